What follows belongs to an exercise in optimizing a design on an open flow for small area; a production flow would make more cautious choices. In this exercise RTL edits were held to simulation tests only and were not proved equivalent to the original. The runs stand in the order in which they began. Some may have run side by side, so a run need not build on the results above it, and the first need not be the original design. The series may have gaps, and a smaller design here may also do less where the tests do not look. In runs 6 to 12 the design's own scripts or RTL, not TritonCTS, make the clock network. No driver is modelled on the clock port, so clock power and skew are understated where the tree is cut down; a real chip needs a root buffer or a tree.

$ cat flow/config.mk
export PLATFORM = sky130hd
export DESIGN_NAME = uart_top
export DESIGN_NICKNAME = uart_top
export VERILOG_FILES = /design/flow/design.v
export SDC_FILE = /design/flow/constraint.sdc
export NUM_CORES = 4
export LEC_CHECK = 0
export CAP_MARGIN = 20
export CORE_MARGIN = 2
export CORE_UTILIZATION = 40
export SLEW_MARGIN = 20
$ cat flow/constraint.sdc
create_clock -name core_clock -period 40.0 [get_ports {clk}]
set_input_delay 8.0000 -clock core_clock [delete_from_list [all_inputs] [get_ports {clk}]]
set_output_delay 8.0000 -clock core_clock [all_outputs]
set_load 0.01 [all_outputs]
$ cat flow/design.v
`timescale 1ns / 1ps
module baudGenerator #(  parameter CLK_FREQ  = 25000000,
                                  BAUD_RATE = 19200,
                                  WIDTH	   = 8 ) 
                      ( input clk, 
                        input reset, 
                        output max_tick
                      );
  parameter DVSR = CLK_FREQ/(16*BAUD_RATE);	 
  reg [WIDTH-1:0] count;
  always @(posedge clk, negedge reset)
		begin
			if(!reset)
				count <= {WIDTH{1'b0}};
          	else if(count == DVSR)
          		count <= {WIDTH{1'b0}};
          	else
              count <= count + 1;
		end
  assign max_tick = (count == DVSR)? 1'b1 : 1'b0; 
endmodule
`timescale 1ns / 1ps
module fifo_buf #(parameter 	WIDTH = 8,
				DEPTH = 8) 
                (input  clk, 
                 input  reset, 
                 input  wr_en, 
                 input  rd_en,  
                 output full, 
                 output empty, 
                 output not_empty,
                 input  [WIDTH-1:0] w_data, 
                 output reg [WIDTH-1:0] r_data);
	reg [WIDTH-1:0] mem [DEPTH-1:0]; 
	reg [$clog2(DEPTH):0] rd_ptr, wr_ptr; 		 
	integer i;
	always @(posedge clk, negedge reset)
		begin
			if(!reset)
				begin
					r_data <= 0;
				end
			else if(rd_en && (!empty)) 
				begin
					r_data <= mem[rd_ptr[$clog2(DEPTH)-1:0]];
				end
		end
	always @(posedge clk, negedge reset)
		begin
			if(!reset)
				begin
					for(i=0; i<8; i=i+1)
						mem[i] <= 0;
				end
			else if(wr_en && (!full)) 
				begin
					mem[wr_ptr[$clog2(DEPTH)-1:0]] <= w_data;
				end
		end
	always @(posedge clk, negedge reset)
		begin
			if(!reset)
				begin
					rd_ptr <= 0;
					wr_ptr <= 0;
				end
			else
				begin
					if(rd_en && (!empty))
						rd_ptr <= rd_ptr + 1;
					if(wr_en && (!full))
						wr_ptr <= wr_ptr + 1;
				end
		end
	assign full  = ((wr_ptr[$clog2(DEPTH)] != rd_ptr[$clog2(DEPTH)]) &&(wr_ptr[$clog2(DEPTH)-1:0] == rd_ptr[$clog2(DEPTH)-1:0]))? 1'b1 : 1'b0;
	assign empty = (wr_ptr == rd_ptr)? 1'b1 : 1'b0;
	assign not_empty = ~empty;
endmodule
`timescale 1ns / 1ps
module uart_rx #(parameter DBIT = 8,
			                    SB_TICK = 16 )
               (  input clk, 
                  input reset, 
                  input rx, 
                  input s_tick, 
                  output reg rx_done_tick, 
                  output [7:0] dout );
	parameter [1:0] IDLE  = 2'b00,
					        START = 2'b01,
					        DATA  = 2'b10,
					        STOP  = 2'b11;	
	reg [1:0] cur_state, next_state;
	reg [7:0] b_reg, b_next;
	reg [2:0] n_reg, n_next;
	reg [3:0] s_reg, s_next;
	always @(posedge clk, negedge reset)
		begin
			if(!reset)
				begin
					cur_state <= IDLE;
					b_reg	<= 0;
					n_reg	<= 0;
					s_reg 	<= 0;
				end
			else
				begin
					cur_state <= next_state;
					b_reg <= b_next;
					n_reg <= n_next;
					s_reg <= s_next;
				end
		end
	always @(*)
		begin
			next_state = cur_state;
			rx_done_tick = 1'b0;
			s_next = s_reg;
			n_next = n_reg;
			b_next = b_reg;
			case(cur_state)
				IDLE	: begin 
							if(rx == 1'b0)
								begin
									next_state = START;
									s_next = 0;
								end
						  end
				START	: begin
							if(s_tick) 
								if(s_reg == 7)
									begin
										next_state = DATA;
										s_next = 0;
										n_next = 0;
									end
								else
									s_next = s_reg + 1;
						 end
				DATA	: begin
							if(s_tick)
								if(s_reg == 15)
									begin
										s_next = 0;
										b_next = {rx, b_reg[7:1]};
										if(n_reg == (DBIT-1))
											next_state = STOP;
										else
											n_next = n_reg + 1;
									end
								else
									s_next = s_reg + 1;
						 end
				STOP	: begin
							if(s_tick)
								if(s_reg == (SB_TICK-1))
									begin
										next_state = IDLE;
										rx_done_tick = 1'b1;
									end
								else
									s_next = s_reg + 1;
						  end
			endcase
		end
	assign dout = b_reg;
endmodule
`timescale 1ns / 1ps
module uart_tx #(parameter DBIT = 8,  
                           SB_TICK = 16)  
                (  input clk, 
                   input reset, 
                   input tx_start, 
                   input s_tick, 
                   input [7:0] din, 
                   output tx_done_tick, 
                   output tx );
	parameter [1:0] IDLE  = 2'b00,
					      START = 2'b01,
					      DATA  = 2'b10,
					      STOP  = 2'b11;
	reg [1:0] cur_state, next_state;
	reg [7:0] b_reg, b_next;
	reg [2:0] n_reg, n_next;
	reg [3:0] s_reg, s_next;
	reg tx_reg, tx_next;
  	reg tx_done_tick_reg, tx_done_tick_reg_next;
	always @(posedge clk, negedge reset)
		begin
			if(!reset)
				begin
					cur_state <= IDLE;
					b_reg	<= 0;
					n_reg	<= 0;
					s_reg 	<= 0;
					tx_reg  <= 1'b1;
                  	tx_done_tick_reg <= 1'b0;
				end
			else
				begin
					cur_state <= next_state;
					b_reg <= b_next;
					n_reg <= n_next;
					s_reg <= s_next;
					tx_reg <= tx_next;
					tx_done_tick_reg <= tx_done_tick_reg_next;
				end
		end
	always @(*)
		begin
			next_state = cur_state;
			tx_done_tick_reg_next = 1'b0;
			s_next = s_reg;
			n_next = n_reg;
			b_next = b_reg;
			tx_next = tx_reg;
			case(cur_state)
				IDLE	: begin 
							if(tx_start)
								begin
									next_state = START;
									s_next = 0;
								end
						  end
				START	: begin
							tx_next = 1'b0;
                  			if(s_tick) begin
								if(s_reg == 15)
									begin
                                      	b_next = din;
										next_state = DATA;
										s_next = 0;
										n_next = 0;
									end
								else
									s_next = s_reg + 1;
                            end
						 end
				DATA	: begin
							tx_next = b_reg[0];
                  			if(s_tick) begin
								if(s_reg == 15)
									begin
										s_next = 0;
										b_next = b_reg >> 1;
										if(n_reg == (DBIT-1))
											next_state = STOP;
										else
											n_next = n_reg + 1;
									end
								else
									s_next = s_reg + 1;
                            end
						 end
				STOP	: begin
							tx_next = 1'b1; 
                  			if(s_tick) begin
								if(s_reg == (SB_TICK-1))
									begin
										next_state = IDLE;
										tx_done_tick_reg_next = 1'b1;
									end
								else
									s_next = s_reg + 1;
                  			end
						  end
			endcase
		end	
  assign tx = tx_reg;
  assign tx_done_tick = ((reset!=0)&&(cur_state==IDLE))? 1'b1 : tx_done_tick_reg;
endmodule
`timescale 1ns / 1ps
module uart_rcvr #( parameter W = 8 )
                  (  input clk, 
                     input reset, 
                     input s_tick, 
                     input rx, 
                     input rd_uart, 
                     output [W-1:0] r_data, 
                     output rx_empty, 
                     output rx_full );
	wire [W-1:0]rx_dout;
	wire rx_done_tick;
	uart_rx UART_RX (	.clk(clk), 
						.reset(reset), 
						.rx(rx), 
						.s_tick(s_tick), 
						.rx_done_tick(rx_done_tick), 
						.dout(rx_dout)
					 );
	fifo_buf FIFO_RX (	.clk(clk), 
						.reset(reset), 
						.wr_en(rx_done_tick), 
						.rd_en(rd_uart), 
						.w_data(rx_dout), 
						.r_data(r_data), 
						.full(rx_full), 
						.empty(rx_empty),
						.not_empty()
					 );
endmodule
`timescale 1ns / 1ps
module uart_txmt #(parameter 	WIDTH = 8, 
				                      DBIT = 8,			 
                              SB_TICK = 16)  
                  (  input clk, 
                     input reset, 
                     input s_tick, 
                     input [WIDTH-1:0] w_data, 
                     input wr_uart, 
                     output tx, 
                     output tx_full );
	wire [WIDTH-1:0]tx_din;
	wire tx_done_tick, tx_empty;
	wire tx_fifo_not_empty;  
	fifo_buf FIFO_TX ( .clk(clk), 
						.reset(reset), 
						.wr_en(wr_uart), 
						.rd_en(tx_done_tick), 
						.w_data(w_data), 
						.r_data(tx_din), 
						.full(tx_full), 
						.empty(),
						.not_empty(tx_fifo_not_empty)
					);
	uart_tx  #( 
				.DBIT(DBIT),			 
				.SB_TICK(SB_TICK)    
			  )
			UART_TX( 	.clk(clk), 
						.reset(reset), 
						.tx_start(tx_fifo_not_empty), 
						.s_tick(s_tick), 
						.din(tx_din), 
						.tx_done_tick(tx_done_tick), 
						.tx(tx)
					);
endmodule
`timescale 1ns / 1ps
module uart_top #(	parameter WIDTH = 8,
			                        BR = 115200,
  			                      CLK_FQ = 25000000)
                (  input clk, 
                   input reset,
                   input rd_uart, 
                   input wr_uart,
                   input rx,
                   input [WIDTH-1:0] w_data,
                   output [WIDTH-1:0] r_data,
                   output tx,
                   output rx_fifo_full, 
                   output rx_fifo_empty, 
                   output tx_fifo_full );
	wire tick;
  	baudGenerator #(.BAUD_RATE(BR),
                  	.CLK_FREQ(CLK_FQ),
                  	.WIDTH(WIDTH)
                   )  
  		   BAUD_GEN (	.clk(clk), 
				.reset(reset), 
				.max_tick(tick)
			 );
 	 uart_rcvr UART_RCVR (	.clk(clk), 
				.reset(reset), 
				.s_tick(tick), 
				.rx(rx), 
				.rd_uart(rd_uart), 
				.r_data(r_data),
				.rx_empty(rx_fifo_empty), 
				.rx_full(rx_fifo_full)
                        );
	uart_txmt UART_TXMT	(	.clk(clk), 
					.reset(reset), 
					.s_tick(tick), 
					.w_data(w_data), 
					.wr_uart(wr_uart), 
					.tx(tx), 
					.tx_full(tx_fifo_full)
				);
endmodule
$ cat flow/run.sh
#!/bin/bash
# synth_recipe.tcl (not shown) runs the flow's synth.tcl, then flattens the netlist and writes it again
# the make line also repeats each setting of config.mk as NAME=value (left out here)
make -C /OpenROAD-flow-scripts/flow DESIGN_CONFIG=/design/flow/config.mk WORK_HOME=/design/flow/orfs CLKGATE_MAP_FILE= SYNTH_SCRIPT=/design/flow/synth_recipe.tcl finish
==> results by group, run 1 <==
Setup path
  • WP buf/inv: 1
  • Crit path kind: register to primary output
  • Worst path required time: 32.00 ns
  • CP endpoint kind: primary output
  • Crit path DAT: 2.70 ns
  • Crit path launch type: register
  • Crit path cell chain: xor2_1, or2_1, nor3_1, clkdlybuf4s50_1
  • Logic depth of the worst path, buffers included: 4
  • Critical path endpoint: tx_fifo_full
  • Critical Path Fanout Max: 26
  • Worst Reg-to-Reg Cells: 6
  • Critical Path Start: UART_TXMT.FIFO_TX.rd_ptr[2]
  • Worst path top cell family by delay: flip-flops
  • Max incr delay on CP: 0.91 ns
  • R2R setup slack: 36.92 ns
  • R2r endpoint: UART_RCVR.FIFO_RX.r_data[5]
  • FF-to-FF Start: UART_RCVR.FIFO_RX.rd_ptr[2]
  • CP max-delay cell: dfrtp_1

Route
  • Wire per inst: 16.9 um
  • DR vias/cell: 5.31
  • First-pass DRT Iterations: 4
  • DR vias: 6,059
  • Antenna viol nets, final: 0
  • Total Wirelength: 19.2 mm
  • Drt drc: 0
  • Initial drt markers: 352

Yosys
  • Fraction of registers with async set/reset: 1.00
  • Sequential share of the synthesized area: 0.517
  • Top cells by area, synth: dfrtp_1 51%, mux2_2 14%, ha_1 5.5%, mux2_4 4.9%, nand2_1 2.7%
  • Largest area contributor in the netlist: dfrtp_1
  • Synth unique cells: 60
  • Share of the synthesized area in the top cell type: 0.515
  • Mean Syn Cell Area: 12.3 sq um
  • Number of synthesized flops with an enable pin: 0
  • Mapped Nets: 857
  • Synth Instances: 801
  • Synth Register Bits: 204
  • Leading register cell type out of synthesis: dfrtp_1
  • Mapped Area: 9870 sq um
  • Yosys warning count: 5

Global routing
  • First-pass GRT wire length: 32.8 mm
  • Vias in the first global route: 6,097
  • GRT overflow: 0
  • GRT Resource Usage Total: 0.153
  • Largest net degree at the start of global routing: 82
  • Antenna violations before repair: 0

CTS
  • H-tree depth: 1
  • Root Driver: clkbuf_16
  • Total CTS buffers: 23
  • Worst skew pair latency: 0.50 ns
  • Sink Count: 204
  • CTS tree: done
  • Resized Gates After CTS: 0
  • Postcts setup bufs: 0
  • Clock transition at path regs: 0.06 ns
  • Clock buffer depth: 3
  • Hold-fix buffer count after cts: 0

STA
  • Final setup fails: 0
  • Clock Skew: 0.00584 ns
  • Pins over their slew limit: 0
  • Fin crit share: 0.267
  • Min Clock Period, post-route: 10.70 ns
  • Final hold vios: 0
  • Max frequency: 93.5 MHz
  • Slew HR: 0.310
  • Unrepaired setup endpoints after global routing: no
  • Aggregate negative setup slack: 0 ns
  • Final WS setup: 29.30 ns
  • Worst slew pin tran: 1.02 ns

Finish
  • Commonest non-fill, non-tap cell in the layout: dfrtp_1
  • Antenna diodes: 0
  • Share of cells above drive strength 1: 0.247
  • # fillers: 2,271
  • Nets@finish: 862
  • Area Overhead vs Synth: 11.6%
  • Most frequent cells in the layout: 203 x dfrtp_1, 121 x mux2_2, 70 x nand2_1, 43 x ha_1, 40 x o21ai_0

Floorplan
  • Die Height: 161 um
  • Die area: 25,900 sq um
  • Core outline area: 24,200 sq um
  • Ports: 25
  • Rows: 57
  • Initial core utilization: 0.407
  • Die extent in x: 161 um

Place
  • Placer Congestion: 0.727
  • Dpl ws: 29.81 ns
  • HPWL Detailed: 12.8 mm
  • Port buffer count: 24

Status
  • Status: no timing/DRC/antenna violations

Hold path
  • Min-Delay Path Class: register to register

Flow run
  • MaxCap Viol Count: 0
==> final cells by class <==
type                    instances  area, sq um  area share
flip-flops and latches        204         5110       0.464
multi-input cells             526         4420       0.402
clock buffers                  33          643      0.0584
well taps                     324          405      0.0368
repair buffers                 28          278      0.0252
inverters                      23         86.3     0.00784
clock inverters                 3         67.6     0.00614
==> how the worst min path moves through the flow <==
stage	start	endpoint	slack, ns	cells after the start
after global placement	BAUD_GEN.count[7]	BAUD_GEN.count[7]	0.46	1
after global routing	UART_RCVR.FIFO_RX.r_data[1]	UART_RCVR.FIFO_RX.r_data[1]	0.50	2
after CTS	BAUD_GEN.count[7]	BAUD_GEN.count[7]	0.47	1
after detailed placement	BAUD_GEN.count[7]	BAUD_GEN.count[7]	0.46	1
final	BAUD_GEN.count[7]	BAUD_GEN.count[7]	0.47	1
after floorplan	BAUD_GEN.count[7]	BAUD_GEN.count[7]	0.43	1
==> worst reg2reg max path, cell delays in order (launching register included) <==
cell and delay (ns):
dfrtp_1 0.93, inv_1 0.24, ha_1 0.40, or4_1 0.53, nor2_1 0.50, a221oi_1 0.23
o21ai_0 0.17
==> synth_stat cells, types with 6 or more instances <==
cell type,instances
mux2_2,121
nor2_1,18
buf_2,12
a222oi_1,12
and3_1,6
xnor2_1,13
dfrtp_1,203
a21oi_1,18
inv_1,23
buf_1,10
ha_1,43
xor2_1,9
clkbuf_1,20
mux2i_1,9
mux2_4,32
and2_1,6
a22oi_1,7
nand2_1,70
o21ai_0,42
o211ai_1,6
nor3_1,7
a221oi_1,10
nand3_1,27
==> metrics by stage <==
stage                     hold slack [ns]  instances  area, sq um  utilization
after global placement              0.463       1105        10300        0.424
final                               0.466       1141        11000        0.454
after CTS                           0.472       1141        11000        0.454
after floorplan                     0.433        801         9870            -
after detailed placement            0.463       1105        10300        0.424
after global routing                0.497       1141        11000        0.454
==> routing by layer <==
layer | GRT usage | vias to the layer above | share of wire
li1 | - | 2891 | -
met1 | 0.220 | 3057 | 0.49
met2 | 0.246 | 76 | 0.46
met3 | 0.0213 | 35 | 0.028
met4 | 0.0345 | 0 | 0.022
met5 | 0 | - | 0
==> kinds of logic after synthesis <==
family | after synthesis | share of synthesized area
muxes | 166 | 0.200
and+or+nand+nor | 165 | 0.0824
buffers and inverters | 71 | 0.0346
xor gates and xnor gates | 22 | 0.0195
AOI/OAI and AO/OA | 130 | 0.0910
adders and majority gates | 43 | 0.0545
DFF | 204 | 0.517
Power of run 1 is not shown: the default activity estimate is doubtful for this run.
==> run 2, diff against run 1 <==
==> flow/design.v (replaced) <==
`timescale 1ns / 1ps
module uart_top #(parameter WIDTH = 8,
                            BR = 115200,
                            CLK_FQ = 25000000)
                (  input clk,
                   input reset,
                   input rd_uart,
                   input wr_uart,
                   input rx,
                   input [WIDTH-1:0] w_data,
                   output [WIDTH-1:0] r_data,
                   output tx,
                   output rx_fifo_full,
                   output rx_fifo_empty,
                   output tx_fifo_full );
  reg [3:0] bcnt;
  wire tick = (bcnt == 4'd13);
  always @(posedge clk, negedge reset)
    if (!reset)     bcnt <= 4'd0;
    else if (tick)  bcnt <= 4'd0;
    else            bcnt <= bcnt + 4'd1;
  reg       rx_idle;
  reg [7:0] rc;
  reg [7:0] rb;
  wire rx_end  = ~rx_idle & tick & (rc == 8'h0F);
  always @(posedge clk, negedge reset)
    if (!reset)               rx_idle <= 1'b1;
    else if (rx_idle)         rx_idle <= rx;
    else if (rx_end)          rx_idle <= 1'b1;
  always @(posedge clk)
    if (rx_idle)              rc <= 8'h78;
    else if (tick)            rc <= rc + 8'd1;
  always @(posedge clk)
    if (~rx_idle & tick & rc[7] & (rc[3:0] == 4'hF))
      rb <= {rx, rb[7:1]};
  reg [7:0] rmem [0:7];
  reg [3:0] rwp, rrp;
  reg [7:0] rdata;
  wire r_empty = (rwp == rrp);
  wire r_full  = (rwp[2:0] == rrp[2:0]) & (rwp[3] != rrp[3]);
  wire r_push  = rx_end & ~r_full;
  wire r_pop   = rd_uart & ~r_empty;
  always @(posedge clk)
    if (r_push) rmem[rwp[2:0]] <= rb;
  always @(posedge clk, negedge reset)
    if (!reset) begin
      rwp <= 4'd0; rrp <= 4'd0; rdata <= 8'd0;
    end else begin
      if (r_push) rwp <= rwp + 4'd1;
      if (r_pop) begin
        rrp   <= rrp + 4'd1;
        rdata <= rmem[rrp[2:0]];
      end
    end
  assign r_data        = rdata;
  assign rx_fifo_full  = r_full;
  assign rx_fifo_empty = r_empty;
  reg [7:0] tmem [0:7];
  reg [3:0] twp, trp;
  wire t_empty = (twp == trp);
  wire t_full  = (twp[2:0] == trp[2:0]) & (twp[3] != trp[3]);
  wire t_push  = wr_uart & ~t_full;
  reg       tx_idle;
  wire t_pop   = tx_idle & ~t_empty;
  always @(posedge clk)
    if (t_push) tmem[twp[2:0]] <= w_data;
  always @(posedge clk, negedge reset)
    if (!reset) begin
      twp <= 4'd0; trp <= 4'd0;
    end else begin
      if (t_push) twp <= twp + 4'd1;
      if (t_pop)  trp <= trp + 4'd1;
    end
  assign tx_fifo_full = t_full;
  reg [7:0] tc;
  reg [7:0] tb;
  reg       txr;
  wire tx_end = ~tx_idle & tick & (tc == 8'h0F);
  always @(posedge clk, negedge reset)
    if (!reset)               tx_idle <= 1'b1;
    else if (tx_idle)         tx_idle <= t_empty;
    else if (tx_end)          tx_idle <= 1'b1;
  always @(posedge clk)
    if (tx_idle)              tc <= 8'h70;
    else if (tick)            tc <= tc + 8'd1;
  always @(posedge clk)
    if (t_pop) tb <= tmem[trp[2:0]];
  always @(posedge clk, negedge reset)
    if (!reset)               txr <= 1'b1;
    else if (tx_idle)         txr <= 1'b1;
    else if (tc[7])           txr <= tb[tc[6:4]];
    else                      txr <= (tc[6:4] != 3'd7);
  assign tx = txr;
endmodule
==> results by group, run 2 <==
Status
  • Status: no timing/DRC/antenna violations

Flow run
  • MaxCap Viol Count: 0 (unchanged)

Global routing
  • Largest net degree at the start of global routing: 32 (-61%)
  • Vias in the first global route: 3,779 (-38%)
  • GRT Resource Usage Total: 0.140 (-0.0123)
  • GRT overflow: 0 (unchanged)
  • Antenna violations before repair: 0 (unchanged)
  • First-pass GRT wire length: 21.0 mm (-36%)

CTS
  • Sink Count: 191 (-6.4%)
  • Clock buffer depth: 2 (-1)
  • Clock transition at path regs: 0.07 ns (about the same)
  • Root Driver: clkbuf_16
  • Total CTS buffers: 17 (-26%)
  • H-tree depth: 4 (+3)
  • Resized Gates After CTS: 0 (unchanged)
  • Worst skew pair latency: 0.43 ns (-0.07 ns)
  • Hold-fix buffer count after cts: 0 (unchanged)
  • Postcts setup bufs: 0 (unchanged)
  • CTS tree: done

Route
  • Wire per inst: 18.2 um (+7.7%)
  • Drt drc: 0 (unchanged)
  • DR vias/cell: 5.09 (-4.2%)
  • Initial drt markers: 245 (-30%)
  • First-pass DRT Iterations: 6 (+2)
  • Total Wirelength: 12.9 mm (-33%)
  • Antenna viol nets, final: 0 (unchanged)
  • DR vias: 3,629 (-40%)

Floorplan
  • Die Height: 142 um (-12%)
  • Die area: 20,200 sq um (-22%)
  • Die extent in x: 142 um (-12%)
  • Rows: 50 (-12%)
  • Ports: 25 (unchanged)
  • Initial core utilization: 0.408 (+0.00140)
  • Core outline area: 18,700 sq um (-23%)

Yosys
  • Share of the synthesized area in the top cell type: 0.566 (+0.0513)
  • Number of synthesized flops with an enable pin: 144 (+144)
  • Mean Syn Cell Area: 17.5 sq um (+42%)
  • Leading register cell type out of synthesis: edfxtp_1
  • Largest area contributor in the netlist: edfxtp_1
  • Mapped Nets: 455 (-47%)
  • Sequential share of the synthesized area: 0.710 (+0.193)
  • Synth Register Bits: 191 (-6.4%)
  • Most numerous cell in the Yosys netlist: edfxtp_1
  • Yosys warning count: 1 (-4)
  • Mapped Area: 7640 sq um (-23%)
  • Synth Instances: 436 (-46%)
  • Top cells by area, synth: edfxtp_1 57%, mux4_2 10%, dfrtp_1 9.2%, dfxtp_1 4.2%, xnor2_1 2.4%
  • Fraction of registers with async set/reset: 0.162 (-0.838)
  • Synth unique cells: 44 (-27%)
  • Top post-synthesis cells by count: 144 x edfxtp_1, 34 x mux4_2, 32 x nand2_1

Setup path
  • Crit path DAT: 2.79 ns (+0.09 ns)
  • Critical Path Fanout Max: 20 (-23%)
  • CP endpoint kind: primary output
  • CP max-delay cell: dfrtp_1
  • FF-to-FF Start: trp[1]
  • Crit path kind: register to primary output
  • Worst path required time: 32.00 ns (about the same)
  • WP buf/inv: 2 (+1)
  • Max incr delay on CP: 0.92 ns (about the same)
  • Worst path top cell family by delay: flip-flops
  • Critical Path Start: rrp[1]
  • Crit path launch type: register
  • Logic depth of the worst path, buffers included: 4 (unchanged)
  • Crit path cell chain: xor2_1, or4_4, inv_1, clkdlybuf4s50_1
  • Worst Reg-to-Reg Cells: 4 (-2)

STA
  • Aggregate negative setup slack: 0 ns (unchanged)
  • Final setup fails: 0 (unchanged)
  • Final hold vios: 0 (unchanged)
  • Min Clock Period, post-route: 10.79 ns (+0.0935 ns)
  • Unrepaired setup endpoints after global routing: no
  • Pins over their slew limit: 0 (unchanged)
  • Clock Skew: 0.0132 ns (+0.00735 ns)
  • Max frequency: 92.6 MHz (-0.87%)
  • Slew HR: 0.345 (+0.0351)
  • Final WS setup: 29.21 ns (-0.0935 ns)
  • Fin crit share: 0.270 (+0.00234)
  • Worst slew pin tran: 0.975 ns (-0.0458 ns)

Finish
  • Finished Core Util: 0.463 (+0.00907)
  • # fillers: 1,590 (-30%)
  • Antenna diodes: 0 (unchanged)
  • Multi-input gate area: 2070 sq um (-53%)
  • Share of cells above drive strength 1: 0.209 (-0.0385)
  • Most frequent cells in the layout: 144 x edfxtp_1, 34 x mux4_2, 32 x nand2_1, 28 x dfrtp_1, 23 x clkdlybuf4s50_1
  • Nets@finish: 485 (-44%)
  • Non-Filler Instances: 713 (-38%)
  • Commonest non-fill, non-tap cell in the layout: edfxtp_1
  • Area Overhead vs Synth: 13.4%
  • Sequential cell area: 5420 sq um (+6.2%)

Place
  • Dpl ws: 29.64 ns (-0.172 ns)
  • Placer Congestion: 0.781 (+7.3%)
  • HPWL Detailed: 8.33 mm (-35%)
  • Inst Count DP: 681 (-38%)
  • Port buffer count: 24 (unchanged)

Hold path
  • Worst hold start: rdata[4]
  • Min-Delay Path Class: register to register
  • Hold path depth: 2 (+1)
-- run 2: changes by cell type after synthesis, moves of 13 or more --
| cell | delta |
|---|---|
| a21oi_1 | -13 |
| clkbuf_1 | -15 |
| dfrtp_1 | -175 |
| dfxtp_1 | +16 |
| edfxtp_1 | +144 |
| ha_1 | -37 |
| inv_1 | -14 |
| mux2_2 | -109 |
| mux2_4 | -31 |
| mux4_2 | +34 |
| nand2_1 | -38 |
| nand3_1 | -24 |
| o21ai_0 | -29 |
-- run 2: logic make-up after synthesis --
logic type | Yosys count | synth area share
mux | 55 | 0.130
xor+xnor | 35 | 0.0411
flops | 191 | 0.710
compound gates | 23 | 0.0201
fa+ha+maj | 6 | 0.00983
simple gates | 95 | 0.0680
buf+inv | 31 | 0.0205
-- run 2: metal layers --
| metal | vias up | global-route usage | part of all wire |
|---|---|---|---|
| li1 | 1730 | - | - |
| met1 | 1837 | 0.187 | 0.48 |
| met2 | 49 | 0.228 | 0.49 |
| met3 | 13 | 0.0357 | 0.027 |
| met4 | 0 | 0.0442 | 0.010 |
| met5 | - | 0 | 0 |
-- run 2: worst min-delay path: stages, from the launching register on --
cell and delay (ns):
dfrtp_1 0.34, nand2_1 0.04, o21ai_0 0.06
-- run 2: path summary, 6_finish.rpt --
kind                                     end  slack (ns)
min in group asynchronous             rwp[0]        7.65
worst min register to register      rdata[4]        0.47
worst max-delay path            rx_fifo_full       29.21
worst max register to register    tmem[0][3]       36.99
worst min-delay path                rdata[4]        0.47
max in group asynchronous           rdata[2]       31.86
-- run 2: through the flow --
stage          cell area, sq um  hold slack (ns)
3_5_place_dp               8120            0.470
4_1_cts                    8660            0.485
6_report                   8660            0.475
2_1_floorplan              7640            0.449
5_1_grt                    8660            0.508
3_3_place_gp               8110            0.460
-- run 2: area by class of cell --
class | count | area share
sequential | 191 | 0.626
multi-input combinational | 214 | 0.239
clock buffer | 18 | 0.0495
timing repair buffer | 33 | 0.0358
tap | 234 | 0.0338
clock inverter | 14 | 0.0121
inverter | 9 | 0.00390
Power of run 2 is not shown: the default activity estimate is doubtful for this run.
==> run 3, diff against run 2 <==
--- a/flow/design.v
+++ b/flow/design.v
@@ -33,49 +33,77 @@
   always @(posedge clk)
     if (~rx_idle & tick & rc[7] & (rc[3:0] == 4'hF))
       rb <= {rx, rb[7:1]};
-  reg [7:0] rmem [0:7];
-  reg [3:0] rwp, rrp;
+  reg [7:0] ring [0:7];
+  reg [2:0] rpos, wpos;
+  reg       rfull, rpend;
   reg [7:0] rdata;
-  wire r_empty = (rwp == rrp);
-  wire r_full  = (rwp[2:0] == rrp[2:0]) & (rwp[3] != rrp[3]);
+  wire r_same  = (rpos == wpos);
+  wire r_empty = r_same & ~rfull;
+  wire r_full  = r_same & rfull;
   wire r_push  = rx_end & ~r_full;
   wire r_pop   = rd_uart & ~r_empty;
-  always @(posedge clk)
-    if (r_push) rmem[rwp[2:0]] <= rb;
+  wire r_ins   = (r_push & (wpos == 3'd7)) | (rpend & (wpos == 3'd6));
+  wire r_byp   = rpend & (rpos == wpos + 3'd1);
+  integer i;
+  always @(posedge clk) begin
+    ring[0] <= r_ins ? rb : ring[7];
+    for (i = 1; i < 8; i = i + 1)
+      ring[i] <= ring[i-1];
+  end
   always @(posedge clk, negedge reset)
     if (!reset) begin
-      rwp <= 4'd0; rrp <= 4'd0; rdata <= 8'd0;
+      rpos <= 3'd0; wpos <= 3'd0; rfull <= 1'b0; rpend <= 1'b0; rdata <= 8'd0;
     end else begin
-      if (r_push) rwp <= rwp + 4'd1;
-      if (r_pop) begin
-        rrp   <= rrp + 4'd1;
-        rdata <= rmem[rrp[2:0]];
-      end
+      if (!r_pop)  rpos <= rpos + 3'd1;
+      if (!r_push) wpos <= wpos + 3'd1;
+      if (r_push & ~r_pop)
+        rfull <= (rpos + 3'd1 == wpos);
+      else if (r_pop & ~r_push)
+        rfull <= 1'b0;
+      rpend <= (r_push | rpend) & ~r_ins;
+      if (r_pop)
+        rdata <= r_byp ? rb : ring[rpos];
     end
   assign r_data        = rdata;
   assign rx_fifo_full  = r_full;
   assign rx_fifo_empty = r_empty;
-  reg [7:0] tmem [0:7];
-  reg [3:0] twp, trp;
-  wire t_empty = (twp == trp);
-  wire t_full  = (twp[2:0] == trp[2:0]) & (twp[3] != trp[3]);
+  reg [7:0] tring [0:7];
+  reg [2:0] trpos, twpos;
+  reg       tfull;
+  wire t_same  = (trpos == twpos);
+  wire t_empty = t_same & ~tfull;
+  wire t_full  = t_same & tfull;
   wire t_push  = wr_uart & ~t_full;
   reg       tx_idle;
   wire t_pop   = tx_idle & ~t_empty;
-  always @(posedge clk)
-    if (t_push) tmem[twp[2:0]] <= w_data;
+  wire [2:0] t_wslot = twpos + 3'd1;
+  integer j;
+  always @(posedge clk) begin
+    tring[0] <= (t_push & (t_wslot == 3'd0)) ? w_data : tring[7];
+    for (j = 1; j < 8; j = j + 1)
+      tring[j] <= (t_push & (t_wslot == j)) ? w_data : tring[j-1];
+  end
   always @(posedge clk, negedge reset)
     if (!reset) begin
-      twp <= 4'd0; trp <= 4'd0;
+      trpos <= 3'd0; twpos <= 3'd0; tfull <= 1'b0;
     end else begin
-      if (t_push) twp <= twp + 4'd1;
-      if (t_pop)  trp <= trp + 4'd1;
+      if (!t_pop)  trpos <= trpos + 3'd1;
+      if (!t_push) twpos <= twpos + 3'd1;
+      if (t_push & ~t_pop)
+        tfull <= (trpos + 3'd1 == twpos);
+      else if (t_pop & ~t_push)
+        tfull <= 1'b0;
     end
   assign tx_fifo_full = t_full;
   reg [7:0] tc;
   reg [7:0] tb;
+  reg       tbv;
   reg       txr;
-  wire tx_end = ~tx_idle & tick & (tc == 8'h0F);
+  wire tx_data  = ~tx_idle & tc[7];
+  wire tx_start = ~tx_idle & (tc[7:4] == 4'h7);
+  wire tx_end   = ~tx_idle & tick & (tc == 8'h0F);
+  wire tb_head  = ~tx_data & ~tx_start & ~t_empty & (trpos == 3'd7);
+  wire tb_pop   = tx_start & ~tbv & (trpos == 3'd6);
   always @(posedge clk, negedge reset)
     if (!reset)               tx_idle <= 1'b1;
     else if (tx_idle)         tx_idle <= t_empty;
@@ -84,7 +112,11 @@
     if (tx_idle)              tc <= 8'h70;
     else if (tick)            tc <= tc + 8'd1;
   always @(posedge clk)
-    if (t_pop) tb <= tmem[trp[2:0]];
+    if (tb_head | tb_pop) tb <= tring[7];
+  always @(posedge clk, negedge reset)
+    if (!reset)               tbv <= 1'b0;
+    else if (tx_data)         tbv <= 1'b0;
+    else if (tb_head | tb_pop) tbv <= 1'b1;
   always @(posedge clk, negedge reset)
     if (!reset)               txr <= 1'b1;
     else if (tx_idle)         txr <= 1'b1;
==> results by group, run 3 <==
Yosys
  • Mapped Area: 6850 sq um (-10%)
  • Synth unique cells: 51 (+16%)
  • Share of the synthesized area in the top cell type: 0.421 (-0.146)
  • Most numerous cell in the Yosys netlist: dfxtp_1
  • Mapped Nets: 568 (+25%)
  • Number of synthesized flops with an enable pin: 16 (-89%)
  • Sequential share of the synthesized area: 0.604 (-0.106)
  • Top cells by area, synth: dfxtp_1 42%, mux2_2 11%, dfrtp_1 10%, edfxtp_1 7.0%, ha_1 3.8%
  • Synth Instances: 534 (+22%)
  • Synth Register Bits: 191 (unchanged)
  • Top post-synthesis cells by count: 144 x dfxtp_1, 68 x mux2_2, 31 x nand2_1
  • Largest area contributor in the netlist: dfxtp_1
  • Leading register cell type out of synthesis: dfxtp_1
  • Mean Syn Cell Area: 12.8 sq um (-27%)
  • Yosys warning count: 3 (+2)
  • Fraction of registers with async set/reset: 0.162 (unchanged)

Finish
  • Commonest non-fill, non-tap cell in the layout: dfxtp_1
  • Antenna diodes: 0 (unchanged)
  • Area Overhead vs Synth: 14.7%
  • Sequential cell area: 4140 sq um (-24%)
  • Nets@finish: 594 (+22%)
  • Finished Core Util: 0.472 (+0.00915)
  • Multi-input gate area: 2580 sq um (+25%)
  • Share of cells above drive strength 1: 0.213 (+0.00415)
  • # fillers: 1,432 (-9.9%)
  • Most frequent cells in the layout: 144 x dfxtp_1, 68 x mux2_2, 31 x nand2_1, 29 x nor2_1, 28 x dfrtp_1

Hold path
  • Worst hold path endpoint: ring[7][4]
  • Worst hold start: ring[6][4]
  • Min-Delay Path Class: register to register
  • Hold path depth: 0 (-2)

Global routing
  • GRT Resource Usage Total: 0.146 (+0.00614)
  • Vias in the first global route: 4,065 (+7.6%)
  • GRT overflow: 0 (unchanged)
  • Antenna violations before repair: 0 (unchanged)
  • Largest net degree at the start of global routing: 32 (unchanged)
  • First-pass GRT wire length: 20.5 mm (-2.5%)

Route
  • Total Wirelength: 12.5 mm (-3.3%)
  • First-pass DRT Iterations: 4 (-2)
  • Initial drt markers: 239 (-2.4%)
  • Wire per inst: 15.8 um (-13%)
  • Antenna viol nets, final: 0 (unchanged)
  • Drt drc: 0 (unchanged)
  • DR vias/cell: 4.99 (-1.9%)
  • DR vias: 3,960 (+9.1%)

Setup path
  • Worst Reg-to-Reg Cells: 7 (+3)
  • Crit path launch type: register
  • FF-to-FF Start: rpos[1]
  • CP endpoint kind: primary output
  • Crit path kind: register to primary output
  • Worst path required time: 32.00 ns (about the same)
  • R2R setup slack: 37.37 ns (+0.38 ns)
  • R2r endpoint: rdata[1]
  • Crit path DAT: 2.31 ns (-0.48 ns)
  • Critical Path Fanout Max: 16 (-20%)

Place
  • Port buffer count: 24 (unchanged)
  • HPWL Detailed: 8.14 mm (-2.4%)
  • Dpl ws: 30.12 ns (+0.478 ns)
  • Placer Congestion: 0.787 (+0.82%)

CTS
  • Resized Gates After CTS: 0 (unchanged)
  • Clock buffer depth: 2 (unchanged)
  • Sink Count: 191 (unchanged)
  • Clock transition at path regs: 0.07 ns (about the same)
  • Hold-fix buffer count after cts: 0 (unchanged)
  • Total CTS buffers: 17 (unchanged)
  • Worst skew pair latency: 0.42 ns (about the same)
  • Postcts setup bufs: 0 (unchanged)
  • Root Driver: clkbuf_16
  • CTS tree: done
  • H-tree depth: 4 (unchanged)

STA
  • Pins over their slew limit: 0 (unchanged)
  • Fin crit share: 0.258 (-0.0120)
  • Worst slew pin tran: 0.776 ns (-0.199 ns)
  • Final hold slack: 0.351 ns (-0.124 ns)
  • Min Clock Period, post-route: 10.31 ns (-0.481 ns)
  • Aggregate negative setup slack: 0 ns (unchanged)
  • Clock Skew: 0.00626 ns (-0.00694 ns)
  • Final setup fails: 0 (unchanged)
  • Unrepaired setup endpoints after global routing: no
  • Final WS setup: 29.69 ns (+0.481 ns)
  • Max frequency: 97.0 MHz (+4.7%)
  • Final hold vios: 0 (unchanged)
  • Slew HR: 0.482 (+0.138)

Floorplan
  • Die area: 18,200 sq um (-10%)
  • Die Height: 135 um (-5.1%)
  • Core outline area: 16,600 sq um (-11%)
  • Initial core utilization: 0.412 (+0.00349)
  • Rows: 47 (-6.0%)
  • Ports: 25 (unchanged)
  • Die extent in x: 135 um (-5.1%)

Flow run
  • MaxCap Viol Count: 0 (unchanged)

Status
  • Status: no timing/DRC/antenna violations
==> run 3: kinds of logic (layout without fill, tap and decap cells) <==
| family | count (synthesis) | in the layout | synth area share |
|---|---|---|---|
| flip-flops | 191 | 191 | 0.604 |
| multiplexers | 82 | 82 | 0.142 |
| AO/OA/AOI/OAI | 62 | 62 | 0.0675 |
| adder cells (fa/ha/maj) | 21 | 21 | 0.0383 |
| buffers and inverters | 33 | 72 | 0.0186 |
| AND/OR/NAND/NOR | 113 | 113 | 0.0885 |
| XOR/XNOR | 32 | 32 | 0.0409 |
==> run 3: metal layers <==
layer / GRT usage / vias to the layer above / share of wire
met3: 0.0432 / 10 / 0.028
met2: 0.233 / 59 / 0.47
met5: 0 / - / 0
met1: 0.189 / 1922 / 0.49
li1: - / 1969 / -
met4: 0.0550 / 0 / 0.0097
==> run 3: critical path: stages (launching register included) <==
cell and delay [ns]:
dfrtp_1 0.74, xor2_1 0.23, nor4b_4 0.33, clkdlybuf4s50_1 0.60
==> run 3: worst max path at each step <==
stage	depth (start not counted)	slack (ns)	to	from
finish	3	29.69	rx_fifo_full	rpos[2]
global route	4	29.54	tx_fifo_full	twpos[0]
CTS	3	29.64	rx_fifo_full	rpos[2]
detailed placement	3	30.12	rx_fifo_empty	rpos[2]
global placement	3	30.14	rx_fifo_full	rpos[2]
floorplan	3	30.76	rx_fifo_empty	rpos[1]
==> run 3: area by class of cell <==
type                    instances  area share
clock buffers                  18      0.0559
repair buffers                 27      0.0334
inverters                      13     0.00621
flip-flops and latches        191       0.527
multi-input cells             310       0.329
well taps                     220      0.0350
clock inverters                14      0.0137
==> run 3: stage by stage <==
stage	cells	area [sq um]
after floorplan	534	6850
final	793	7860
after detailed placement	761	7310
after CTS	793	7860
after global placement	761	7310
after global routing	793	7860
Power of run 3 is not shown: the default activity estimate is doubtful for this run.
==> run 4, diff against run 3 <==
--- a/flow/config.mk
+++ b/flow/config.mk
@@ -7,5 +7,6 @@
 export LEC_CHECK = 0
 export CAP_MARGIN = 20
 export CORE_MARGIN = 2
-export CORE_UTILIZATION = 40
+export CORE_UTILIZATION = 60
+export CTS_BUF_LIST = sky130_fd_sc_hd__clkbuf_8
 export SLEW_MARGIN = 20
==> results by group, run 4 <==
Yosys
  • Top post-synthesis cells by count: 144 x dfxtp_1, 68 x mux2_2, 31 x nand2_1
  • Largest area contributor in the netlist: dfxtp_1
  • Mapped Area: 6850 sq um (unchanged)
  • Most numerous cell in the Yosys netlist: dfxtp_1
  • Mapped Nets: 568 (unchanged)
  • Leading register cell type out of synthesis: dfxtp_1
  • Fraction of registers with async set/reset: 0.162 (unchanged)
  • Synth Register Bits: 191 (unchanged)
  • Sequential share of the synthesized area: 0.604 (unchanged)
  • Number of synthesized flops with an enable pin: 16 (unchanged)
  • Synth unique cells: 51 (unchanged)
  • Top cells by area, synth: dfxtp_1 42%, mux2_2 11%, dfrtp_1 10%, edfxtp_1 7.0%, ha_1 3.8%
  • Share of the synthesized area in the top cell type: 0.421 (unchanged)
  • Mean Syn Cell Area: 12.8 sq um (unchanged)
  • Synth Instances: 534 (unchanged)
  • Yosys warning count: 3 (unchanged)

STA
  • Unrepaired setup endpoints after global routing: no
  • Pins over their slew limit: 0 (unchanged)
  • Fin crit share: 0.260 (+0.00250)
  • Slew HR: 0.483 (+0.000954)
  • Max frequency: 96.0 MHz (-0.96%)
  • Worst slew pin tran: 0.775 ns (-0.00143 ns)
  • Min Clock Period, post-route: 10.41 ns (+0.100 ns)
  • Aggregate negative setup slack: 0 ns (unchanged)
  • Final hold slack: 0.348 ns (-0.00314 ns)
  • Final setup fails: 0 (unchanged)
  • Clock Skew: 0.0124 ns (+0.00616 ns)
  • Final hold vios: 0 (unchanged)

Route
  • Wire per inst: 16.8 um (+6.7%)
  • DR vias: 4,031 (+1.8%)
  • Initial drt markers: 233 (-2.5%)
  • First-pass DRT Iterations: 4 (unchanged)
  • Total Wirelength: 12.1 mm (-3.6%)
  • DR vias/cell: 5.63 (+13%)
  • Antenna viol nets, final: 0 (unchanged)
  • Drt drc: 0 (unchanged)

Place
  • Inst Count DP: 684 (-10%)
  • Port buffer count: 24 (unchanged)
  • Placer Congestion: 0.797 (+1.2%)
  • HPWL Detailed: 7.79 mm (-4.2%)

Hold path
  • Min-Delay Path Class: register to register
  • Worst hold start: ring[2][5]

Global routing
  • Largest net degree at the start of global routing: 32 (unchanged)
  • Antenna violations before repair: 0 (unchanged)
  • First-pass GRT wire length: 20.0 mm (-2.3%)
  • GRT overflow: 0 (unchanged)
  • GRT Resource Usage Total: 0.207 (+0.0604)
  • Vias in the first global route: 4,083 (+0.44%)

Finish
  • Antenna diodes: 0 (unchanged)
  • Commonest non-fill, non-tap cell in the layout: dfxtp_1
  • Nets@finish: 594 (unchanged)
  • Share of cells above drive strength 1: 0.209 (-0.00349)
  • Sequential cell area: 4140 sq um (unchanged)
  • Non-Filler Instances: 716 (-9.7%)
  • # fillers: 873 (-39%)
  • Most frequent cells in the layout: 144 x dfxtp_1, 68 x mux2_2, 31 x nand2_1, 29 x nor2_1, 28 x dfrtp_1
  • Area Overhead vs Synth: 11.9%
  • Multi-input gate area: 2580 sq um (unchanged)

Floorplan
  • Rows: 39 (-17%)
  • Ports: 25 (unchanged)
  • Initial core utilization: 0.608 (+0.196)
  • Die area: 12,300 sq um (-32%)
  • Die Height: 111 um (-18%)
  • Die extent in x: 111 um (-18%)
  • Core outline area: 11,300 sq um (-32%)

Setup path
  • Crit path kind: register to primary output
  • CP endpoint kind: primary output
  • Critical Path Start: rpos[2]
  • CP max-delay cell: dfrtp_1
  • Crit path DAT: 2.41 ns (+0.10 ns)
  • FF-to-FF Start: bcnt[1]
  • Critical Path Fanout Max: 16 (unchanged)
  • Crit path launch type: register
  • WP buf/inv: 1 (unchanged)
  • Crit path cell chain: xor2_1, nor4b_4, clkdlybuf4s50_1
  • Max incr delay on CP: 0.80 ns (+0.06 ns)
  • Worst path top cell family by delay: flip-flops
  • Worst path required time: 32.00 ns (about the same)

CTS
  • CTS tree: done
  • Postcts setup bufs: 0 (unchanged)
  • Root Driver: clkbuf_8
  • H-tree depth: 4 (unchanged)
  • Hold-fix buffer count after cts: 0 (unchanged)
  • Resized Gates After CTS: 0 (unchanged)
  • Worst skew pair latency: 0.45 ns (+0.03 ns)
  • Clock transition at path regs: 0.09 ns (+0.02 ns)
  • Clock buffer depth: 2 (unchanged)
  • Total CTS buffers: 17 (unchanged)
  • Sink Count: 191 (unchanged)

Status
  • Status: no timing/DRC/antenna violations

Flow run
  • MaxCap Viol Count: 0 (unchanged)
run 4: cell counts after synthesis:
No cell type changed its count.
run 4: cell families after synthesis:
kind of cell | synth area share
fa+ha+maj | 0.0383
buf+inv | 0.0186
simple gates | 0.0885
compound gates | 0.0675
xor+xnor | 0.0409
flops | 0.604
mux | 0.142
run 4: cell type report:
class,instances,share of cell area
Timing Repair Buffer,27,0.0343
Clock buffer,17,0.0305
Sequential cell,191,0.540
Inverter,13,0.00636
Multi-Input combinational cell,310,0.337
Clock inverter,15,0.0282
Tap cell,143,0.0233
run 4: path summary, 6_finish.rpt:
check                               end  slack [ns]  cells past startpoint
min in group asynchronous       wpos[0]        7.96                      2
max reg2reg                  ring[0][4]       37.41                      5
max in group asynchronous           txr       31.69                      2
min reg2reg                  ring[3][5]        0.35                      0
max                        rx_fifo_full       29.59                      3
min                          ring[3][5]        0.35                      0
run 4: per-layer routing:
metal	wire, um	global-route usage	vias to the layer above	share of wire
met4	212	0.0742	0	0.018
met3	440	0.0585	19	0.036
met5	0	0	-	0
li1	-	-	1967	-
met1	5550	0.263	1981	0.46
met2	5850	0.340	64	0.49
run 4: metrics by stage:
stage | instance area, sq um | setup WS, ns | utilization
after floorplan | 6850 | 30.76 | -
after global placement | 7220 | 30.11 | 0.640
after detailed placement | 7220 | 30.09 | 0.640
after CTS | 7670 | 29.57 | 0.680
after global routing | 7670 | 29.47 | 0.680
final | 7670 | 29.59 | 0.680
Power of run 4 is not shown: the default activity estimate is doubtful for this run.
==> run 5, diff against run 4 <==
--- a/flow/design.v
+++ b/flow/design.v
@@ -79,9 +79,9 @@
   wire [2:0] t_wslot = twpos + 3'd1;
   integer j;
   always @(posedge clk) begin
-    tring[0] <= (t_push & (t_wslot == 3'd0)) ? w_data : tring[7];
+    tring[0] <= (t_push & (t_wslot == 3'd0)) ? w_data : ~tring[7];
     for (j = 1; j < 8; j = j + 1)
-      tring[j] <= (t_push & (t_wslot == j)) ? w_data : tring[j-1];
+      tring[j] <= (t_push & (t_wslot == j)) ? (j[0] ? ~w_data : w_data) : ~tring[j-1];
   end
   always @(posedge clk, negedge reset)
     if (!reset) begin
@@ -112,7 +112,7 @@
     if (tx_idle)              tc <= 8'h70;
     else if (tick)            tc <= tc + 8'd1;
   always @(posedge clk)
-    if (tb_head | tb_pop) tb <= tring[7];
+    if (tb_head | tb_pop) tb <= ~tring[7];
   always @(posedge clk, negedge reset)
     if (!reset)               tbv <= 1'b0;
     else if (tx_data)         tbv <= 1'b0;
==> flow/flow/run.sh (new file) <==
#!/bin/bash
# Standard layout with two changes: ports buffered with buf_1, and CTS
# without dummy loads. Every tool's output goes to a log file here.


export BUFFER_PORTS_ARGS="-buffer_cell sky130_fd_sc_hd__buf_1"
export CTS_ARGS="-sink_clustering_enable -repair_clock_nets -buf_list sky130_fd_sc_hd__clkbuf_8 -dont_use_dummy_load"
bash standard.sh > standard.log 2>&1
==> flow/standard.sh (new file) <==
#!/bin/bash
# synth_recipe.tcl (not shown) runs the flow's synth.tcl, then flattens the netlist and writes it again
# the make line also repeats each setting of config.mk as NAME=value (left out here)
make -C /OpenROAD-flow-scripts/flow DESIGN_CONFIG=/design/flow/config.mk WORK_HOME=/design/flow/orfs CLKGATE_MAP_FILE= SYNTH_SCRIPT=/design/flow/synth_recipe.tcl "${@:-finish}"
removed: flow/run.sh
==> results by group, run 5 <==
Status
  • Status: no timing/DRC/antenna violations

Yosys
  • Leading register cell type out of synthesis: dfxtp_1
  • Mean Syn Cell Area: 11.7 sq um (-9.1%)
  • Synth unique cells: 53 (+3.9%)
  • Synth Register Bits: 191 (unchanged)
  • Mapped Area: 6830 sq um (-0.38%)
  • Number of synthesized flops with an enable pin: 16 (unchanged)
  • Mapped Nets: 619 (+9.0%)
  • Most numerous cell in the Yosys netlist: dfxtp_1
  • Top post-synthesis cells by count: 144 x dfxtp_1, 59 x nor2_1, 36 x mux2i_1
  • Fraction of registers with async set/reset: 0.162 (unchanged)
  • Sequential share of the synthesized area: 0.607 (+0.00233)
  • Largest area contributor in the netlist: dfxtp_1
  • Yosys warning count: 3 (unchanged)
  • Top cells by area, synth: dfxtp_1 42%, dfrtp_1 10%, edfxtp_1 7.0%, mux2i_1 5.3%, ha_1 3.8%
  • Share of the synthesized area in the top cell type: 0.422 (+0.00162)
  • Synth Instances: 585 (+9.6%)

Finish
  • Commonest non-fill, non-tap cell in the layout: dfxtp_1
  • Nets@finish: 632 (+6.4%)
  • Share of cells above drive strength 1: 0.0755 (-0.134)
  • # fillers: 881 (+0.92%)
  • Area Overhead vs Synth: 5.68%
  • Most frequent cells in the layout: 144 x dfxtp_1, 59 x nor2_1, 36 x mux2i_1, 35 x a21oi_1, 32 x nand2_1
  • Antenna diodes: 0 (unchanged)

CTS
  • Root Driver: clkbuf_8
  • Total CTS buffers: 17 (unchanged)
  • Clock buffer depth: 2 (unchanged)
  • Clock transition at path regs: 0.09 ns (about the same)
  • Sink Count: 191 (unchanged)
  • H-tree depth: 4 (unchanged)
  • Worst skew pair latency: 0.45 ns (about the same)
  • Hold-fix buffer count after cts: 0 (unchanged)
  • Postcts setup bufs: 0 (unchanged)
  • Resized Gates After CTS: 0 (unchanged)
  • CTS tree: done

STA
  • Max frequency: 99.6 MHz (+3.7%)
  • Clock Skew: 0.0218 ns (+0.00937 ns)
  • Worst slew pin tran: 0.899 ns (+0.124 ns)
  • Aggregate negative setup slack: 0 ns (unchanged)
  • Unrepaired setup endpoints after global routing: no
  • Slew HR: 0.400 (-0.0829)
  • Final hold vios: 0 (unchanged)
  • Final setup fails: 0 (unchanged)
  • Fin crit share: 0.251 (-0.00934)
  • Min Clock Period, post-route: 10.04 ns (-0.374 ns)
  • Pins over their slew limit: 0 (unchanged)

Global routing
  • Antenna violations before repair: 0 (unchanged)
  • GRT Resource Usage Total: 0.216 (+0.00922)
  • GRT overflow: 0 (unchanged)
  • Largest net degree at the start of global routing: 32 (unchanged)
  • Vias in the first global route: 4,180 (+2.4%)
  • First-pass GRT wire length: 21.0 mm (+4.9%)

Floorplan
  • Die Height: 111 um (-0.18%)
  • Die area: 12,200 sq um (-0.37%)
  • Ports: 25 (unchanged)
  • Die extent in x: 111 um (-0.18%)
  • Rows: 38 (-2.6%)
  • Initial core utilization: 0.622 (+0.0136)
  • Core outline area: 11,000 sq um (-2.6%)

Route
  • DR vias/cell: 5.57 (-1.1%)
  • Antenna viol nets, final: 0 (unchanged)
  • Initial drt markers: 258 (+11%)
  • Total Wirelength: 12.2 mm (+0.99%)
  • Drt drc: 0 (unchanged)
  • DR vias: 4,097 (+1.6%)
  • First-pass DRT Iterations: 6 (+2)
  • Wire per inst: 16.5 um (-1.8%)

Flow run
  • MaxCap Viol Count: 0 (unchanged)

Setup path
  • CP endpoint kind: primary output
  • WP buf/inv: 1 (unchanged)
  • R2R setup slack: 37.38 ns (-0.03 ns)
  • Crit path kind: register to primary output
  • FF-to-FF Start: rpos[1]
  • Worst Reg-to-Reg Cells: 7 (+2)
  • Crit path launch type: register
  • Worst path required time: 32.00 ns (about the same)
  • Crit path cell chain: xor2_1, nor4b_4, buf_1
  • Worst path top cell family by delay: flip-flops
  • Critical Path Fanout Max: 17 (+1)
  • Critical path endpoint: rx_fifo_full
  • Logic depth of the worst path, buffers included: 3 (unchanged)
  • Max incr delay on CP: 0.78 ns (-0.02 ns)
  • R2r endpoint: rdata[0]
  • Crit path DAT: 2.04 ns (-0.37 ns)
  • CP max-delay cell: dfrtp_1
  • Critical Path Start: rpos[2]

Place
  • Port buffer count: 24 (unchanged)
  • HPWL Detailed: 8.01 mm (+2.8%)
  • Placer Congestion: 0.751 (-5.7%)

Hold path
  • Hold path depth: 0 (unchanged)
  • Min-Delay Path Class: register to register
## run 5: cell types whose count changed in the layout (fill, tap and decap cells not counted), moves of 3 or more
| cell | change |
|---|---|
| a21oi_1 | +31 |
| mux2_2 | -64 |
| inv_1 | +7 |
| bufinv_16 | -5 |
| clkdlybuf4s50_1 | -24 |
| nor2_1 | +30 |
| buf_1 | +23 |
| clkinv_4 | -3 |
| mux2i_1 | +32 |
## run 5: layer usage
layer | track usage | vias to the layer above | part of all wire
li1 | - | 2042 | -
met1 | 0.277 | 1973 | 0.46
met2 | 0.351 | 67 | 0.49
met3 | 0.0536 | 15 | 0.035
met4 | 0.0933 | 0 | 0.016
met5 | 0 | - | 0
## run 5: how the worst min path moves through the flow
stage / from / endpoint / slack (ns)
after floorplan: ring[3][0] / ring[4][0] / 0.33
after global placement: ring[0][7] / ring[1][7] / 0.33
after detailed placement: ring[0][7] / ring[1][7] / 0.34
after CTS: ring[1][4] / ring[2][4] / 0.34
after global routing: ring[1][4] / ring[2][4] / 0.35
final: ring[6][4] / ring[7][4] / 0.34
## run 5: area by class of cell
cell class              instances  area, sq um  area share
multi-input cells             341         2480       0.344
flip-flops and latches        191         4140       0.574
well taps                     140          175      0.0243
clock buffers                  17          234      0.0324
repair buffers                 26          106      0.0147
inverters                      21         78.8      0.0109
## run 5: per-stage QoR
stage               instance area, sq um  std cells  hold slack (ns)  setup WS, ns   util
floorplan                           6830        585            0.330         30.75      -
global placement                    6980        719            0.332         30.51  0.636
detailed placement                  6980        719            0.337         30.44  0.636
CTS                                 7220        736            0.344         29.93  0.657
global route                        7220        736            0.351         29.87  0.657
finish                              7220        736            0.340         29.96  0.657
## run 5: cells by family after synthesis
kind of cell / Yosys count / share of synthesized area
adder cells (fa/ha/maj): 21 / 0.0385
multiplexers: 50 / 0.0836
AND/OR/NAND/NOR: 145 / 0.107
XOR/XNOR: 32 / 0.0432
AO/OA/AOI/OAI: 93 / 0.0911
flip-flops: 191 / 0.607
buffers and inverters: 53 / 0.0302
Power of run 5 is not shown: the default activity estimate is doubtful for this run.
==> run 6, diff against run 5 <==
==> flow/flow/run.sh (replaced) <==
#!/bin/bash
# Standard layout (standard.sh) with these changes:
#  - ports buffered with buf_1
#  - clock tree built by flow/mytree.tcl: a root buffer and balanced
#    clusters of sinks, each cluster driven by one leaf buffer
# Every tool's output goes to standard.log here (ORFS's own logs are kept
# under orfs/logs).
export MYFLOW_DIR=$PWD/flow
export MY_CTS_ROOT=sky130_fd_sc_hd__clkbuf_16
export MY_CTS_LEAF=sky130_fd_sc_hd__clkbuf_8
export MY_CTS_NLEAF=${MY_CTS_NLEAF:-12}
export BUFFER_PORTS_ARGS="-buffer_cell sky130_fd_sc_hd__buf_1"
export PRE_CTS_TCL=$PWD/flow/cts_hook.tcl
bash standard.sh > standard.log 2>&1
==> flow/flow/cts_hook.tcl (new file) <==
# PRE_CTS hook: build the clock tree by hand (flow/mytree.tcl) and turn the
# clock_tree_synthesis call that follows in cts.tcl into a no-op.
source $::env(MYFLOW_DIR)/mytree.tcl
my_clock_tree $::env(MY_CTS_ROOT) $::env(MY_CTS_LEAF) $::env(MY_CTS_NLEAF)
rename clock_tree_synthesis orig_clock_tree_synthesis
proc clock_tree_synthesis {args} { puts "clock tree built by flow/mytree.tcl" }
==> flow/flow/mytree.tcl (new file) <==
# Manual clock tree: clk -> one root buffer -> NLEAF leaf buffers, each
# driving one k-means cluster of the clock sinks. Replaces TritonCTS.
proc my_clock_tree {root_cell leaf_cell nleaf} {
  set block [ord::get_db_block]
  set db [ord::get_db]
  set clk [$block findNet clk]
  set sinks {}
  foreach it [$clk getITerms] {
    if {[$it isInputSignal] || [[$it getMTerm] getSigType] == "CLOCK" || [$it getMTerm] != "NULL"} {
      lappend sinks $it
    }
  }
  # sink coordinates
  set pts {}
  foreach it $sinks {
    set inst [$it getInst]
    set bb [$inst getBBox]
    lappend pts [list [expr {([$bb xMin]+[$bb xMax])/2.0}] [expr {([$bb yMin]+[$bb yMax])/2.0}]]
  }
  set n [llength $pts]
  # k-means, initial centres spread by sorting on x then y
  set cent {}
  set srt [lsort -real -index 0 $pts]
  for {set k 0} {$k < $nleaf} {incr k} {
    lappend cent [lindex $srt [expr {int(($k + 0.5) * $n / $nleaf)}]]
  }
  set cap [expr {($n + $nleaf - 1) / $nleaf}]
  for {set iter 0} {$iter < 30} {incr iter} {
    # capacitated assignment: nearest pairs first, at most cap sinks a leaf
    set pairs {}
    set i 0
    foreach p $pts {
      for {set k 0} {$k < $nleaf} {incr k} {
        set c [lindex $cent $k]
        lappend pairs [list [expr {abs([lindex $p 0]-[lindex $c 0]) + abs([lindex $p 1]-[lindex $c 1])}] $i $k]
      }
      incr i
    }
    set pairs [lsort -real -index 0 $pairs]
    set asg [lrepeat $n -1]
    set cnt [lrepeat $nleaf 0]
    foreach pr $pairs {
      lassign $pr d i k
      if {[lindex $asg $i] >= 0} continue
      if {[lindex $cnt $k] >= $cap} continue
      lset asg $i $k
      lset cnt $k [expr {[lindex $cnt $k] + 1}]
    }
    set newc {}
    for {set k 0} {$k < $nleaf} {incr k} {
      set sx 0; set sy 0; set m 0
      foreach p $pts a $asg { if {$a == $k} { set sx [expr {$sx+[lindex $p 0]}]; set sy [expr {$sy+[lindex $p 1]}]; incr m } }
      if {$m > 0} { lappend newc [list [expr {$sx/$m}] [expr {$sy/$m}]] } else { lappend newc [lindex $cent $k] }
    }
    set cent $newc
  }
  # root buffer at the centre of the leaf centres
  set rx 0; set ry 0
  foreach c $cent { set rx [expr {$rx+[lindex $c 0]}]; set ry [expr {$ry+[lindex $c 1]}] }
  set rx [expr {int($rx/$nleaf)}]; set ry [expr {int($ry/$nleaf)}]
  set rm [$db findMaster $root_cell]
  set lm [$db findMaster $leaf_cell]
  set root [odb::dbInst_create $block $rm clkbuf_root]
  $root setLocation $rx $ry
  $root setPlacementStatus PLACED
  set rnet [odb::dbNet_create $block clknet_root]
  $rnet setSigType CLOCK
  [$root findITerm A] connect $clk
  [$root findITerm X] connect $rnet
  for {set k 0} {$k < $nleaf} {incr k} {
    set c [lindex $cent $k]
    set b [odb::dbInst_create $block $lm clkbuf_leaf_$k]
    $b setLocation [expr {int([lindex $c 0])}] [expr {int([lindex $c 1])}]
    $b setPlacementStatus PLACED
    set net [odb::dbNet_create $block clknet_leaf_$k]
    $net setSigType CLOCK
    [$b findITerm A] connect $rnet
    [$b findITerm X] connect $net
    foreach it $sinks a $asg {
      if {$a == $k} { $it disconnect; $it connect $net }
    }
  }
  puts "my_clock_tree: $n sinks, root $root_cell, $nleaf x $leaf_cell"
}
--- a/flow/config.mk
+++ b/flow/config.mk
@@ -8,5 +8,4 @@
 export CAP_MARGIN = 20
 export CORE_MARGIN = 2
 export CORE_UTILIZATION = 60
-export CTS_BUF_LIST = sky130_fd_sc_hd__clkbuf_8
 export SLEW_MARGIN = 20
==> results by group, run 6 <==
Floorplan
  • Initial core utilization: 0.622 (unchanged)
  • Die Height: 111 um (unchanged)
  • Ports: 25 (unchanged)
  • Die area: 12,200 sq um (unchanged)
  • Die extent in x: 111 um (unchanged)
  • Rows: 38 (unchanged)
  • Core outline area: 11,000 sq um (unchanged)

Yosys
  • Sequential share of the synthesized area: 0.607 (unchanged)
  • Top cells by area, synth: dfxtp_1 42%, dfrtp_1 10%, edfxtp_1 7.0%, mux2i_1 5.3%, ha_1 3.8%
  • Top post-synthesis cells by count: 144 x dfxtp_1, 59 x nor2_1, 36 x mux2i_1
  • Yosys warning count: 3 (unchanged)
  • Synth unique cells: 53 (unchanged)
  • Share of the synthesized area in the top cell type: 0.422 (unchanged)
  • Synth Instances: 585 (unchanged)
  • Fraction of registers with async set/reset: 0.162 (unchanged)
  • Most numerous cell in the Yosys netlist: dfxtp_1
  • Mean Syn Cell Area: 11.7 sq um (unchanged)
  • Synth Register Bits: 191 (unchanged)
  • Mapped Nets: 619 (unchanged)
  • Number of synthesized flops with an enable pin: 16 (unchanged)
  • Leading register cell type out of synthesis: dfxtp_1
  • Largest area contributor in the netlist: dfxtp_1
  • Mapped Area: 6830 sq um (unchanged)

Route
  • First-pass DRT Iterations: 4 (-2)
  • Antenna viol nets, final: 0 (unchanged)
  • Wire per inst: 16.6 um (+0.49%)
  • Initial drt markers: 231 (-10%)
  • DR vias/cell: 5.60 (+0.64%)
  • Drt drc: 0 (unchanged)
  • Total Wirelength: 12.2 mm (about the same)
  • DR vias: 4,101 (+0.098%)

Place
  • Port buffer count: 24 (unchanged)
  • Placer Congestion: 0.751 (unchanged)
  • HPWL Detailed: 8.01 mm (unchanged)
  • Placed Instance Area: 6980 sq um (unchanged)

STA
  • Final hold vios: 0 (unchanged)
  • Fin crit share: 0.249 (-0.00195)
  • Unrepaired setup endpoints after global routing: no
  • Pins over their slew limit: 0 (unchanged)
  • Aggregate negative setup slack: 0 ns (unchanged)
  • Min Clock Period, post-route: 9.96 ns (-0.0780 ns)
  • Slew HR: 0.411 (+0.0106)
  • Worst slew pin tran: 0.883 ns (-0.0159 ns)
  • Clock Skew: 0.0103 ns (-0.0115 ns)
  • Max frequency: 100 MHz (+0.78%)
  • Final setup fails: 0 (unchanged)

Setup path
  • R2R setup slack: 37.40 ns (+0.02 ns)
  • Worst Reg-to-Reg Cells: 7 (unchanged)
  • Critical Path Fanout Max: 17 (unchanged)
  • R2r endpoint: rdata[3]
  • FF-to-FF Start: rpos[1]
  • Crit path kind: register to primary output
  • CP endpoint kind: primary output
  • Crit path DAT: 1.96 ns (-0.08 ns)
  • Crit path launch type: register
  • Worst path required time: 32.00 ns (about the same)

Hold path
  • Hold path depth: 0 (unchanged)
  • Worst hold path endpoint: ring[3][6]
  • Worst hold start: ring[2][6]
  • Min-Delay Path Class: register to register

Flow run
  • MaxCap Viol Count: 0 (unchanged)

CTS
  • Clock transition at path regs: 0.10 ns (about the same)
  • Hold-fix buffer count after cts: 0 (unchanged)
  • Resized Gates After CTS: 0 (unchanged)
  • Worst skew pair latency: 0.38 ns (-0.07 ns)
  • Postcts setup bufs: 0 (unchanged)

Finish
  • Nets@finish: 628 (-0.63%)
  • Antenna diodes: 0 (unchanged)
  • Most frequent cells in the layout: 144 x dfxtp_1, 59 x nor2_1, 36 x mux2i_1, 35 x a21oi_1, 32 x nand2_1
  • Share of cells above drive strength 1: 0.0693 (-0.00625)
  • Finished Cell Area: 7170 sq um (-0.61%)
  • Commonest non-fill, non-tap cell in the layout: dfxtp_1
  • Area Overhead vs Synth: 5.04%

Global routing
  • GRT Resource Usage Total: 0.201 (-0.0151)
  • First-pass GRT wire length: 20.8 mm (-0.66%)
  • Antenna violations before repair: 0 (unchanged)
  • Vias in the first global route: 4,191 (+0.26%)
  • GRT overflow: 0 (unchanged)
  • Largest net degree at the start of global routing: 32 (unchanged)

Status
  • Status: no timing/DRC/antenna violations
-- run 6: cell counts after synthesis --
Identical to the previous run, type by type.
-- run 6: worst max-delay path by stage --
stage / from / to / slack, ns / cells after the start
2_1_floorplan: rpos[1] / rx_fifo_empty / 30.75 / 3
3_3_place_gp: rpos[2] / rx_fifo_full / 30.51 / 3
3_5_place_dp: rpos[2] / rx_fifo_full / 30.44 / 3
4_1_cts: rpos[2] / rx_fifo_full / 30.43 / 3
5_1_grt: rpos[2] / rx_fifo_full / 29.94 / 3
6_report: rpos[2] / rx_fifo_full / 30.04 / 3
-- run 6: cell families (layout without fill, tap and decap cells) --
logic type / after synthesis / in the layout / share of synthesized area
compound gates: 93 / 93 / 0.0911
xor+xnor: 32 / 32 / 0.0432
fa+ha+maj: 21 / 21 / 0.0385
buf+inv: 53 / 60 / 0.0302
flops: 191 / 191 / 0.607
mux: 50 / 50 / 0.0836
simple gates: 145 / 145 / 0.107
-- run 6: worst max-delay path: stages (launching register included) --
cell and delay, ns:
dfrtp_1 0.76, xor2_1 0.23, nor4b_4 0.39, buf_1 0.20
-- run 6: metrics by stage --
stage / cells / hold WS, ns / worst slack, ns / utilization
final: 732 / 0.352 / 30.04 / 0.653
after detailed placement: 719 / 0.337 / 30.44 / 0.636
after global routing: 732 / 0.361 / 29.94 / 0.653
after global placement: 719 / 0.332 / 30.51 / 0.636
after CTS: 732 / 0.337 / 30.43 / 0.653
after floorplan: 585 / 0.330 / 30.75 / -
-- run 6: cell type report --
cell class | count | area [sq um]
buffer | 13 | 190
multi-input combinational | 341 | 2480
inverter | 21 | 78.8
timing repair buffer | 26 | 106
sequential | 191 | 4140
fill | 884 | 3810
tap | 140 | 175
-- run 6: routing by layer --
layer / global-route usage / vias up / wire (um) / part of all wire
li1: - / 2034 / - / -
met1: 0.272 / 1993 / 5560 / 0.46
met2: 0.357 / 53 / 5990 / 0.49
met3: 0.0180 / 21 / 385 / 0.032
met4: 0.0375 / 0 / 238 / 0.020
met5: 0 / - / 0 / 0
Power of run 6 is not shown: the default activity estimate is doubtful for this run.
==> run 7, diff against run 6 <==
--- a/flow/flow/run.sh
+++ b/flow/flow/run.sh
@@ -8,7 +8,7 @@
 export MYFLOW_DIR=$PWD/flow
 export MY_CTS_ROOT=sky130_fd_sc_hd__clkbuf_16
 export MY_CTS_LEAF=sky130_fd_sc_hd__clkbuf_8
-export MY_CTS_NLEAF=${MY_CTS_NLEAF:-12}
+export MY_CTS_NLEAF=${MY_CTS_NLEAF:-10}
 export BUFFER_PORTS_ARGS="-buffer_cell sky130_fd_sc_hd__buf_1"
 export PRE_CTS_TCL=$PWD/flow/cts_hook.tcl
 bash standard.sh > standard.log 2>&1
--- a/flow/config.mk
+++ b/flow/config.mk
@@ -8,4 +8,5 @@
 export CAP_MARGIN = 20
 export CORE_MARGIN = 2
 export CORE_UTILIZATION = 60
+export PLACE_DENSITY = 0.8
 export SLEW_MARGIN = 20
==> results by group, run 7 <==
Setup path
  • WP buf/inv: 1 (unchanged)
  • Crit path cell chain: xor2_1, nor4b_4, buf_1
  • Crit path kind: register to primary output
  • CP endpoint kind: primary output
  • Worst path required time: 32.00 ns (about the same)
  • Crit path DAT: 1.93 ns (-0.03 ns)
  • CP max-delay cell: dfrtp_1
  • Max incr delay on CP: 0.80 ns (+0.04 ns)
  • Crit path launch type: register
  • Worst path top cell family by delay: flip-flops
  • R2R setup slack: 37.39 ns (about the same)
  • Critical Path Fanout Max: 17 (unchanged)

Route
  • Wire per inst: 16.1 um (-3.2%)
  • DR vias/cell: 5.70 (+1.7%)
  • Antenna viol nets, final: 0 (unchanged)
  • First-pass DRT Iterations: 5 (+1)
  • Total Wirelength: 11.7 mm (-3.6%)
  • Initial drt markers: 299 (+29%)
  • DR vias: 4,152 (+1.2%)
  • Drt drc: 0 (unchanged)

Hold path
  • Min-Delay Path Class: register to register

Global routing
  • GRT Resource Usage Total: 0.194 (-0.00746)
  • Largest net degree at the start of global routing: 32 (unchanged)
  • First-pass GRT wire length: 20.4 mm (-2.0%)
  • Vias in the first global route: 4,291 (+2.4%)
  • GRT overflow: 0 (unchanged)
  • Antenna violations before repair: 0 (unchanged)

STA
  • Fin crit share: 0.248 (-0.000668)
  • Pins over their slew limit: 0 (unchanged)
  • Final hold slack: 0.355 ns (+0.00283 ns)
  • Unrepaired setup endpoints after global routing: no
  • Min Clock Period, post-route: 9.93 ns (-0.0267 ns)
  • Clock Skew: 0.0252 ns (+0.0149 ns)
  • Aggregate negative setup slack: 0 ns (unchanged)
  • Max frequency: 101 MHz (+0.27%)
  • Final hold vios: 0 (unchanged)
  • Final setup fails: 0 (unchanged)
  • Slew HR: 0.449 (+0.0383)
  • Worst slew pin tran: 0.826 ns (-0.0575 ns)

CTS
  • Hold-fix buffer count after cts: 0 (unchanged)
  • Clock transition at path regs: 0.12 ns (+0.02 ns)
  • Postcts setup bufs: 0 (unchanged)
  • Worst skew pair latency: 0.38 ns (about the same)
  • Resized Gates After CTS: 0 (unchanged)

Finish
  • Commonest non-fill, non-tap cell in the layout: dfxtp_1
  • Share of cells above drive strength 1: 0.0662 (-0.00304)
  • Antenna diodes: 0 (unchanged)
  • Non-Filler Instances: 729 (-0.41%)
  • Area Overhead vs Synth: 4.60%
  • Nets@finish: 625 (-0.48%)
  • Most frequent cells in the layout: 144 x dfxtp_1, 59 x nor2_1, 36 x mux2i_1, 35 x a21oi_1, 32 x nand2_1

Floorplan
  • Die Height: 111 um (unchanged)
  • Rows: 38 (unchanged)
  • Ports: 25 (unchanged)
  • Core outline area: 11,000 sq um (unchanged)
  • Initial core utilization: 0.622 (unchanged)
  • Die area: 12,200 sq um (unchanged)
  • Die extent in x: 111 um (unchanged)

Yosys
  • Synth Instances: 585 (unchanged)
  • Mean Syn Cell Area: 11.7 sq um (unchanged)
  • Mapped Nets: 619 (unchanged)
  • Top post-synthesis cells by count: 144 x dfxtp_1, 59 x nor2_1, 36 x mux2i_1
  • Share of the synthesized area in the top cell type: 0.422 (unchanged)
  • Compound-cell area share of the yosys netlist: 0.0911 (unchanged)
  • Mapped Area: 6830 sq um (unchanged)
  • Yosys warning count: 3 (unchanged)
  • Number of synthesized flops with an enable pin: 16 (unchanged)
  • Mux cell area share after synthesis: 0.0836 (unchanged)
  • Largest area contributor in the netlist: dfxtp_1
  • Synth Register Bits: 191 (unchanged)
  • Top cells by area, synth: dfxtp_1 42%, dfrtp_1 10%, edfxtp_1 7.0%, mux2i_1 5.3%, ha_1 3.8%
  • Most numerous cell in the Yosys netlist: dfxtp_1
  • Fraction of registers with async set/reset: 0.162 (unchanged)
  • Combinational family with the most area after synthesis: simple AND/OR/NAND/NOR gates
  • Post-Synth XOR/XNOR Area: 0.0432 (unchanged)
  • Sequential share of the synthesized area: 0.607 (unchanged)
  • Post-Synth Adder-Cell Area: 0.0385 (unchanged)
  • Area share of and/or/nand/nor cells after synthesis: 0.107 (unchanged)
  • Synth unique cells: 53 (unchanged)
  • Leading register cell type out of synthesis: dfxtp_1

Place
  • Inst Count DP: 718 (-0.14%)
  • Placer Congestion: 0.784 (+4.4%)
  • HPWL Detailed: 8.04 mm (+0.33%)
  • Port buffer count: 24 (unchanged)

Flow run
  • MaxCap Viol Count: 0 (unchanged)

Status
  • Status: no timing/DRC/antenna violations
run 7: cell types whose count changed in the layout (fill, tap and decap cells not counted):
cell | before | now
buf_4 | 2 | 1
nor3b_2 | 0 | 1
clkbuf_8 | 12 | 10
nor3b_1 | 1 | 0
run 7: path summary, 6_finish.rpt:
kind,cells past startpoint,start,endpoint
hold / removal,0,ring[1][7],ring[2][7]
setup reg to reg,7,rpos[1],rdata[2]
max in group asynchronous,1,reset,tbv
min in group asynchronous,1,reset,bcnt[1]
setup / recovery,3,rpos[2],rx_fifo_full
hold reg to reg,0,ring[1][7],ring[2][7]
run 7: logic make-up (layout without fill, tap and decap cells):
logic type,count (synthesis),after routing
DFF,191,191
and+or+nand+nor,145,145
AOI/OAI and AO/OA,93,93
buffers and inverters,53,57
muxes,50,50
xor gates and xnor gates,32,32
adders and majority gates,21,21
run 7: routing by layer:
metal | global-route usage | vias to the layer above | part of all wire
li1 | - | 2040 | -
met1 | 0.269 | 2020 | 0.46
met2 | 0.338 | 79 | 0.48
met3 | 0.0213 | 13 | 0.044
met4 | 0.0283 | 0 | 0.013
met5 | 0 | - | 0
run 7: worst register-to-register path, delay by kind of cell, from the launching register on:
kind                       cells  cell delay, ns
AOI/OAI and AO/OA              4            1.02
adders and majority gates      1            0.65
DFF                            1            0.53
and+or+nand+nor                1            0.17
buffers and inverters          1            0.14
run 7: metrics by stage:
stage | setup WS, ns | area, sq um | util
after floorplan | 30.75 | 6830 | -
after global placement | 30.55 | 6970 | 0.635
after detailed placement | 30.50 | 6970 | 0.635
after CTS | 30.49 | 7140 | 0.650
after global routing | 29.96 | 7140 | 0.650
final | 30.07 | 7140 | 0.650
run 7: area by class of cell:
cell class / instances / area, sq um
timing repair buffer: 25 / 98.8
inverter: 21 / 78.8
sequential: 191 / 4140
tap: 140 / 175
multi-input combinational: 341 / 2480
fill: 821 / 3840
buffer: 11 / 163
Power of run 7 is not shown: the default activity estimate is doubtful for this run.
==> run 8, diff against run 7 <==
--- a/flow/flow/run.sh
+++ b/flow/flow/run.sh
@@ -8,7 +8,7 @@
 export MYFLOW_DIR=$PWD/flow
 export MY_CTS_ROOT=sky130_fd_sc_hd__clkbuf_16
 export MY_CTS_LEAF=sky130_fd_sc_hd__clkbuf_8
-export MY_CTS_NLEAF=${MY_CTS_NLEAF:-10}
+export MY_CTS_NLEAF=${MY_CTS_NLEAF:-9}
 export BUFFER_PORTS_ARGS="-buffer_cell sky130_fd_sc_hd__buf_1"
 export PRE_CTS_TCL=$PWD/flow/cts_hook.tcl
 bash standard.sh > standard.log 2>&1
--- a/flow/config.mk
+++ b/flow/config.mk
@@ -7,6 +7,6 @@
 export LEC_CHECK = 0
 export CAP_MARGIN = 20
 export CORE_MARGIN = 2
-export CORE_UTILIZATION = 60
-export PLACE_DENSITY = 0.8
+export CORE_UTILIZATION = 75
+export PLACE_DENSITY = 0.85
 export SLEW_MARGIN = 20
==> results by group, run 8 <==
Finish
  • Nets@finish: 625 (unchanged)
  • Finished Cell Area: 7090 sq um (-0.72%)
  • Most frequent cells in the layout: 144 x dfxtp_1, 59 x nor2_1, 36 x mux2i_1, 35 x a21oi_1, 32 x nand2_1
  • Commonest non-fill, non-tap cell in the layout: dfxtp_1
  • Antenna diodes: 0 (unchanged)
  • Sequential cell area: 4140 sq um (unchanged)
  • Share of cells above drive strength 1: 0.0645 (-0.00170)
  • Multi-input gate area: 2480 sq um (-0.20%)
  • Area Overhead vs Synth: 3.85%
  • # fillers: 511 (-38%)

Global routing
  • Vias in the first global route: 4,105 (-4.3%)
  • First-pass GRT wire length: 19.9 mm (-2.5%)
  • Largest net degree at the start of global routing: 32 (unchanged)
  • GRT overflow: 0 (unchanged)
  • GRT Resource Usage Total: 0.244 (+0.0502)
  • Antenna violations before repair: 0 (unchanged)

STA
  • Aggregate negative setup slack: 0 ns (unchanged)
  • Max frequency: 101 MHz (+0.31%)
  • Final hold vios: 0 (unchanged)
  • Unrepaired setup endpoints after global routing: no
  • Pins over their slew limit: 0 (unchanged)
  • Fin crit share: 0.248 (-0.000762)
  • Final setup fails: 0 (unchanged)
  • Slew HR: 0.444 (-0.00565)
  • Min Clock Period, post-route: 9.90 ns (-0.0305 ns)
  • Clock Skew: 0.0130 ns (-0.0122 ns)
  • Worst slew pin tran: 0.834 ns (+0.00847 ns)

CTS
  • Clock transition at path regs: 0.12 ns (about the same)
  • Hold-fix buffer count after cts: 0 (unchanged)
  • Resized Gates After CTS: 0 (unchanged)
  • Worst skew pair latency: 0.36 ns (-0.02 ns)
  • Postcts setup bufs: 0 (unchanged)

Route
  • Wire per inst: 16.9 um (+5.1%)
  • DR vias: 4,156 (+0.096%)
  • Initial drt markers: 192 (-36%)
  • First-pass DRT Iterations: 5 (unchanged)
  • DR vias/cell: 5.96 (+4.7%)
  • Total Wirelength: 11.8 mm (+0.48%)
  • Drt drc: 0 (unchanged)
  • Antenna viol nets, final: 0 (unchanged)

Setup path
  • Critical Path Fanout Max: 17 (unchanged)
  • Crit path DAT: 1.90 ns (-0.03 ns)
  • Crit path kind: register to primary output
  • Crit path launch type: register
  • Worst path required time: 32.00 ns (about the same)
  • CP endpoint kind: primary output
  • R2R setup slack: 37.39 ns (about the same)

Floorplan
  • Rows: 34 (-11%)
  • Die Height: 99.4 um (-10%)
  • Ports: 25 (unchanged)
  • Die extent in x: 99.4 um (-10%)
  • Die area: 9880 sq um (-19%)
  • Initial core utilization: 0.779 (+0.157)
  • Core outline area: 8760 sq um (-20%)

Yosys
  • Synth Instances: 585 (unchanged)
  • Largest area contributor in the netlist: dfxtp_1
  • Mapped Area: 6830 sq um (unchanged)
  • Number of synthesized flops with an enable pin: 16 (unchanged)
  • Sequential share of the synthesized area: 0.607 (unchanged)
  • Mean Syn Cell Area: 11.7 sq um (unchanged)
  • Mapped Nets: 619 (unchanged)
  • Share of the synthesized area in the top cell type: 0.422 (unchanged)
  • Leading register cell type out of synthesis: dfxtp_1
  • Fraction of registers with async set/reset: 0.162 (unchanged)
  • Top post-synthesis cells by count: 144 x dfxtp_1, 59 x nor2_1, 36 x mux2i_1
  • Most numerous cell in the Yosys netlist: dfxtp_1
  • Synth Register Bits: 191 (unchanged)
  • Yosys warning count: 3 (unchanged)
  • Top cells by area, synth: dfxtp_1 42%, dfrtp_1 10%, edfxtp_1 7.0%, mux2i_1 5.3%, ha_1 3.8%
  • Synth unique cells: 53 (unchanged)

Flow run
  • MaxCap Viol Count: 0 (unchanged)

Hold path
  • Min-Delay Path Class: register to register

Status
  • Status: no timing/DRC/antenna violations

Place
  • Placed Instance Area: 6940 sq um (-0.47%)
  • Port buffer count: 24 (unchanged)
  • HPWL Detailed: 8.07 mm (+0.32%)
  • Placer Congestion: 0.794 (+1.2%)
-- run 8: cell types whose count changed in the layout (fill, tap and decap cells not counted), sizes merged --
| cell | before | now |
|---|---|---|
| clkbuf | 12 | 11 |
| buf | 24 | 25 |
-- run 8: final timing paths --
path / startpoint / end / depth (start not counted)
max: rpos[2] / rx_fifo_full / 3
min: ring[5][2] / ring[6][2] / 0
max reg2reg: rpos[1] / rdata[0] / 7
min reg2reg: ring[5][2] / ring[6][2] / 0
max in group asynchronous: reset / wpos[2] / 1
min in group asynchronous: reset / rdata[6] / 1
-- run 8: logic make-up after synthesis --
logic type / synth area share
mux: 0.0836
fa+ha+maj: 0.0385
compound gates: 0.0911
xor+xnor: 0.0432
simple gates: 0.107
buf+inv: 0.0302
flops: 0.607
-- run 8: layout make-up --
cell class                 instances  area share
tap                              108      0.0191
buffer                            10      0.0210
inverter                          21      0.0111
timing repair buffer              26      0.0150
sequential                       191       0.584
multi-input combinational        341       0.350
-- run 8: metal layers --
| layer | vias up | GRT usage | part of all wire |
|---|---|---|---|
| li1 | 2035 | - | - |
| met1 | 2037 | 0.335 | 0.44 |
| met2 | 72 | 0.428 | 0.51 |
| met3 | 12 | 0.0274 | 0.033 |
| met4 | 0 | 0.0421 | 0.011 |
| met5 | - | 0 | 0 |
-- run 8: worst max-delay path, cell delays in order (launching register included) --
cell	delay, ns
dfrtp_1	0.77
xor2_1	0.23
nor4b_4	0.36
buf_1	0.19
-- run 8: metrics by stage --
stage	hold slack [ns]	worst slack, ns	utilization	cells
global route	0.360	29.96	0.809	697
detailed placement	0.337	30.49	0.792	687
floorplan	0.330	30.75	-	585
global placement	0.332	30.58	0.792	687
CTS	0.338	30.49	0.809	697
finish	0.356	30.10	0.809	697
Power of run 8 is not shown: the default activity estimate is doubtful for this run.
==> run 9, diff against run 8 <==
==> flow/flow/run.sh (replaced) <==
#!/bin/bash
# Standard layout (standard.sh) with these changes:
#  - ports buffered with buf_1
#  - before CTS, cells sized down where setup slack allows
#  - clock tree built by flow/mytree.tcl: a root buffer and balanced
#    clusters of sinks, each cluster driven by one leaf buffer
# Every tool's output goes to standard.log here (ORFS's own logs are kept
# under orfs/logs).
export MYFLOW_DIR=$PWD/flow
export MY_CTS_ROOT=sky130_fd_sc_hd__clkbuf_16
export MY_CTS_LEAF=sky130_fd_sc_hd__clkbuf_8
export MY_CTS_NLEAF=${MY_CTS_NLEAF:-10}
export BUFFER_PORTS_ARGS="-buffer_cell sky130_fd_sc_hd__buf_1"
export PRE_CTS_TCL=$PWD/flow/cts_hook.tcl
bash standard.sh > standard.log 2>&1
==> flow/flow/cts_hook.tcl (replaced) <==
# PRE_CTS hook:
#  1. size cells down where setup slack allows (repair_timing -recover_power)
#  2. build the clock tree by hand (flow/mytree.tcl) and turn the
#     clock_tree_synthesis call that follows in cts.tcl into a no-op.
estimate_parasitics -placement
repair_timing -recover_power 100 -verbose
source $::env(MYFLOW_DIR)/mytree.tcl
my_clock_tree $::env(MY_CTS_ROOT) $::env(MY_CTS_LEAF) $::env(MY_CTS_NLEAF)
rename clock_tree_synthesis orig_clock_tree_synthesis
proc clock_tree_synthesis {args} { puts "clock tree built by flow/mytree.tcl" }
--- a/flow/config.mk
+++ b/flow/config.mk
@@ -7,6 +7,6 @@
 export LEC_CHECK = 0
 export CAP_MARGIN = 20
 export CORE_MARGIN = 2
-export CORE_UTILIZATION = 75
-export PLACE_DENSITY = 0.85
+export CORE_UTILIZATION = 60
+export PLACE_DENSITY = 0.8
 export SLEW_MARGIN = 20
==> results by group, run 9 <==
Route
  • DR vias: 4,184 (+0.67%)
  • Antenna viol nets, final: 0 (unchanged)
  • Total Wirelength: 11.8 mm (+0.14%)
  • Initial drt markers: 275 (+43%)
  • Wire per inst: 16.2 um (-4.5%)
  • First-pass DRT Iterations: 7 (+2)
  • Drt drc: 0 (unchanged)
  • DR vias/cell: 5.72 (-4.0%)

Finish
  • Multi-input gate area: 2430 sq um (-1.8%)
  • Sequential cell area: 4140 sq um (unchanged)
  • Nets@finish: 627 (+0.32%)
  • Commonest non-fill, non-tap cell in the layout: dfxtp_1
  • # fillers: 826 (+62%)
  • Share of cells above drive strength 1: 0.0626 (-0.00191)
  • Finished Core Util: 0.649 (-0.160)
  • Antenna diodes: 0 (unchanged)
  • Most frequent cells in the layout: 144 x dfxtp_1, 59 x nor2_1, 36 x mux2i_1, 35 x a21oi_1, 32 x nand2_1
  • Area Overhead vs Synth: 4.34%

Global routing
  • Vias in the first global route: 4,295 (+4.6%)
  • First-pass GRT wire length: 20.4 mm (+2.7%)
  • GRT Resource Usage Total: 0.194 (-0.0500)
  • Largest net degree at the start of global routing: 32 (unchanged)
  • Antenna violations before repair: 0 (unchanged)
  • GRT overflow: 0 (unchanged)

Yosys
  • Post-Synth XOR/XNOR Area: 0.0432 (unchanged)
  • Post-Synth Adder-Cell Area: 0.0385 (unchanged)
  • Share of the synthesized area in the top cell type: 0.422 (unchanged)
  • Top post-synthesis cells by count: 144 x dfxtp_1, 59 x nor2_1, 36 x mux2i_1
  • Synth unique cells: 53 (unchanged)
  • Top cells by area, synth: dfxtp_1 42%, dfrtp_1 10%, edfxtp_1 7.0%, mux2i_1 5.3%, ha_1 3.8%
  • Fraction of registers with async set/reset: 0.162 (unchanged)
  • Mapped Nets: 619 (unchanged)
  • Yosys warning count: 3 (unchanged)
  • Number of synthesized flops with an enable pin: 16 (unchanged)
  • Compound-cell area share of the yosys netlist: 0.0911 (unchanged)
  • Mapped Area: 6830 sq um (unchanged)
  • Leading register cell type out of synthesis: dfxtp_1
  • Sequential share of the synthesized area: 0.607 (unchanged)
  • Largest area contributor in the netlist: dfxtp_1
  • Area share of and/or/nand/nor cells after synthesis: 0.107 (unchanged)
  • Synth Register Bits: 191 (unchanged)
  • Combinational family with the most area after synthesis: simple AND/OR/NAND/NOR gates
  • Most numerous cell in the Yosys netlist: dfxtp_1
  • Mux cell area share after synthesis: 0.0836 (unchanged)
  • Synth Instances: 585 (unchanged)
  • Mean Syn Cell Area: 11.7 sq um (unchanged)

CTS
  • Clock transition at path regs: 0.11 ns (about the same)
  • Worst skew pair latency: 0.38 ns (+0.02 ns)
  • Hold-fix buffer count after cts: 0 (unchanged)
  • Resized Gates After CTS: 0 (unchanged)
  • Postcts setup bufs: 0 (unchanged)

STA
  • Aggregate negative setup slack: 0 ns (unchanged)
  • Slew HR: 0.461 (+0.0170)
  • Fin crit share: 0.252 (+0.00436)
  • Min Clock Period, post-route: 10.08 ns (+0.174 ns)
  • Final hold vios: 0 (unchanged)
  • Final setup fails: 0 (unchanged)
  • Max frequency: 99.2 MHz (-1.7%)
  • Worst slew pin tran: 0.809 ns (-0.0255 ns)
  • Pins over their slew limit: 0 (unchanged)
  • Unrepaired setup endpoints after global routing: no
  • Clock Skew: 0.0253 ns (+0.0123 ns)
  • Final hold slack: 0.356 ns (-0.000180 ns)

Setup path
  • Worst path required time: 32.00 ns (about the same)
  • Crit path launch type: register
  • Crit path DAT: 2.08 ns (+0.18 ns)
  • Max incr delay on CP: 0.80 ns (+0.03 ns)
  • Critical Path Fanout Max: 17 (unchanged)
  • Crit path kind: register to primary output
  • CP endpoint kind: primary output
  • CP max-delay cell: dfrtp_1
  • Crit path cell chain: xor2_1, nor4b_1, buf_1

Place
  • HPWL Detailed: 8.04 mm (-0.32%)
  • Placer Congestion: 0.784 (-1.2%)
  • Port buffer count: 24 (unchanged)

Floorplan
  • Rows: 38 (+12%)
  • Initial core utilization: 0.622 (-0.157)
  • Core outline area: 11,000 sq um (+25%)
  • Die extent in x: 111 um (+11%)
  • Die area: 12,200 sq um (+24%)
  • Die Height: 111 um (+11%)
  • Ports: 25 (unchanged)

Flow run
  • MaxCap Viol Count: 0 (unchanged)

Hold path
  • Min-Delay Path Class: register to register

Status
  • Status: no timing/DRC/antenna violations
-- run 9: area by class of cell --
class / instances / share of cell area
Sequential cell: 191 / 0.581
Multi-Input combinational cell: 341 / 0.342
Tap cell: 140 / 0.0246
Buffer: 11 / 0.0228
Timing Repair Buffer: 27 / 0.0183
Inverter: 21 / 0.0111
-- run 9: critical path: cells and delay by family, from the launching register on --
kind | cells | cell delay (ns)
DFF | 1 | 0.80
and+or+nand+nor | 1 | 0.51
buffers and inverters | 1 | 0.21
xor gates and xnor gates | 1 | 0.19
-- run 9: cell families after synthesis --
group,count (synthesis)
adder cells (fa/ha/maj),21
flip-flops,191
buffers and inverters,53
AO/OA/AOI/OAI,93
multiplexers,50
XOR/XNOR,32
AND/OR/NAND/NOR,145
-- run 9: path summary, 6_finish.rpt --
path                            start           end  slack [ns]  cells past startpoint
max                           rpos[2]  rx_fifo_full       29.92                      3
min                        ring[6][7]    ring[7][7]        0.36                      0
max reg2reg                   bcnt[1]    ring[0][2]       36.89                      6
min reg2reg                ring[6][7]    ring[7][7]        0.36                      0
max in group asynchronous       reset       rx_idle       31.91                      2
min in group asynchronous       reset       bcnt[2]        7.56                      1
-- run 9: through the flow --
| step | instance area, sq um | setup WS, ns | instances |
|---|---|---|---|
| after floorplan | 6830 | 30.75 | 585 |
| after global placement | 6970 | 30.55 | 718 |
| after detailed placement | 6970 | 30.50 | 718 |
| after CTS | 7080 | 30.29 | 729 |
| after global routing | 7120 | 29.81 | 731 |
| final | 7120 | 29.92 | 731 |
-- run 9: layer usage --
| layer | vias to the layer above | global-route usage | routed length (um) |
|---|---|---|---|
| met2 | 95 | 0.338 | 5630 |
| met1 | 2034 | 0.269 | 5480 |
| met4 | 0 | 0.0283 | 152 |
| li1 | 2042 | - | - |
| met3 | 13 | 0.0213 | 556 |
| met5 | - | 0 | 0 |
Power of run 9 is not shown: the default activity estimate is doubtful for this run.
==> run 10, diff against run 9 <==
--- a/flow/flow/run.sh
+++ b/flow/flow/run.sh
@@ -1,7 +1,6 @@
 #!/bin/bash
 # Standard layout (standard.sh) with these changes:
 #  - ports buffered with buf_1
-#  - before CTS, cells sized down where setup slack allows
 #  - clock tree built by flow/mytree.tcl: a root buffer and balanced
 #    clusters of sinks, each cluster driven by one leaf buffer
 # Every tool's output goes to standard.log here (ORFS's own logs are kept
==> flow/flow/cts_hook.tcl (replaced) <==
# PRE_CTS hook: build the clock tree by hand (flow/mytree.tcl) and turn the
# clock_tree_synthesis call that follows in cts.tcl into a no-op.
source $::env(MYFLOW_DIR)/mytree.tcl
my_clock_tree $::env(MY_CTS_ROOT) $::env(MY_CTS_LEAF) $::env(MY_CTS_NLEAF)
rename clock_tree_synthesis orig_clock_tree_synthesis
proc clock_tree_synthesis {args} { puts "clock tree built by flow/mytree.tcl" }
--- a/flow/config.mk
+++ b/flow/config.mk
@@ -5,8 +5,8 @@
 export SDC_FILE = /design/flow/constraint.sdc
 export NUM_CORES = 4
 export LEC_CHECK = 0
-export CAP_MARGIN = 20
+export CAP_MARGIN = 5
 export CORE_MARGIN = 2
 export CORE_UTILIZATION = 60
 export PLACE_DENSITY = 0.8
-export SLEW_MARGIN = 20
+export SLEW_MARGIN = 5
==> results by group, run 10 <==
Status
  • Status: no timing/DRC/antenna violations

Place
  • Placed Instance Area: 6970 sq um (unchanged)
  • Inst Count DP: 718 (unchanged)
  • Port buffer count: 24 (unchanged)
  • Placer Congestion: 0.784 (unchanged)
  • HPWL Detailed: 8.04 mm (unchanged)

Finish
  • Commonest non-fill, non-tap cell in the layout: dfxtp_1
  • Area Overhead vs Synth: 4.53%
  • Finished Cell Area: 7140 sq um (+0.18%)
  • Antenna diodes: 0 (unchanged)
  • Finished Core Util: 0.650 (+0.00114)
  • Nets@finish: 625 (-0.32%)
  • Share of cells above drive strength 1: 0.0645 (+0.00191)
  • Most frequent cells in the layout: 144 x dfxtp_1, 59 x nor2_1, 36 x mux2i_1, 35 x a21oi_1, 32 x nand2_1
  • # fillers: 824 (-0.24%)
  • Non-Filler Instances: 729 (-0.27%)

CTS
  • Worst skew pair latency: 0.37 ns (about the same)
  • Postcts setup bufs: 0 (unchanged)
  • Resized Gates After CTS: 0 (unchanged)
  • Clock transition at path regs: 0.11 ns (about the same)
  • Hold-fix buffer count after cts: 0 (unchanged)

Floorplan
  • Die Height: 111 um (unchanged)
  • Core outline area: 11,000 sq um (unchanged)
  • Die extent in x: 111 um (unchanged)
  • Ports: 25 (unchanged)
  • Die area: 12,200 sq um (unchanged)
  • Rows: 38 (unchanged)
  • Initial core utilization: 0.622 (unchanged)

Yosys
  • Fraction of registers with async set/reset: 0.162 (unchanged)
  • Synth Register Bits: 191 (unchanged)
  • Top post-synthesis cells by count: 144 x dfxtp_1, 59 x nor2_1, 36 x mux2i_1
  • Leading register cell type out of synthesis: dfxtp_1
  • Most numerous cell in the Yosys netlist: dfxtp_1
  • Synth unique cells: 53 (unchanged)
  • Sequential share of the synthesized area: 0.607 (unchanged)
  • Yosys warning count: 3 (unchanged)
  • Synth Instances: 585 (unchanged)
  • Mapped Area: 6830 sq um (unchanged)
  • Mean Syn Cell Area: 11.7 sq um (unchanged)
  • Mapped Nets: 619 (unchanged)
  • Top cells by area, synth: dfxtp_1 42%, dfrtp_1 10%, edfxtp_1 7.0%, mux2i_1 5.3%, ha_1 3.8%
  • Largest area contributor in the netlist: dfxtp_1
  • Share of the synthesized area in the top cell type: 0.422 (unchanged)
  • Number of synthesized flops with an enable pin: 16 (unchanged)

STA
  • Clock Skew: 0.0251 ns (-0.000112 ns)
  • Final hold vios: 0 (unchanged)
  • Min Clock Period, post-route: 9.94 ns (-0.141 ns)
  • Unrepaired setup endpoints after global routing: no
  • Final setup fails: 0 (unchanged)
  • Slew HR: 0.218 (-0.243)
  • Aggregate negative setup slack: 0 ns (unchanged)
  • Fin crit share: 0.248 (-0.00352)
  • Max frequency: 101 MHz (+1.4%)
  • Worst slew pin tran: 1.17 ns (+0.362 ns)
  • Pins over their slew limit: 0 (unchanged)

Route
  • DR vias/cell: 5.71 (-0.25%)
  • First-pass DRT Iterations: 5 (-2)
  • Total Wirelength: 11.7 mm (-0.58%)
  • Initial drt markers: 299 (+8.7%)
  • Antenna viol nets, final: 0 (unchanged)
  • Drt drc: 0 (unchanged)
  • Wire per inst: 16.1 um (-0.31%)
  • DR vias: 4,162 (-0.53%)

Global routing
  • GRT overflow: 0 (unchanged)
  • First-pass GRT wire length: 20.4 mm (about the same)
  • Antenna violations before repair: 0 (unchanged)
  • Largest net degree at the start of global routing: 32 (unchanged)
  • Vias in the first global route: 4,291 (-0.093%)
  • GRT Resource Usage Total: 0.194 (-0.000236)

Setup path
  • Crit path kind: register to primary output
  • Critical Path Fanout Max: 17 (unchanged)
  • Crit path DAT: 1.94 ns (-0.14 ns)
  • Crit path launch type: register
  • CP endpoint kind: primary output
  • Worst path required time: 32.00 ns (about the same)

Hold path
  • Min-Delay Path Class: register to register

Flow run
  • MaxCap Viol Count: 0 (unchanged)
run 10: cell counts after synthesis:
No cell type changed its count.
run 10: final timing paths:
check,startpoint,end,slack [ns],cells after the start
max,rpos[2],rx_fifo_full,30.06,3
min,ring[1][3],ring[2][3],0.36,0
max reg2reg,bcnt[1],rb[7],37.32,3
min reg2reg,ring[1][3],ring[2][3],0.36,0
max in group asynchronous,reset,tbv,31.76,1
min in group asynchronous,reset,bcnt[1],7.70,1
run 10: critical path: stages (launching register included):
cell     delay, ns
dfrtp_1       0.80
xor2_1        0.23
nor4b_4       0.34
buf_1         0.19
run 10: cell families (layout without fill, tap and decap cells):
| kind of cell | after synthesis | after routing | synth area share |
|---|---|---|---|
| buf+inv | 53 | 57 | 0.0302 |
| fa+ha+maj | 21 | 21 | 0.0385 |
| compound gates | 93 | 93 | 0.0911 |
| simple gates | 145 | 145 | 0.107 |
| xor+xnor | 32 | 32 | 0.0432 |
| mux | 50 | 50 | 0.0836 |
| flops | 191 | 191 | 0.607 |
run 10: per-layer routing:
metal  share of wire  global-route usage
met5               0                   0
met4           0.013              0.0283
met3           0.043              0.0213
met2            0.48               0.338
met1            0.47               0.269
run 10: layout make-up:
class	count	area, sq um	share of cell area
sequential	191	4140	0.580
multi-input combinational	341	2480	0.347
tap	140	175	0.0245
buffer	11	163	0.0228
timing repair buffer	25	98.8	0.0138
inverter	21	78.8	0.0110
run 10: per-stage QoR:
step           worst slack (ns)  hold slack [ns]
6_report                  30.06            0.356
5_1_grt                   29.96            0.357
4_1_cts                   30.49            0.338
3_5_place_dp              30.50            0.337
3_3_place_gp              30.55            0.335
2_1_floorplan             30.75            0.330
Power of run 10 is not shown: the default activity estimate is doubtful for this run.
==> run 11, diff against run 10 <==
--- a/flow/flow/run.sh
+++ b/flow/flow/run.sh
@@ -1,6 +1,7 @@
 #!/bin/bash
 # Standard layout (standard.sh) with these changes:
 #  - ports buffered with buf_1
+#  - before CTS, cells sized down where setup slack allows
 #  - clock tree built by flow/mytree.tcl: a root buffer and balanced
 #    clusters of sinks, each cluster driven by one leaf buffer
 # Every tool's output goes to standard.log here (ORFS's own logs are kept
==> flow/flow/cts_hook.tcl (replaced) <==
# PRE_CTS hook:
#  1. size cells down where setup slack allows (repair_timing -recover_power)
#  2. build the clock tree by hand (flow/mytree.tcl) and turn the
#     clock_tree_synthesis call that follows in cts.tcl into a no-op.
estimate_parasitics -placement
repair_timing -recover_power 100 -verbose
source $::env(MYFLOW_DIR)/mytree.tcl
my_clock_tree $::env(MY_CTS_ROOT) $::env(MY_CTS_LEAF) $::env(MY_CTS_NLEAF)
rename clock_tree_synthesis orig_clock_tree_synthesis
proc clock_tree_synthesis {args} { puts "clock tree built by flow/mytree.tcl" }
==> results by group, run 11 <==
Place
  • Placer Congestion: 0.784 (unchanged)
  • HPWL Detailed: 8.04 mm (unchanged)
  • Port buffer count: 24 (unchanged)

Yosys
  • Top cells by area, synth: dfxtp_1 42%, dfrtp_1 10%, edfxtp_1 7.0%, mux2i_1 5.3%, ha_1 3.8%
  • Number of synthesized flops with an enable pin: 16 (unchanged)
  • Leading register cell type out of synthesis: dfxtp_1
  • Synth Instances: 585 (unchanged)
  • Fraction of registers with async set/reset: 0.162 (unchanged)
  • Mean Syn Cell Area: 11.7 sq um (unchanged)
  • Largest area contributor in the netlist: dfxtp_1
  • Top post-synthesis cells by count: 144 x dfxtp_1, 59 x nor2_1, 36 x mux2i_1
  • Most numerous cell in the Yosys netlist: dfxtp_1
  • Synth Register Bits: 191 (unchanged)
  • Yosys warning count: 3 (unchanged)
  • Sequential share of the synthesized area: 0.607 (unchanged)
  • Mapped Area: 6830 sq um (unchanged)
  • Mapped Nets: 619 (unchanged)
  • Synth unique cells: 53 (unchanged)
  • Share of the synthesized area in the top cell type: 0.422 (unchanged)

Finish
  • Sequential cell area: 4140 sq um (unchanged)
  • Nets@finish: 626 (+0.16%)
  • Most frequent cells in the layout: 144 x dfxtp_1, 59 x nor2_1, 36 x mux2i_1, 35 x a21oi_1, 32 x nand2_1
  • # fillers: 830 (+0.73%)
  • Commonest non-fill, non-tap cell in the layout: dfxtp_1
  • Antenna diodes: 0 (unchanged)
  • Area Overhead vs Synth: 3.78%
  • Multi-input gate area: 2420 sq um (-2.2%)
  • Share of cells above drive strength 1: 0.0576 (-0.00689)

Status
  • Status: no timing/DRC/antenna violations

Setup path
  • Critical Path Fanout Max: 17 (unchanged)
  • Worst path required time: 32.00 ns (about the same)
  • Crit path kind: register to primary output
  • Crit path DAT: 2.02 ns (+0.08 ns)
  • Crit path launch type: register
  • CP endpoint kind: primary output

CTS
  • Worst skew pair latency: 0.37 ns (about the same)
  • Postcts setup bufs: 0 (unchanged)
  • Resized Gates After CTS: 0 (unchanged)
  • Hold-fix buffer count after cts: 0 (unchanged)
  • Clock transition at path regs: 0.11 ns (about the same)

Route
  • First-pass DRT Iterations: 5 (unchanged)
  • Total Wirelength: 11.8 mm (about the same)
  • Antenna viol nets, final: 0 (unchanged)
  • Drt drc: 0 (unchanged)
  • DR vias/cell: 5.70 (about the same)
  • DR vias: 4,164 (+0.048%)
  • Initial drt markers: 303 (+1.3%)
  • Wire per inst: 16.1 um (about the same)

STA
  • Pins over their slew limit: 0 (unchanged)
  • Fin crit share: 0.251 (+0.00219)
  • Final setup fails: 0 (unchanged)
  • Unrepaired setup endpoints after global routing: no
  • Aggregate negative setup slack: 0 ns (unchanged)
  • Slew HR: 0.184 (-0.0335)
  • Final hold vios: 0 (unchanged)
  • Min Clock Period, post-route: 10.02 ns (+0.0875 ns)
  • Worst slew pin tran: 1.21 ns (+0.0415 ns)
  • Clock Skew: 0.0245 ns (-0.000621 ns)
  • Max frequency: 99.8 MHz (-0.87%)

Floorplan
  • Initial core utilization: 0.622 (unchanged)
  • Core outline area: 11,000 sq um (unchanged)
  • Die Height: 111 um (unchanged)
  • Die extent in x: 111 um (unchanged)
  • Rows: 38 (unchanged)
  • Die area: 12,200 sq um (unchanged)
  • Ports: 25 (unchanged)

Global routing
  • Largest net degree at the start of global routing: 32 (unchanged)
  • First-pass GRT wire length: 20.4 mm (about the same)
  • Antenna violations before repair: 0 (unchanged)
  • Vias in the first global route: 4,295 (+0.093%)
  • GRT overflow: 0 (unchanged)
  • GRT Resource Usage Total: 0.194 (+0.000236)

Flow run
  • MaxCap Viol Count: 0 (unchanged)

Hold path
  • Min-Delay Path Class: register to register
run 11: area by class of cell:
class	instances	share of cell area
Inverter	21	0.0111
Tap cell	140	0.0247
Sequential cell	191	0.585
Timing Repair Buffer	26	0.0145
Multi-Input combinational cell	341	0.342
Buffer	11	0.0230
run 11: cell families (layout without fill, tap and decap cells):
| kind of cell | Yosys count | after routing | synth area share |
|---|---|---|---|
| DFF | 191 | 191 | 0.607 |
| and+or+nand+nor | 145 | 145 | 0.107 |
| AOI/OAI and AO/OA | 93 | 93 | 0.0911 |
| buffers and inverters | 53 | 58 | 0.0302 |
| muxes | 50 | 50 | 0.0836 |
| xor gates and xnor gates | 32 | 32 | 0.0432 |
| adders and majority gates | 21 | 21 | 0.0385 |
run 11: final timing paths:
path                       startpoint            to  slack [ns]  cells past startpoint
max                           rpos[2]  rx_fifo_full       29.98                      3
min                        ring[6][7]    ring[7][7]        0.35                      0
max reg2reg                   bcnt[1]    ring[0][2]       36.52                      6
min reg2reg                ring[6][7]    ring[7][7]        0.35                      0
max in group asynchronous       reset           tbv       31.76                      1
min in group asynchronous       reset       bcnt[1]        7.70                      1
run 11: metal layers:
metal,up-vias,wire length [um],GRT usage
met3,13,541,0.0213
met4,0,154,0.0283
met5,-,0,0
met1,2024,5440,0.269
met2,92,5610,0.338
li1,2035,-,-
run 11: worst max-delay path, cell delays in order (launching register included):
cell and delay [ns]:
dfrtp_1 0.79, xor2_1 0.19, nor4b_1 0.47, buf_1 0.20
run 11: per-stage QoR:
stage	hold WS (ns)	cells	worst slack (ns)	util	area, sq um
finish	0.354	730	29.98	0.645	7090
global route	0.357	730	29.88	0.645	7090
CTS	0.338	729	30.29	0.644	7080
detailed placement	0.337	718	30.50	0.635	6970
global placement	0.335	718	30.55	0.635	6970
floorplan	0.330	585	30.75	-	6830
Power of run 11 is not shown: the default activity estimate is doubtful for this run.
==> run 12, diff against run 11 <==
--- a/flow/config.mk
+++ b/flow/config.mk
@@ -5,8 +5,8 @@
 export SDC_FILE = /design/flow/constraint.sdc
 export NUM_CORES = 4
 export LEC_CHECK = 0
-export CAP_MARGIN = 5
+export CAP_MARGIN = 0
 export CORE_MARGIN = 2
 export CORE_UTILIZATION = 60
 export PLACE_DENSITY = 0.8
-export SLEW_MARGIN = 5
+export SLEW_MARGIN = 0
==> results by group, run 12 <==
STA
  • Pins over their slew limit: 0 (unchanged)
  • Min Clock Period, post-route: 10.03 ns (+0.00990 ns)
  • Final setup fails: 0 (unchanged)
  • Worst slew pin tran: 1.41 ns (+0.202 ns)
  • Clock Skew: 0.0250 ns (+0.000452 ns)
  • Slew HR: 0.0571 (-0.127)
  • Max frequency: 99.7 MHz (about the same)
  • Final hold vios: 0 (unchanged)
  • Unrepaired setup endpoints after global routing: no
  • Aggregate negative setup slack: 0 ns (unchanged)
  • Fin crit share: 0.251 (about the same)

CTS
  • Hold-fix buffer count after cts: 0 (unchanged)
  • Postcts setup bufs: 0 (unchanged)
  • Worst skew pair latency: 0.37 ns (about the same)
  • Clock transition at path regs: 0.11 ns (about the same)
  • Resized Gates After CTS: 0 (unchanged)

Floorplan
  • Die extent in x: 111 um (unchanged)
  • Ports: 25 (unchanged)
  • Initial core utilization: 0.622 (unchanged)
  • Die area: 12,200 sq um (unchanged)
  • Rows: 38 (unchanged)
  • Die Height: 111 um (unchanged)
  • Core outline area: 11,000 sq um (unchanged)

Hold path
  • Worst hold start: ring[6][7]
  • Min-Delay Path Class: register to register

Route
  • Drt drc: 0 (unchanged)
  • Antenna viol nets, final: 0 (unchanged)
  • Wire per inst: 16.2 um (+0.64%)
  • DR vias: 4,148 (-0.38%)
  • First-pass DRT Iterations: 5 (unchanged)
  • DR vias/cell: 5.69 (-0.25%)
  • Total Wirelength: 11.8 mm (+0.50%)
  • Initial drt markers: 288 (-5.0%)

Finish
  • Commonest non-fill, non-tap cell in the layout: dfxtp_1
  • Antenna diodes: 0 (unchanged)
  • Nets@finish: 625 (-0.16%)
  • Most frequent cells in the layout: 144 x dfxtp_1, 59 x nor2_1, 36 x mux2i_1, 35 x a21oi_1, 32 x nand2_1
  • Share of cells above drive strength 1: 0.0560 (-0.00160)
  • Multi-input gate area: 2420 sq um (unchanged)
  • Area Overhead vs Synth: 3.67%
  • Sequential cell area: 4140 sq um (unchanged)
  • # fillers: 832 (+0.24%)

Yosys
  • Top cells by area, synth: dfxtp_1 42%, dfrtp_1 10%, edfxtp_1 7.0%, mux2i_1 5.3%, ha_1 3.8%
  • Mean Syn Cell Area: 11.7 sq um (unchanged)
  • Synth Instances: 585 (unchanged)
  • Largest area contributor in the netlist: dfxtp_1
  • Mapped Area: 6830 sq um (unchanged)
  • Mapped Nets: 619 (unchanged)
  • Synth unique cells: 53 (unchanged)
  • Most numerous cell in the Yosys netlist: dfxtp_1
  • Number of synthesized flops with an enable pin: 16 (unchanged)
  • Fraction of registers with async set/reset: 0.162 (unchanged)
  • Sequential share of the synthesized area: 0.607 (unchanged)
  • Yosys warning count: 3 (unchanged)
  • Synth Register Bits: 191 (unchanged)
  • Share of the synthesized area in the top cell type: 0.422 (unchanged)
  • Top post-synthesis cells by count: 144 x dfxtp_1, 59 x nor2_1, 36 x mux2i_1
  • Leading register cell type out of synthesis: dfxtp_1

Setup path
  • Critical Path Start: rpos[2]
  • Critical Path Fanout Max: 17 (unchanged)
  • CP endpoint kind: primary output
  • Crit path launch type: register
  • Max incr delay on CP: 0.80 ns (about the same)
  • Worst path required time: 32.00 ns (about the same)
  • Crit path DAT: 2.03 ns (about the same)
  • FF-to-FF Start: bcnt[1]
  • CP max-delay cell: dfrtp_1
  • Crit path cell chain: xor2_1, nor4b_1, buf_1
  • Crit path kind: register to primary output

Global routing
  • Antenna violations before repair: 0 (unchanged)
  • Largest net degree at the start of global routing: 32 (unchanged)
  • GRT Resource Usage Total: 0.194 (unchanged)
  • First-pass GRT wire length: 20.4 mm (unchanged)
  • GRT overflow: 0 (unchanged)
  • Vias in the first global route: 4,295 (unchanged)

Status
  • Status: no timing/DRC/antenna violations

Flow run
  • MaxCap Viol Count: 0 (unchanged)

Place
  • HPWL Detailed: 8.04 mm (unchanged)
  • Placer Congestion: 0.784 (unchanged)
  • Port buffer count: 24 (unchanged)
run 12: cell counts after synthesis:
No cell type changed its count.
run 12: worst paths after layout:
path                       cells after the start  slack, ns            to
max in group asynchronous                      1      31.77           tbv
min in group asynchronous                      1       7.70       bcnt[1]
max                                            3      29.97  rx_fifo_full
min reg2reg                                    0       0.35    ring[7][7]
max reg2reg                                    5      36.37    ring[0][2]
min                                            0       0.35    ring[7][7]
run 12: per-stage QoR:
step / cell area [sq um] / utilization / instances / setup WS, ns / hold WS (ns)
final: 7080 / 0.644 / 729 / 29.97 / 0.354
after global placement: 6970 / 0.635 / 718 / 30.55 / 0.335
after CTS: 7080 / 0.644 / 729 / 30.29 / 0.338
after floorplan: 6830 / - / 585 / 30.75 / 0.330
after global routing: 7080 / 0.644 / 729 / 29.88 / 0.357
after detailed placement: 6970 / 0.635 / 718 / 30.50 / 0.337
run 12: critical path: cells and delay by family, from the launching register on:
| family | cells | cell delay (ns) |
|---|---|---|
| xor gates and xnor gates | 1 | 0.19 |
| buffers and inverters | 1 | 0.20 |
| DFF | 1 | 0.80 |
| and+or+nand+nor | 1 | 0.47 |
run 12: cell type report:
cell class	count	share of cell area
Sequential cell	191	0.585
Timing Repair Buffer	25	0.0134
Inverter	21	0.0111
Tap cell	140	0.0247
Buffer	11	0.0230
Multi-Input combinational cell	341	0.342
run 12: kinds of logic (layout without fill, tap and decap cells):
logic type | after synthesis | in the layout | synth area share
DFF | 191 | 191 | 0.607
and+or+nand+nor | 145 | 145 | 0.107
AOI/OAI and AO/OA | 93 | 93 | 0.0911
buffers and inverters | 53 | 57 | 0.0302
muxes | 50 | 50 | 0.0836
xor gates and xnor gates | 32 | 32 | 0.0432
adders and majority gates | 21 | 21 | 0.0385
run 12: layer usage:
| layer | wire [um] | part of all wire | global-route usage |
|---|---|---|---|
| met1 | 5490 | 0.46 | 0.269 |
| met2 | 5640 | 0.48 | 0.338 |
| met3 | 525 | 0.044 | 0.0213 |
| met4 | 161 | 0.014 | 0.0283 |
| met5 | 0 | 0 | 0 |
Power of run 12 is not shown: the default activity estimate is doubtful for this run.

static timing again, ports no longer ideal:
No port has a modelled driver above. Below, the same layouts with a new extraction and two added sets of constraints. Step 1 sets driving cells, clkbuf_16 on the clock port and buf_2 on the other inputs (assumed; they add their load-dependent delay and slew). Step 2 adds t to the input delays and takes it off the output delays; t is the mean of the earliest and latest rising clock arrival at the registers after step 1. Input paths then give back, and output paths get back, about the clock's delay inside the block. Slacks: ideal / step 1 / step 2; pairs: ideal / step 1.
run | shift t [ns] | slack for setup (ns) | worst slew at a driven data input, ns
run 1 | 0.534 | 29.300 / 29.258 / 29.792 | 0.05
run 2 | 0.466 | 29.206 / 29.166 / 29.632 | 0.03
run 3 | 0.462 | 29.687 / 29.644 / 30.106 | 0.03
run 4 | 0.479 | 29.587 / 29.553 / 30.032 | 0.05
run 5 | 0.476 | 29.961 / 29.927 / 30.403 | 0.04
run 6 | 0.410 | 30.039 / 30.002 / 30.412 | 0.04
run 7 | 0.398 | 30.065 / 30.030 / 30.428 | 0.03
run 8 | 0.391 | 30.096 / 30.059 / 30.450 | 0.05
run 9 | 0.399 | 29.922 / 29.886 / 30.285 | 0.03
run 10 | 0.398 | 30.063 / 30.027 / 30.425 | 0.03
run 11 | 0.397 | 29.975 / 29.939 / 30.281 | 0.03
run 12 | 0.398 | 29.965 / 29.929 / 30.294 | 0.03
After both steps every run listed still meets setup and hold.
